Context: an optimization exercise on an open-source flow, tuned for small area, a short achievable clock period and few clock cycles. The choices shown serve that exercise and are no tape-out recipe. The RTL was checked by simulation tests, not by an equivalence proof against the original design. Runs are listed by start time; runs that overlapped did not see each other's results, and the first one shown may already differ from the original design. The series may have gaps, and a smaller design here may also do less where the tests do not look. Power is estimated from default activity; no workload was simulated.

[flow/config.mk]
export PLATFORM = sky130hd
export DESIGN_NAME = sd_scoreboard
export DESIGN_NICKNAME = sd_scoreboard
export VERILOG_FILES = /design/flow/design.v
export SDC_FILE = /design/flow/constraint.sdc
export NUM_CORES = 4
export LEC_CHECK = 0
export CAP_MARGIN = 20
export CORE_MARGIN = 2
export CORE_UTILIZATION = 40
export SLEW_MARGIN = 20
[flow/constraint.sdc]
create_clock -name core_clock -period 6.5 [get_ports {clk}]
set_input_delay 1.3000 -clock core_clock [delete_from_list [all_inputs] [get_ports {clk}]]
set_output_delay 1.3000 -clock core_clock [all_outputs]
set_load 0.01 [all_outputs]
[flow/design.v]
module sd_input
  #(parameter width = 8)
  (
   input              clk,
   input              reset,
   input              c_srdy,
   output reg         c_drdy,
   input [width-1:0]  c_data,
   output reg         ip_srdy,
   input              ip_drdy,
   output reg [width-1:0] ip_data
   );
  reg 	  load;
  reg 	  drain;
  reg 	  occupied, nxt_occupied;
  reg [width-1:0] hold, nxt_hold;
  reg 		  nxt_c_drdy;
  always @*
    begin
      nxt_hold = hold;
      nxt_occupied = occupied;
      drain = occupied & ip_drdy;
      load = c_srdy & c_drdy & (!ip_drdy | drain);
      if (occupied)
	ip_data = hold;
      else
	ip_data = c_data;
      ip_srdy = (c_srdy & c_drdy) | occupied;
      if (load)
	begin
	  nxt_hold = c_data;
	  nxt_occupied =  1;
	end
      else if (drain)
	nxt_occupied = 0;
      nxt_c_drdy = (!occupied & !load) | (drain & !load);
    end
  always @(posedge clk or posedge reset)
    begin
      if (reset)
	begin
	  hold     <=  0;
	  occupied <=  0;
	  c_drdy   <=  0;
	end
      else
	begin
	  hold     <=  nxt_hold;
	  occupied <=  nxt_occupied;
	  c_drdy   <=  nxt_c_drdy;
	end  
    end  
endmodule
module sd_output
  #(parameter width = 8)
  (
   input              clk,
   input              reset,
   input              ic_srdy,
   output reg         ic_drdy,
   input [width-1:0]  ic_data,
   output reg         p_srdy,
   input              p_drdy,
   output reg [width-1:0] p_data
   );
  reg 	  load;    
  reg 	  nxt_p_srdy;
  always @*
    begin
      ic_drdy = p_drdy | !p_srdy;
      load  = ic_srdy & ic_drdy;
      nxt_p_srdy = load | (p_srdy & !p_drdy);
    end
  always @(posedge clk or posedge reset)
    begin
      if (reset)
	begin
	  p_srdy <=  0;
	end
      else
	begin
	  p_srdy <=  nxt_p_srdy;
	end  
    end  
  always @(posedge clk)
    if (load)
      p_data <=  ic_data;
endmodule  
module behave1p_mem
  #(parameter depth=256,
    parameter width=8,
    parameter addr_sz=$clog2(depth))
  ( 
  d_out,
  wr_en, rd_en, clk, d_in, addr
  );
  input        wr_en, rd_en, clk;
  input [width-1:0] d_in;
  input [addr_sz-1:0]     addr;
  output [width-1:0]     d_out;
  reg [addr_sz-1:0] r_addr;
  reg [width-1:0]            array[0:depth-1];
  always @(posedge clk)
    begin
      if (wr_en)
        begin
          array[addr] <= d_in;
        end
      else if (rd_en)
        begin
          r_addr <= addr;
        end
    end  
  assign d_out = array[r_addr];
endmodule
module sd_scoreboard_fsm
  #(parameter width=8,
    parameter items=64,
    parameter use_txid=0,
    parameter use_mask=0,
    parameter txid_sz=2,
    parameter asz=6)   
  (input      clk,
   input      reset,
   input      ip_srdy,
   output reg     ip_drdy,
   input      ip_req_type,  
   input [txid_sz-1:0] ip_txid,
   input [width-1:0] ip_mask,
   input [width-1:0] ip_data,
   input [asz-1:0]   ip_itemid,
   output reg     ic_srdy,
   input      ic_drdy,
   output reg [txid_sz-1:0] ic_txid,
   output reg [width-1:0]   ic_data,
   input [width-1:0]    d_out,
   output reg               wr_en,
   output reg               rd_en,
   output reg [width-1:0]   d_in,
   output reg [asz-1:0]     addr
   );
  localparam s_idle = 0, s_read = 1, s_rdmod = 2;
  reg [2:0]                 state, nxt_state;
  reg [txid_sz-1:0]         txid, nxt_txid;
  always @*
    begin
      ip_drdy = 0;
      ic_srdy = 0;
      ic_data = 0;
      wr_en = 0;
      rd_en = 0;
      d_in = 0;
      addr = ip_itemid;
      nxt_state = state;
      nxt_txid  = txid;
      if (use_txid)
        ic_txid = txid;
      else
        ic_txid = 0;
      nxt_state[s_read] = 0;
      if (state[s_idle])
        begin
	  if (state[s_read] & !ic_drdy)
	    begin
	    end
          else if (ip_srdy & (ip_req_type==1))
            begin
              if ((use_mask==0) | (ip_mask=={width{1'b1}}))
                begin
                  ip_drdy = 1;
                  wr_en   = 1;
                  d_in    = ip_data;
                end
              else
                begin
                  rd_en = 1;
                  nxt_state[s_rdmod] = 1;
                  nxt_state[s_idle]  = 0;
                end
            end
          else if (ip_srdy & (ip_req_type==0))
            begin
              rd_en = 1;
              nxt_state[s_read] = 1;
              nxt_txid  = ip_txid;
              ip_drdy   = 1;
            end
        end  
      if (state[s_read])
        begin
          ic_srdy = 1;
          ic_data = d_out;
          if (!ic_drdy)
            begin
              nxt_state[s_read] = 1;
            end
        end  
      if (state[s_rdmod])
        begin
          ip_drdy = 1;
          d_in = (d_out & ~ip_mask) | (ip_data & ip_mask);
          wr_en   = 1;
          nxt_state[s_rdmod] = 0;
          nxt_state[s_idle]  = 1;
        end
    end  
  always @(posedge clk or posedge reset)
    begin
      if (reset)
        begin
          state <=  1;
        end
      else
        begin
          state <=  nxt_state;
        end
    end  
  generate
    if (use_txid != 0)
      begin : gen_txid_hold
        always @(posedge clk or posedge reset)
          begin
            if (reset)
              begin
                txid  <=  0;
              end
            else
              begin
                txid  <=  nxt_txid;
              end
          end  
      end  
  endgenerate
endmodule  
module sd_scoreboard
  #(parameter width=32,
    parameter items=128,
    parameter use_txid=1,
    parameter use_mask=1,
    parameter txid_sz=4,
    parameter asz=7)   
  (input      clk,
   input      reset,
   input      c_srdy,
   output     c_drdy,
   input      c_req_type,  
   input [txid_sz-1:0] c_txid,
   input [width-1:0] c_mask,
   input [width-1:0] c_data,
   input [asz-1:0]   c_itemid,
   output     p_srdy,
   input      p_drdy,
   output [txid_sz-1:0] p_txid,
   output [width-1:0]   p_data
   );
  localparam tot_in_sz = ((use_mask)?width*2:width)+
                         ((use_txid)?txid_sz:0)+asz+1;
  wire                  ip_req_type;  
  wire [txid_sz-1:0]    ip_txid;
  wire [width-1:0]      ip_mask;
  wire [width-1:0]      ip_data;
  wire [asz-1:0]        ip_itemid;
  wire [txid_sz-1:0]    ic_txid;
  wire [width-1:0]      ic_data;
  wire [(asz)-1:0]      addr;                    
  wire [(width)-1:0]    d_in;                    
  wire [(width)-1:0]    d_out;                   
  wire                  ic_drdy;                 
  wire                  ic_srdy;                 
  wire                  ip_drdy;                 
  wire                  ip_srdy;                 
  wire                  rd_en;                   
  wire                  wr_en;                   
  wire [tot_in_sz-1:0]  c_hold_data, p_hold_data;
  generate if ((use_txid == 1) && (use_mask == 1))
    begin : txid_and_mask
      assign c_hold_data = {c_txid,c_req_type,c_itemid,c_mask,c_data};
      assign {ip_txid,ip_req_type,ip_itemid,ip_mask,ip_data} = p_hold_data;
    end
  else if ((use_txid == 0) && (use_mask == 1))
    begin : no_txid_and_mask
      assign c_hold_data = {c_req_type,c_itemid,c_mask,c_data};
      assign {ip_req_type,ip_itemid,ip_mask,ip_data} = p_hold_data;
      assign ip_txid = 0;
    end
  else if ((use_txid == 1) && (use_mask == 0))
    begin : txid_and_no_mask
      assign c_hold_data = {c_txid,c_req_type,c_itemid,c_data};
      assign {ip_txid,ip_req_type,ip_itemid,ip_data} = p_hold_data;
      assign ip_mask = 0;
    end
  else if ((use_txid == 0) && (use_mask == 0))
    begin : no_txid_no_mask
      assign c_hold_data = {c_req_type,c_itemid,c_data};
      assign {ip_req_type,ip_itemid,ip_data} = p_hold_data;
      assign ip_mask = 0;
      assign ip_txid = 0;
    end
  endgenerate
  sd_input #(.width(tot_in_sz)) inhold
    (
     .c_data     (c_hold_data),
     .ip_data    (p_hold_data),
     .c_drdy                            (c_drdy),
     .ip_srdy                           (ip_srdy),
     .clk                               (clk),
     .reset                             (reset),
     .c_srdy                            (c_srdy),
     .ip_drdy                           (ip_drdy));
  behave1p_mem #(.depth(items),
                 .addr_sz               (asz),  
                 .width                 (width)) sb_mem
    (
     .addr                              (addr[asz-1:0]),
     .d_out                             (d_out[(width)-1:0]),
     .wr_en                             (wr_en),
     .rd_en                             (rd_en),
     .clk                               (clk),
     .d_in                              (d_in[(width)-1:0]));
  sd_scoreboard_fsm #( 
                      .width            (width),
                      .items            (items),
                      .use_txid         (use_txid),
                      .use_mask         (use_mask),
                      .txid_sz          (txid_sz),
                      .asz              (asz)) fsm
    ( 
     .ip_drdy                           (ip_drdy),
     .ic_srdy                           (ic_srdy),
     .ic_txid                           (ic_txid[(txid_sz)-1:0]),
     .ic_data                           (ic_data[(width)-1:0]),
     .wr_en                             (wr_en),
     .rd_en                             (rd_en),
     .d_in                              (d_in[(width)-1:0]),
     .addr                              (addr[(asz)-1:0]),
     .clk                               (clk),
     .reset                             (reset),
     .ip_srdy                           (ip_srdy),
     .ip_req_type                       (ip_req_type),
     .ip_txid                           (ip_txid[(txid_sz)-1:0]),
     .ip_mask                           (ip_mask[(width)-1:0]),
     .ip_data                           (ip_data[(width)-1:0]),
     .ip_itemid                         (ip_itemid[(asz)-1:0]),
     .ic_drdy                           (ic_drdy),
     .d_out                             (d_out[(width)-1:0]));
  sd_output #(.width(width+txid_sz)) outhold
    (
     .p_data                            ({p_txid,p_data}),
     .ic_data                           ({ic_txid,ic_data}),
     .ic_drdy                           (ic_drdy),
     .p_srdy                            (p_srdy),
     .clk                               (clk),
     .reset                             (reset),
     .ic_srdy                           (ic_srdy),
     .p_drdy                            (p_drdy));
endmodule  
[flow/run.sh]
#!/bin/bash
# synth_recipe.tcl (not shown) runs the flow's synth.tcl, then flattens the netlist and writes it again
# the make line also repeats each setting of config.mk as NAME=value (left out here)
make -C /OpenROAD-flow-scripts/flow DESIGN_CONFIG=/design/flow/config.mk WORK_HOME=/design/flow/orfs CLKGATE_MAP_FILE= SYNTH_SCRIPT=/design/flow/synth_recipe.tcl finish
==> results of run 1 <==
[synth_stat cells (all sizes together)]
| master | count | share of area (%) |
|---|---|---|
| edfxtp | 4139 | 75 |
| mux2i | 782 | 4.8 |
| mux4 | 668 | 9.1 |
| nor2 | 303 | 0.69 |
| buf | 264 | 1.2 |
| clkbuf | 238 | 0.54 |
| o21ai | 228 | 0.70 |
| o221ai | 228 | 1.2 |
| nor3 | 225 | 0.74 |
| nand2 | 201 | 0.46 |
| o22ai | 161 | 0.61 |
| a21oi | 127 | 0.39 |
| nor4 | 100 | 0.42 |
| mux2 | 88 | 0.60 |
| dfrtp | 85 | 1.3 |
| nand4 | 77 | 0.29 |
| and2 | 70 | 0.27 |
| nand3 | 68 | 0.21 |
| a211oi | 34 | 0.15 |
| nand2b | 33 | 0.13 |
| a31o | 32 | 0.17 |
| o211ai | 32 | 0.15 |
| o31ai | 31 | 0.14 |
| inv | 8 | 0.018 |
| or2 | 8 | 0.030 |
| dfxtp | 7 | 0.085 |
| nor2b | 5 | 0.019 |
| nand4b | 4 | 0.021 |
| a31oi | 3 | 0.011 |
| and4bb | 3 | 0.023 |
| nor3b | 3 | 0.014 |
| a22oi | 2 | 0.0091 |
| or3b | 2 | 0.011 |
| a2111oi | 1 | 0.0053 |
| a22o | 1 | 0.0053 |
| and3 | 1 | 0.0038 |
| and4 | 1 | 0.0053 |
| and4b | 1 | 0.0061 |
| clkinv | 1 | 0.0023 |
| dfstp | 1 | 0.016 |
| maj3 | 1 | 0.0061 |
| nand3b | 1 | 0.0046 |
| o21a | 1 | 0.0046 |
| or4 | 1 | 0.0046 |
[cell type report]
| class | count | area [sq um] | area share [%] |
|---|---|---|---|
| sequential | 4232 | 127000 | 66.2 |
| multi-input combinational | 3527 | 36700 | 19.2 |
| clock buffer | 507 | 10900 | 5.69 |
| timing repair buffer | 696 | 7550 | 3.95 |
| tap | 5451 | 6820 | 3.57 |
| clock inverter | 264 | 2650 | 1.39 |
| antenna | 28 | 70.1 | 0.0366 |
| inverter | 9 | 43.8 | 0.0229 |
[power breakdown]
| part | switching (mW) | leakage [nW] | internal [mW] |
|---|---|---|---|
| sequential | 0.465 | 40.6 | 30.8 |
| combinational | 15.9 | 16.3 | 8.14 |
| clock | 10.5 | 6.61 | 13.7 |
| total | 26.8 | 63.5 | 52.6 |
[worst max-delay path, delay by kind of cell (launching register included)]
kind	cells	cell delay, ns
compound gates	2	1.52
buf+inv	4	1.33
flops	1	0.75
simple gates	5	2.17
[kinds of logic (layout without fill, tap and decap cells)]
kind of cell / after synthesis / count (layout) / share of synthesized area [%]
other cells: 0 / 28 / 0
compound gates: 881 / 881 / 3.56
flops: 4232 / 4232 / 76.9
buf+inv: 511 / 1476 / 1.75
fa+ha+maj: 1 / 1 / 0.00608
mux: 1538 / 1538 / 14.5
simple gates: 1107 / 1107 / 3.35
[through the flow]
stage               power, mW  area [sq um]  utilization, %
floorplan                44.8        165000               -
global placement         55.1        178000            43.3
detailed placement       55.2        178000            43.3
CTS                      79.1        191000            46.6
global route             81.1        191000            46.7
finish                   79.5        191000            46.7
[routing by layer]
| layer | up-vias | wire length [microns] |
|---|---|---|
| met5 | - | 132 |
| met1 | 47652 | 205000 |
| met3 | 944 | 66900 |
| li1 | 35571 | - |
| met4 | 20 | 31300 |
| met2 | 6155 | 237000 |
[state kept, by name, indices dropped and copies added, names as in the netlist, named ones only]
name and cells:
fsm.state 3, fsm.txid 4, inhold.c_drdy 1, inhold.hold 76, inhold.occupied 1, outhold.p_data 36
outhold.p_srdy 1, sb_mem.array 4096, sb_mem.r_addr 7
[path summary, 6_finish.rpt]
kind,end,cells past startpoint,start
worst max-delay path,sb_mem.array[103][28]$_DFFE_PP_,11,flop
worst min-delay path,outhold.p_data[35]$_DFFE_PP_,0,fsm.txid[3]$_DFFE_PP0P_
worst max register to register,sb_mem.array[103][28]$_DFFE_PP_,11,flop
worst min register to register,outhold.p_data[35]$_DFFE_PP_,0,fsm.txid[3]$_DFFE_PP0P_
max in group asynchronous,inhold.occupied$_DFFE_PP0P_,3,reset
min in group asynchronous,inhold.hold[70]$_DFFE_PP0P_,2,reset
==> results.ini, run 1 <==
[outcome]
status=no timing/DRC/antenna violations

[power]
p_per_area_mw_per_mm2=415
vdd_drop_max_v=0.000377
p_leak_nw=63.5

[clocking]
holdBufCountCts=0
insertion_delay_ns=1.02
cts-root-buf=clkbuf_16
cts_buffer_depth=4
clock_sinks=4232
cts-buffers-inserted=417
postCtsSetupBuffers=0
cts_resized=0
cts_tree=built
clk_transition_reported_paths_ns=0.06
htreeDepth=5

[route]
wl_per_cell_microns=36.7
dr.pass1.iters=6
vias_per_cell=6.14
detail-route-antenna-nets=0
wl_microns=541000
drc=0
vias=90342
drt_iter0_drc=15351

[layout]
syn2layout_area_growth_pct=16.1
mostFrequentLayoutCells=edfxtp_1, mux2i_1, mux4_2
n_fill_cell=33846
layout_commonest_cell=edfxtp_1
drive_gt1_share_pct=23.6
fin_cells=14714
num-nets-final=8963

[timing]
rsz0062_at_grt=false
fin_ws_ns=0.334
slew_headroom_pct=14.4
period_needed_ns=6.17
tns_ns=0
hold_viol_final=0
worst_pin_slew_ns=1.28
timing.hold.ws_ns=0.454
setup_viol=0
finClkSkew_ns=0.111
fmax_ghz=0.162
min_period_over_period_pct=94.9
slew_viol_final=0

[placed_design]
port-buffer-count=117
dpl_worst_slack_ns=0.721
place_inst=13913
place_hpwl_microns=354000
place.gp.congestion=1.02

[die]
rows=235
fp.dieH_microns=646
core_area_sq_mm=0.410
initial_core_util_pct=40.2
ioPinCount=118
fp.dieW_microns=646
die_area_sq_mm=0.417

[grt]
antenna_found_initial=57
top_usage_layer=met2
grt_pass1_wl_microns=729000
grt_overflow=0
grtUsageTotal_pct=25.4
grt_pass1_vias=85913
grtUsageMet3_pct=7.05
gr-usage-met2_pct=37.2
met1_usage_pct=34.8
grt_max_degree=128

[flow_run]
cap_violations=0

[setup_path]
crit_path_start_kind=flop
cp_slowest_cell=o22ai_1
cp.arrival_ns=6.90
critical_path.max_fanout=42
worstPathCellList=nand2_4 -> buf_4 -> buf_4 -> o22ai_1 -> nor4_1 -> nor4_1 -> buf_4 -> nand4_1 -> nor3_2 -> a31o_4 -> buf_12
reg2reg_setup_slack_ns=0.33
critical_path_class=flop to flop
worstPathRequired_ns=7.23
worst_path_most_repeated_cell=buf_4
endpoint_kind=flop
slowest_delay_ns=0.77

[yosys]
post_synth_num_cell_types=57
ys_warn_count=4
synth_seq_cells=4232
syn_inst=8270
ys_seq_area_share_pct=76.9
syn_area_sq_mm=0.165
avgSynthCellArea_sq_um=19.9
synth_fp_nets=8350

[min_path]
min_path_type=flop to flop

Testbench counts, summed over its fixed seeds: cycles 15,418.
==> run 2, diff against run 1 <==
==> flow/design.v (replaced) <==
module sd_input
  #(parameter width = 8)
  (
   input              clk,
   input              reset,
   input              c_srdy,
   output reg         c_drdy,
   input [width-1:0]  c_data,
   output reg         ip_srdy,
   input              ip_drdy,
   output reg [width-1:0] ip_data
   );
  reg 	  load;
  reg 	  drain;
  reg 	  occupied, nxt_occupied;
  reg [width-1:0] hold, nxt_hold;
  reg 		  nxt_c_drdy;
  always @*
    begin
      nxt_hold = hold;
      nxt_occupied = occupied;
      drain = occupied & ip_drdy;
      load = c_srdy & c_drdy & (!ip_drdy | drain);
      if (occupied)
	ip_data = hold;
      else
	ip_data = c_data;
      ip_srdy = (c_srdy & c_drdy) | occupied;
      if (load)
	begin
	  nxt_hold = c_data;
	  nxt_occupied =  1;
	end
      else if (drain)
	nxt_occupied = 0;
      nxt_c_drdy = (!occupied & !load) | (drain & !load);
    end
  always @(posedge clk or posedge reset)
    begin
      if (reset)
	begin
	  hold     <=  0;
	  occupied <=  0;
	  c_drdy   <=  0;
	end
      else
	begin
	  hold     <=  nxt_hold;
	  occupied <=  nxt_occupied;
	  c_drdy   <=  nxt_c_drdy;
	end  
    end  
endmodule
module sd_output
  #(parameter width = 8)
  (
   input              clk,
   input              reset,
   input              ic_srdy,
   output reg         ic_drdy,
   input [width-1:0]  ic_data,
   output reg         p_srdy,
   input              p_drdy,
   output reg [width-1:0] p_data
   );
  reg 	  load;    
  reg 	  nxt_p_srdy;
  always @*
    begin
      ic_drdy = p_drdy | !p_srdy;
      load  = ic_srdy & ic_drdy;
      nxt_p_srdy = load | (p_srdy & !p_drdy);
    end
  always @(posedge clk or posedge reset)
    begin
      if (reset)
	begin
	  p_srdy <=  0;
	end
      else
	begin
	  p_srdy <=  nxt_p_srdy;
	end  
    end  
  always @(posedge clk)
    if (load)
      p_data <=  ic_data;
endmodule  
module sb_aoi222 (input a0, b0, a1, b1, a2, b2, output y);
  assign y = ~((a0 & b0) | (a1 & b1) | (a2 & b2));
endmodule
module sb_aoi22 (input a0, b0, a1, b1, output y);
  assign y = ~((a0 & b0) | (a1 & b1));
endmodule
module sb_nand4 (input a, b, c, d, output y);
  assign y = ~(a & b & c & d);
endmodule
module sb_nand3 (input a, b, c, output y);
  assign y = ~(a & b & c);
endmodule
module sb_nor4 (input a, b, c, d, output y);
  assign y = ~(a | b | c | d);
endmodule
module sb_nor3 (input a, b, c, output y);
  assign y = ~(a | b | c);
endmodule
module sb_rdbit (input [127:0] sel, input [127:0] d, output y);
  wire [42:0] l1;    
  wire [10:0] l2;    
  wire [2:0]  l3;    
  genvar i;
  generate
    for (i = 0; i < 42; i = i + 1)
      begin : g1
        sb_aoi222 u (.a0(sel[3*i]), .b0(d[3*i]), .a1(sel[3*i+1]), .b1(d[3*i+1]),
                     .a2(sel[3*i+2]), .b2(d[3*i+2]), .y(l1[i]));
      end
    for (i = 0; i < 10; i = i + 1)
      begin : g2
        sb_nand4 u (.a(l1[4*i]), .b(l1[4*i+1]), .c(l1[4*i+2]), .d(l1[4*i+3]), .y(l2[i]));
      end
  endgenerate
  sb_aoi22 u1l (.a0(sel[126]), .b0(d[126]), .a1(sel[127]), .b1(d[127]), .y(l1[42]));
  sb_nand3 u2l (.a(l1[40]), .b(l1[41]), .c(l1[42]), .y(l2[10]));
  sb_nor4  u3a (.a(l2[0]), .b(l2[1]), .c(l2[2]), .d(l2[3]), .y(l3[0]));
  sb_nor4  u3b (.a(l2[4]), .b(l2[5]), .c(l2[6]), .d(l2[7]), .y(l3[1]));
  sb_nor3  u3c (.a(l2[8]), .b(l2[9]), .c(l2[10]), .y(l3[2]));
  sb_nand3 u4  (.a(l3[0]), .b(l3[1]), .c(l3[2]), .y(y));
endmodule
module sd_scoreboard_fsm
  #(parameter width=8,
    parameter items=64,
    parameter use_txid=0,
    parameter use_mask=0,
    parameter txid_sz=2,
    parameter asz=6)   
  (input      clk,
   input      reset,
   input      ip_srdy,
   output reg     ip_drdy,
   input      ip_req_type,  
   input [txid_sz-1:0] ip_txid,
   input [width-1:0] ip_mask,
   input [width-1:0] ip_data,
   input [asz-1:0]   ip_itemid,
   output reg     ic_srdy,
   input      ic_drdy,
   output reg [txid_sz-1:0] ic_txid,
   output reg [width-1:0]   ic_data,
   input [width-1:0]    d_out,
   output reg               wr_en,
   output reg               rd_en,
   output reg [width-1:0]   d_in,
   output reg [asz-1:0]     addr
   );
  localparam s_idle = 0, s_read = 1, s_rdmod = 2;
  reg [2:0]                 state, nxt_state;
  reg [txid_sz-1:0]         txid, nxt_txid;
  always @*
    begin
      ip_drdy = 0;
      ic_srdy = 0;
      ic_data = 0;
      wr_en = 0;
      rd_en = 0;
      d_in = 0;
      addr = ip_itemid;
      nxt_state = state;
      nxt_txid  = txid;
      if (use_txid)
        ic_txid = txid;
      else
        ic_txid = 0;
      nxt_state[s_read] = 0;
      if (state[s_idle])
        begin
	  if (state[s_read] & !ic_drdy)
	    begin
	    end
          else if (ip_srdy & (ip_req_type==1))
            begin
              if ((use_mask==0) | (ip_mask=={width{1'b1}}))
                begin
                  ip_drdy = 1;
                  wr_en   = 1;
                  d_in    = ip_data;
                end
              else
                begin
                  rd_en = 1;
                  nxt_state[s_rdmod] = 1;
                  nxt_state[s_idle]  = 0;
                end
            end
          else if (ip_srdy & (ip_req_type==0))
            begin
              rd_en = 1;
              nxt_state[s_read] = 1;
              nxt_txid  = ip_txid;
              ip_drdy   = 1;
            end
        end  
      if (state[s_read])
        begin
          ic_srdy = 1;
          ic_data = d_out;
          if (!ic_drdy)
            begin
              nxt_state[s_read] = 1;
            end
        end  
      if (state[s_rdmod])
        begin
          ip_drdy = 1;
          d_in = (d_out & ~ip_mask) | (ip_data & ip_mask);
          wr_en   = 1;
          nxt_state[s_rdmod] = 0;
          nxt_state[s_idle]  = 1;
        end
    end  
  always @(posedge clk or posedge reset)
    begin
      if (reset)
        begin
          state <=  1;
        end
      else
        begin
          state <=  nxt_state;
        end
    end  
  generate
    if (use_txid != 0)
      begin : gen_txid_hold
        always @(posedge clk or posedge reset)
          begin
            if (reset)
              begin
                txid  <=  0;
              end
            else
              begin
                txid  <=  nxt_txid;
              end
          end  
      end  
  endgenerate
endmodule  
module sd_scoreboard
  #(parameter width=32,
    parameter items=128,
    parameter use_txid=1,
    parameter use_mask=1,
    parameter txid_sz=4,
    parameter asz=7)   
  (input      clk,
   input      reset,
   input      c_srdy,
   output reg c_drdy,
   input      c_req_type,  
   input [txid_sz-1:0] c_txid,
   input [width-1:0] c_mask,
   input [width-1:0] c_data,
   input [asz-1:0]   c_itemid,
   output reg p_srdy,
   input      p_drdy,
   output reg [txid_sz-1:0] p_txid,
   output reg [width-1:0]   p_data
   );
  localparam qdepth = 3;           
  localparam qsz    = 2;           
  localparam csz    = 3;           
  wire                c_acc = c_srdy & c_drdy;
  localparam nlo = 8;
  localparam nhi = items / nlo;
  reg                 s2_rd;       
  reg [txid_sz-1:0]   s2_txid;
  reg [width-1:0]     s2_val;
  reg [nlo-1:0]       s2_wlo;      
  reg [nhi-1:0]       s2_whi;      
  wire [nlo-1:0]      c_lo = {{nlo-1{1'b0}}, 1'b1} << c_itemid[2:0];
  wire [nhi-1:0]      c_hi = {{nhi-1{1'b0}}, 1'b1} << c_itemid[asz-1:3];
  wire [items*width-1:0] flat;
  wire [items-1:0]    rsel;
  genvar w, b;
  generate
    for (w = 0; w < items; w = w + 1)
      begin : rec
        reg [width-1:0] word;
        always @(posedge clk)
          if (s2_whi[w/nlo] & s2_wlo[w%nlo])
            word <= s2_val;
        assign flat[w*width +: width] = word;
        assign rsel[w] = c_hi[w/nlo] & c_lo[w%nlo];
      end
  endgenerate
  wire [width-1:0]    rd;
  generate
    for (b = 0; b < width; b = b + 1)
      begin : col
        wire [items-1:0] bits;
        for (w = 0; w < items; w = w + 1)
          begin : pick
            assign bits[w] = flat[w*width+b];
          end
        sb_rdbit rdb (.sel(rsel), .d(bits), .y(rd[b]));
      end
  endgenerate
  wire                fwd = (|(s2_whi & c_hi)) & (|(s2_wlo & c_lo));
  wire [width-1:0]    old = fwd ? s2_val : rd;
  wire [width-1:0]    mm  = (~c_req_type) ? {width{1'b0}} :
                            (use_mask)    ? c_mask : {width{1'b1}};
  wire [width-1:0]    nv  = (old & ~mm) | (c_data & mm);
  always @(posedge clk or posedge reset)
    if (reset)
      begin
        s2_rd  <= 0;
        s2_whi <= 0;
      end
    else
      begin
        s2_rd  <= c_acc & ~c_req_type;
        s2_whi <= c_hi & {nhi{c_acc & c_req_type}};
      end
  always @(posedge clk)
    begin
      s2_txid <= (use_txid) ? c_txid : {txid_sz{1'b0}};
      s2_val  <= nv;
      s2_wlo  <= c_lo;
    end
  reg [txid_sz-1:0]   q_txid [0:qdepth-1];
  reg [width-1:0]     q_data [0:qdepth-1];
  reg [qsz-1:0]       q_rp, q_wp;
  reg [qsz:0]         q_cnt;
  reg [csz-1:0]       owed;        
  wire                push  = s2_rd;
  wire                ofree = ~p_srdy | p_drdy;
  wire                qempty = (q_cnt == 0);
  wire                pop   = ofree & ~qempty;
  wire                byp   = ofree & qempty & push;
  wire                enq   = push & ~byp;
  wire                xfer  = p_srdy & p_drdy;
  wire [csz-1:0]      owed_nxt = owed + {{csz-1{1'b0}}, c_acc & ~c_req_type}
                                 - {{csz-1{1'b0}}, xfer};
  always @(posedge clk or posedge reset)
    if (reset)
      begin
        p_srdy <= 0;
        q_rp   <= 0;
        q_wp   <= 0;
        q_cnt  <= 0;
        owed   <= 0;
        c_drdy <= 0;
      end
    else
      begin
        if (ofree)
          p_srdy <= ~qempty | push;
        if (pop)
          q_rp <= (q_rp == qdepth-1) ? {qsz{1'b0}} : q_rp + 1'b1;
        if (enq)
          q_wp <= (q_wp == qdepth-1) ? {qsz{1'b0}} : q_wp + 1'b1;
        q_cnt  <= q_cnt + {{qsz{1'b0}}, enq} - {{qsz{1'b0}}, pop};
        owed   <= owed_nxt;
        c_drdy <= (owed_nxt <= qdepth);
      end
  always @(posedge clk)
    begin
      if (pop)
        begin
          p_txid <= q_txid[q_rp];
          p_data <= q_data[q_rp];
        end
      else if (byp)
        begin
          p_txid <= s2_txid;
          p_data <= s2_val;
        end
      if (enq)
        begin
          q_txid[q_wp] <= s2_txid;
          q_data[q_wp] <= s2_val;
        end
    end
endmodule  
--- a/flow/config.mk
+++ b/flow/config.mk
@@ -7,5 +7,12 @@
 export LEC_CHECK = 0
+export ABC_CLOCK_PERIOD_IN_PS = 3500
 export CAP_MARGIN = 20
 export CORE_MARGIN = 2
-export CORE_UTILIZATION = 40
+export CORE_UTILIZATION = 55
+export CTS_BUF_LIST = sky130_fd_sc_hd__clkbuf_16
+export CTS_CLUSTER_DIAMETER = 80
+export CTS_CLUSTER_SIZE = 24
+export SETUP_SLACK_MARGIN = 3.0
 export SLEW_MARGIN = 20
+export SYNTH_HIERARCHICAL = 1
+export SYNTH_MINIMUM_KEEP_SIZE = 0
==> run 2 against run 1 <==
Compared with the run above:
- clock power shrank about 40%
- register-to-register slack gained 2.7 ns
- via count shrank 4.9%
- synthesized cell count shrank 15%
- utilization grew 16 points
- clock skew shrank 0.051 ns
- wire length shrank 11%
- cell area shrank 10%
- worst setup slack gained 2.0 ns
- largest cell class unchanged
==> results.ini, run 2 <==
[yosys]
synth_xor_area_share_pct=0.0231  ; +0.023 points
synth_top_family_by_area=compound AO/OA/AOI/OAI gates
synth_fp_nets=7090  ; -15%
synth_mux_area_share_pct=0.307  ; -14 points
ys_seq_area_share_pct=85.3  ; +8.4 points
ys_top_cells_by_area=edfxtp_1, a222oi_1, nand4_1, and2_1, nor4_2
syn_inst=7004  ; -15%
synth_top_area_share_pct=84.6  ; +9.2 points
synth_top_cells_by_count=edfxtp_1, a222oi_1, nand4_1
synth_ff_type=edfxtp_1
yosysMostFrequentCell=edfxtp_1
synth_seq_cells=4313  ; +1.9%
ys_warn_count=7  ; +3
ys_async_sr_fraction_pct=0.672  ; -1.4 points
yosysTopAreaCell=edfxtp_1
syn_area_sq_mm=0.152  ; -8.0%
avgSynthCellArea_sq_um=21.6  ; +8.7%
synth_edf_count=4272  ; +3.2%
post_synth_num_cell_types=50  ; -12%
synth_fa_ha_area_share_pct=0.0594  ; +0.053 points
synth-compound-area-share_pct=10.2  ; +6.6 points
synth-simple-area-share_pct=3.85  ; +0.51 points

[die]
fp.dieH_microns=529  ; -18%
core_area_sq_mm=0.274  ; -33%
initial_core_util_pct=55.4  ; +15 points
die_area_sq_mm=0.280  ; -33%
fp.dieW_microns=529  ; -18%
ioPinCount=118  ; unchanged
rows=192  ; -18%

[route]
wl_per_cell_microns=41.5  ; +13%
dr.pass1.iters=10  ; +4
detail-route-antenna-nets=0  ; unchanged
vias=85939  ; -4.9%
drt_iter0_drc=18800  ; +22%
vias_per_cell=7.40  ; +20%
wl_microns=482000  ; -11%
drc=0  ; unchanged

[clocking]
cts_tree=built
insertion_delay_ns=0.96  ; -0.06 ns
clk_transition_reported_paths_ns=0.09  ; +0.03 ns
holdBufCountCts=0  ; unchanged
cts_buffer_depth=4  ; unchanged
cts-root-buf=clkbuf_16
cts-buffers-inserted=206  ; -51%
htreeDepth=4  ; -1
clock_sinks=4313  ; +1.9%

[timing]
period_needed_ns=4.20  ; -1.97 ns
slew_viol_final=0  ; unchanged
timing.hold.ws_ns=0.481  ; +0.0270 ns
tns_ns=0  ; unchanged
rsz0062_at_grt=true
worst_pin_slew_ns=1.23  ; -0.0565 ns
slew_headroom_pct=18.1  ; +3.8 points
min_period_over_period_pct=64.6  ; -30 points
setup_viol=0  ; unchanged
hold_viol_final=0  ; unchanged
finClkSkew_ns=0.0597  ; -0.0514 ns
fmax_ghz=0.238  ; +47%

[layout]
max_flop_register=rec.word
mostFrequentLayoutCells=edfxtp_1, a222oi_1, buf_4
layout_commonest_cell=edfxtp_1
final_core_util_pct=62.7  ; +16 points
fin_cells=11621  ; -21%
syn2layout_area_growth_pct=13.3
largest_reg_flops=4096  ; unchanged
num-nets-final=8033  ; -10%
top_regs=rec.word (4096), q_data (96), p_data (32)
drive_gt1_share_pct=18.3  ; -5.3 points

[placed_design]
place.gp.congestion=0.892  ; -13%
place_hpwl_microns=274000  ; -23%
place_inst=11022  ; -21%
port-buffer-count=117  ; unchanged

[power]
p_per_area_mw_per_mm2=305  ; -27%
vdd_drop_max_v=0.000275  ; -27%
p_leak_nw=53.0  ; -17%

[outcome]
status=no timing/DRC/antenna violations

[setup_path]
cp.arrival_ns=4.83  ; -2.07 ns
worstPathRequired_ns=7.13  ; -0.10 ns
cp-startpoint=c_itemid[3]
rr_startpoint=rec[30].word[17]$_DFFE_PP_
endpoint_kind=flop
critical_path.max_fanout=7  ; -83%
rr_worst_depth=6  ; -5
crit_path_start_kind=primary input
critical_path_class=primary input to flop
reg2reg_setup_slack_ns=3.02  ; +2.69 ns

[grt]
grt_pass1_wl_microns=651000  ; -11%
antenna_found_initial=23  ; -60%
grt_overflow=0  ; unchanged
grtUsageTotal_pct=33.6  ; +8.2 points
grt_pass1_vias=79706  ; -7.2%
grt_max_degree=109  ; -15%

[flow_run]
cap_violations=0  ; unchanged

[min_path]
min_path_type=flop to flop

run 2: cell count changes after synthesis, sizes merged, moves of 190 or more:
cell,change
nand4,+247
mux2i,-746
clkbuf,-194
nor3,-190
buf,-229
a222oi,+1344
o221ai,-228
o21ai,-190
mux4,-667
run 2: logic make-up (layout without fill, tap and decap cells):
| logic type | after synthesis | after routing |
|---|---|---|
| other | 0 | 20 |
| DFF | 4313 | 4313 |
| AOI/OAI and AO/OA | 1555 | 1555 |
| and+or+nand+nor | 983 | 1018 |
| xor gates and xnor gates | 4 | 4 |
| adders and majority gates | 6 | 6 |
| muxes | 44 | 44 |
| buffers and inverters | 99 | 1072 |
run 2: metrics by stage:
| stage | area [sq um] | worst slack [ns] | power [mW] |
|---|---|---|---|
| global route | 172000 | 2.37 | 53.4 |
| floorplan | 152000 | 2.79 | 35.6 |
| detailed placement | 161000 | -0.159 | 38.2 |
| CTS | 170000 | 2.37 | 52.2 |
| global placement | 161000 | -0.171 | 38.0 |
| finish | 172000 | 2.30 | 52.3 |
run 2: worst min-delay path by stage:
stage,from,endpoint,depth (start not counted)
6_report,s2_txid[1]$_DFF_P_,q_txid[1][1]$_DFFE_PP_,0
5_1_grt,s2_txid[3]$_DFF_P_,q_txid[2][3]$_DFFE_PP_,0
4_1_cts,s2_txid[1]$_DFF_P_,q_txid[2][1]$_DFFE_PP_,0
3_5_place_dp,s2_txid[1]$_DFF_P_,q_txid[2][1]$_DFFE_PP_,0
3_3_place_gp,s2_txid[1]$_DFF_P_,q_txid[2][1]$_DFFE_PP_,0
2_1_floorplan,owed[2]$_DFF_PP0_,c_drdy$_DFF_PP0_,1
run 2: routing by layer:
layer | up-vias | GRT usage, % | share of wire, %
li1 | 34153 | - | -
met1 | 44983 | 47.6 | 36
met5 | - | 0 | 0
met4 | 0 | 16.2 | 5.4
met3 | 736 | 5.53 | 12
met2 | 6067 | 51.4 | 46
run 2: final cells by class:
class                      count  area, sq um
antenna                       20         50.0
inverter                      20         75.1
clock buffer                 211         5280
timing repair buffer         779         7770
clock inverter                62          479
sequential                  4313       129000
tap                         3589         4490
multi-input combinational   2627        24300
fill                       18866       102000
run 2: worst max-delay path, cell delays in order:
cell	delay (ns)
buf_12	0.12
buf_8	0.12
nor2b_4	0.12
buf_6	0.12
nand2_8	0.09
nor2_4	0.05
buf_12	0.12
buf_6	0.11
buf_12	0.14
a222oi_1	0.68
nand4_1	0.51
nor4_4	0.81
nand3_2	0.23
a41oi_2	0.19
o31ai_1	0.09
run 2: modules after synthesis (local to each module, per instance), a selection:
module	cells	cell area, sq um	flip-flops and latches
sb_aoi222	1	10.0	0
sb_nand4	1	6.26	0
sb_nor3	1	10.0	0
sb_aoi22	1	12.5	0
sd_scoreboard	5148	134000	4313
sb_nor4	1	12.5	0
sb_nand3	1	5.00	0
run 2: power breakdown:
group / total [mW] / internal [mW] / switching, mW
clock network: 14.4 / 6.02 / 8.40
registers: 33.0 / 32.7 / 0.240
logic: 4.92 / 0.990 / 3.93
run 2: repair_timing:
action	4_1_cts	5_1_grt
endpoints found under the setup margin	50	32
pin swaps	170	194
gates cloned	26	21
buffers inserted	161	88
endpoints found under the hold margin	0	0
gates resized for setup	261	113
Testbench counts for the RTL of run 2, summed over its fixed seeds: cycles 12,044.
==> run 3, diff against run 2 <==
--- a/flow/design.v
+++ b/flow/design.v
@@ -106,9 +106,8 @@
 endmodule
-module sb_rdbit (input [127:0] sel, input [127:0] d, output y);
-  wire [42:0] l1;    
-  wire [10:0] l2;    
-  wire [2:0]  l3;    
+module sb_rd32 (input [31:0] sel, input [31:0] d, output yn);
+  wire [10:0] l1;    
+  wire [2:0]  l2;    
   genvar i;
   generate
-    for (i = 0; i < 42; i = i + 1)
+    for (i = 0; i < 10; i = i + 1)
       begin : g1
@@ -117,13 +116,8 @@
       end
-    for (i = 0; i < 10; i = i + 1)
-      begin : g2
-        sb_nand4 u (.a(l1[4*i]), .b(l1[4*i+1]), .c(l1[4*i+2]), .d(l1[4*i+3]), .y(l2[i]));
-      end
   endgenerate
-  sb_aoi22 u1l (.a0(sel[126]), .b0(d[126]), .a1(sel[127]), .b1(d[127]), .y(l1[42]));
-  sb_nand3 u2l (.a(l1[40]), .b(l1[41]), .c(l1[42]), .y(l2[10]));
-  sb_nor4  u3a (.a(l2[0]), .b(l2[1]), .c(l2[2]), .d(l2[3]), .y(l3[0]));
-  sb_nor4  u3b (.a(l2[4]), .b(l2[5]), .c(l2[6]), .d(l2[7]), .y(l3[1]));
-  sb_nor3  u3c (.a(l2[8]), .b(l2[9]), .c(l2[10]), .y(l3[2]));
-  sb_nand3 u4  (.a(l3[0]), .b(l3[1]), .c(l3[2]), .y(y));
+  sb_aoi22 u1l (.a0(sel[30]), .b0(d[30]), .a1(sel[31]), .b1(d[31]), .y(l1[10]));
+  sb_nand4 u2a (.a(l1[0]), .b(l1[1]), .c(l1[2]), .d(l1[3]), .y(l2[0]));
+  sb_nand4 u2b (.a(l1[4]), .b(l1[5]), .c(l1[6]), .d(l1[7]), .y(l2[1]));
+  sb_nand3 u2c (.a(l1[8]), .b(l1[9]), .c(l1[10]), .y(l2[2]));
+  sb_nor3  u3  (.a(l2[0]), .b(l2[1]), .c(l2[2]), .y(yn));
 endmodule
@@ -269,18 +263,58 @@
    );
-  localparam qdepth = 3;           
+  localparam qdepth = 4;           
   localparam qsz    = 2;           
   localparam csz    = 3;           
-  wire                c_acc = c_srdy & c_drdy;
   localparam nlo = 8;
   localparam nhi = items / nlo;
-  reg                 s2_rd;       
-  reg [txid_sz-1:0]   s2_txid;
-  reg [width-1:0]     s2_val;
-  reg [nlo-1:0]       s2_wlo;      
-  reg [nhi-1:0]       s2_whi;      
+  localparam gsz = 32;             
+  localparam ngr = items / gsz;
+  wire                c_acc = c_srdy & c_drdy;
   wire [nlo-1:0]      c_lo = {{nlo-1{1'b0}}, 1'b1} << c_itemid[2:0];
   wire [nhi-1:0]      c_hi = {{nhi-1{1'b0}}, 1'b1} << c_itemid[asz-1:3];
+  reg                 s0_rd;       
+  reg                 s0_wv;       
+  reg [nhi-1:0]       s0_hi;       
+  reg [nlo-1:0]       s0_lo;       
+  reg [txid_sz-1:0]   s0_txid;
+  reg [width-1:0]     s0_mm;       
+  reg [width-1:0]     s0_nd;       
+  reg                 s1_rd;
+  reg [nhi-1:0]       s1_whi;      
+  reg [nlo-1:0]       s1_lo;
+  reg [txid_sz-1:0]   s1_txid;
+  reg [width-1:0]     s1_km;       
+  reg [width-1:0]     s1_kf;       
+  reg [width-1:0]     s1_nd;       
+  reg                 s1_f2;       
+  reg [width-1:0]     s1_grp [0:ngr-1];   
+  reg                 s2_rd;
+  reg [nhi-1:0]       s2_whi;
+  reg [nlo-1:0]       s2_lo;
+  reg [txid_sz-1:0]   s2_txid;
+  reg [width-1:0]     s2_val;
+  reg [width-1:0]     s3_val;      
+  wire [width-1:0]    c_mm = (~c_req_type) ? {width{1'b0}} :
+                             (use_mask)    ? c_mask : {width{1'b1}};
+  always @(posedge clk or posedge reset)
+    if (reset)
+      begin
+        s0_rd <= 0;
+        s0_wv <= 0;
+      end
+    else
+      begin
+        s0_rd <= c_acc & ~c_req_type;
+        s0_wv <= c_acc & c_req_type;
+      end
+  always @(posedge clk)
+    begin
+      s0_hi   <= c_hi;
+      s0_lo   <= c_lo;
+      s0_txid <= (use_txid) ? c_txid : {txid_sz{1'b0}};
+      s0_mm   <= c_mm;
+      s0_nd   <= c_data & c_mm;
+    end
   wire [items*width-1:0] flat;
   wire [items-1:0]    rsel;
-  genvar w, b;
+  genvar w, b, g;
   generate
@@ -290,25 +324,57 @@
         always @(posedge clk)
-          if (s2_whi[w/nlo] & s2_wlo[w%nlo])
+          if (s2_whi[w/nlo] & s2_lo[w%nlo])
             word <= s2_val;
         assign flat[w*width +: width] = word;
-        assign rsel[w] = c_hi[w/nlo] & c_lo[w%nlo];
+        assign rsel[w] = s0_hi[w/nlo] & s0_lo[w%nlo];
       end
-  endgenerate
-  wire [width-1:0]    rd;
-  generate
-    for (b = 0; b < width; b = b + 1)
-      begin : col
-        wire [items-1:0] bits;
-        for (w = 0; w < items; w = w + 1)
-          begin : pick
-            assign bits[w] = flat[w*width+b];
+    for (g = 0; g < ngr; g = g + 1)
+      begin : grp
+        wire [width-1:0] yn;
+        for (b = 0; b < width; b = b + 1)
+          begin : col
+            wire [gsz-1:0] bits;
+            for (w = 0; w < gsz; w = w + 1)
+              begin : pick
+                assign bits[w] = flat[(g*gsz+w)*width+b];
+              end
+            sb_rd32 rdg (.sel(rsel[g*gsz +: gsz]), .d(bits), .yn(yn[b]));
           end
-        sb_rdbit rdb (.sel(rsel), .d(bits), .y(rd[b]));
+        always @(posedge clk)
+          s1_grp[g] <= yn;
       end
   endgenerate
-  wire                fwd = (|(s2_whi & c_hi)) & (|(s2_wlo & c_lo));
-  wire [width-1:0]    old = fwd ? s2_val : rd;
-  wire [width-1:0]    mm  = (~c_req_type) ? {width{1'b0}} :
-                            (use_mask)    ? c_mask : {width{1'b1}};
-  wire [width-1:0]    nv  = (old & ~mm) | (c_data & mm);
+  wire                hit1 = (|(s1_whi & s0_hi)) & (|(s1_lo & s0_lo));
+  wire                hit2 = (|(s2_whi & s0_hi)) & (|(s2_lo & s0_lo));
+  always @(posedge clk or posedge reset)
+    if (reset)
+      begin
+        s1_rd  <= 0;
+        s1_whi <= 0;
+      end
+    else
+      begin
+        s1_rd  <= s0_rd;
+        s1_whi <= s0_hi & {nhi{s0_wv}};
+      end
+  always @(posedge clk)
+    begin
+      s1_lo   <= s0_lo;
+      s1_txid <= s0_txid;
+      s1_km   <= ~s0_mm & {width{~(hit1 | hit2)}};
+      s1_kf   <= ~s0_mm & {width{hit1 | hit2}};
+      s1_nd   <= s0_nd;
+      s1_f2   <= hit1;
+    end
+  wire [width-1:0]    rd;
+  integer             k;
+  reg [width-1:0]     all_n;
+  always @*
+    begin
+      all_n = {width{1'b1}};
+      for (k = 0; k < ngr; k = k + 1)
+        all_n = all_n & s1_grp[k];
+    end
+  assign rd = ~all_n;
+  wire [width-1:0]    fv = s1_f2 ? s2_val : s3_val;
+  wire [width-1:0]    nv = (rd & s1_km) | (fv & s1_kf) | s1_nd;
   always @(posedge clk or posedge reset)
@@ -321,4 +387,4 @@
       begin
-        s2_rd  <= c_acc & ~c_req_type;
-        s2_whi <= c_hi & {nhi{c_acc & c_req_type}};
+        s2_rd  <= s1_rd;
+        s2_whi <= s1_whi;
       end
@@ -326,5 +392,6 @@
     begin
-      s2_txid <= (use_txid) ? c_txid : {txid_sz{1'b0}};
+      s2_lo   <= s1_lo;
+      s2_txid <= s1_txid;
       s2_val  <= nv;
-      s2_wlo  <= c_lo;
+      s3_val  <= s2_val;
     end
==> flow/flow/run.sh (new file) <==
#!/bin/bash
# Standard layout, with one change: the port buffers that ORFS inserts
# are buf_4 cells instead of its default choice (a delay cell).
# Each tool's full output stays in the ORFS logs under orfs/logs; make's
# output goes to standard.log.
set -euo pipefail
cat >> config.mk <<'EOF'
export BUFFER_PORTS_ARGS = -buffer_cell sky130_fd_sc_hd__buf_4
EOF
bash standard.sh > standard.log 2>&1
==> flow/standard.sh (new file) <==
#!/bin/bash
# synth_recipe.tcl (not shown) runs the flow's synth.tcl, then flattens the netlist and writes it again
# the make line also repeats each setting of config.mk as NAME=value (left out here)
make -C /OpenROAD-flow-scripts/flow DESIGN_CONFIG=/design/flow/config.mk WORK_HOME=/design/flow/orfs CLKGATE_MAP_FILE= SYNTH_SCRIPT=/design/flow/synth_recipe.tcl "${@:-finish}"
--- a/flow/config.mk
+++ b/flow/config.mk
@@ -18 +18,2 @@
 export SYNTH_MINIMUM_KEEP_SIZE = 0
+export BUFFER_PORTS_ARGS = -buffer_cell sky130_fd_sc_hd__buf_4
removed: flow/run.sh
==> run 3 against run 2 <==
Compared with the run above:
- still clean
- global-route usage down 3.3 points
- register-to-register slack better by 0.48 ns
- die area up 6.3%
- worst hold slack got worse by 0.15 ns
- via count is 1.7% lower
- cell area is 2.0% higher
- sequential share of layout area grew 3.5 points
- combinational power decreased by 44%
- power is 4.3% higher
- synthesized cell count rose by 5.5%
- clock skew down 0.015 ns
==> results.ini, run 3 <==
[route]
vias=84442  ; -1.7%
topRoutingLayerUsed=met5
dr.pass1.iters=8  ; -2
drc=0  ; unchanged
wl_met1_microns=176000  ; +0.40%
wl_met3_microns=52800  ; -9.2%
detail-route-antenna-nets=0  ; unchanged
vias_per_cell=7.06  ; -4.5%
drt_iter0_drc=17295  ; -8.0%
wl_per_cell_microns=38.5  ; -7.3%
wl_microns=460000  ; -4.6%
dr_wl_met2_microns=215000  ; -3.7%

[yosys]
ys_top_cells_by_area=edfxtp_1, a222oi_1, dfxtp_1, and2_1, nand4_1
synth_ff_type=edfxtp_1
avgSynthCellArea_sq_um=21.8  ; +0.80%
synth_edf_count=4276  ; +0.094%
yosysTopAreaCell=edfxtp_1
syn_area_sq_mm=0.161  ; +6.4%
synth_fp_nets=7482  ; +5.5%
post_synth_num_cell_types=44  ; -12%
synth_seq_cells=4729  ; +9.6%
syn_inst=7391  ; +5.5%
ys_async_sr_fraction_pct=1.02  ; +0.34 points
ys_warn_count=8  ; +1
synth_top_cells_by_count=edfxtp_1, a222oi_1, dfxtp_1
ys_seq_area_share_pct=85.4  ; +0.14 points
synth_top_area_share_pct=79.6  ; -5.0 points
yosysMostFrequentCell=edfxtp_1

[power]
p_per_area_mw_per_mm2=311  ; +2.3%
vdd_drop_max_v=0.000260  ; -5.5%
p_leak_nw=54.7  ; +3.3%

[die]
ioPinCount=118  ; unchanged
core_area_sq_mm=0.291  ; +6.4%
fp.dieH_microns=545  ; +3.1%
die_area_sq_mm=0.298  ; +6.3%
rows=198  ; +3.1%
initial_core_util_pct=55.4  ; about the same
fp.dieW_microns=545  ; +3.1%

[grt]
grt_pass1_wl_microns=633000  ; -2.8%
grtUsageTotal_pct=30.3  ; -3.3 points
grt_max_degree=92  ; -16%
antenna_found_initial=56  ; +140%
grt_pass1_vias=79552  ; -0.19%
grt_overflow=0  ; unchanged

[setup_path]
rr_startpoint=s2_lo[2]$_DFF_P_
worstPathCellList=buf_4 -> a22oi_1 -> and4_1 -> o22ai_4 -> buf_4 -> nor2_1
worstPathRequired_ns=7.29  ; +0.16 ns
cp.arrival_ns=3.79  ; -1.04 ns
cp-startpoint=s2_lo[2]$_DFF_P_
worst_path_most_repeated_cell=buf_4
slowest_delay_ns=0.99  ; +0.18 ns
cp_top_family=buffers and inverters
cp_slowest_cell=dfxtp_1
critical_path_class=flop to flop
endpoint_kind=flop
crit_path_start_kind=flop
critical_path.max_fanout=32  ; +25
cp_num_buf_inv=2  ; -4

[clocking]
cts-root-buf=clkbuf_16
htreeDepth=4  ; unchanged
cts-buffers-inserted=220  ; +6.8%
clk_transition_reported_paths_ns=0.09  ; about the same
holdBufCountCts=0  ; unchanged
cts_tree=built
clock_sinks=4729  ; +9.6%
postCtsSetupBuffers=0  ; -100%
cts_resized=0  ; -100%
insertion_delay_ns=0.96  ; about the same
cts_buffer_depth=4  ; unchanged

[timing]
slew_viol_final=0  ; unchanged
timing.hold.ws_ns=0.327  ; -0.154 ns
worst_pin_slew_ns=1.24  ; +0.0142 ns
slew_headroom_pct=17.2  ; -0.95 points
tns_ns=0  ; unchanged
rsz0062_at_grt=false
period_needed_ns=3.00  ; -1.20 ns
min_period_over_period_pct=46.2  ; -18 points
hold_viol_final=0  ; unchanged
finClkSkew_ns=0.0451  ; -0.0146 ns
fmax_ghz=0.333  ; +40%
setup_viol=0  ; unchanged

[layout]
largest_reg_flops=4096  ; unchanged
syn2layout_area_growth_pct=8.55
top_regs=rec.word (4096), q_data (128), s1_grp (128)
layout_commonest_cell=edfxtp_1
mostFrequentLayoutCells=edfxtp_1, a222oi_1, dfxtp_1
num-nets-final=7957  ; -0.95%
max_flop_register=rec.word
final_core_util_pct=60.1  ; -2.6 points
drive_gt1_share_pct=13.8  ; -4.5 points

[flow_run]
cap_violations=0  ; unchanged

[placed_design]
port-buffer-count=117  ; unchanged
place_hpwl_microns=251000  ; -8.3%
place.gp.congestion=0.838  ; -6.0%

[outcome]
status=no timing/DRC/antenna violations

[min_path]
min_path_type=flop to flop
hold_start=s0_nd[30]$_DFF_P_

## run 3: metrics by stage
step | instance area, sq um | std cells | power [mW] | worst slack (ns)
6_report | 175000 | 11956 | 54.5 | 3.50
5_1_grt | 175000 | 11938 | 55.9 | 3.46
4_1_cts | 175000 | 11924 | 54.6 | 3.53
3_5_place_dp | 168000 | 11538 | 39.7 | 2.89
3_3_place_gp | 168000 | 11538 | 39.5 | 2.84
2_1_floorplan | 161000 | 7391 | 37.6 | 3.00
## run 3: area by class of cell
type | count | area [sq um]
antenna | 26 | 65.1
clock buffer | 227 | 5680
clock inverter | 159 | 697
fill | 20853 | 116000
inverter | 11 | 41.3
multi-input combinational | 2589 | 23400
sequential | 4729 | 138000
tap | 3900 | 4880
timing repair buffer | 315 | 2460
## run 3: power by group
part           switching, mW  internal [mW]
sequential              1.35           34.9
clock                   9.10           6.42
combinational           1.95          0.818
total                   12.4           42.1
## run 3: per-layer routing
| layer | vias to the layer above | GRT usage [%] |
|---|---|---|
| met4 | 34 | 10.1 |
| li1 | 34307 | - |
| met5 | - | 0 |
| met2 | 5125 | 47.4 |
| met3 | 642 | 6.44 |
| met1 | 44334 | 42.7 |
## run 3: logic make-up (layout without fill, tap and decap cells)
family	count (synthesis)	after routing	share of synthesized area, %
xor gates and xnor gates	4	4	0.0217
other	0	26	0
muxes	106	106	0.996
buffers and inverters	73	712	0.223
adders and majority gates	11	11	0.0947
and+or+nand+nor	998	998	3.95
AOI/OAI and AO/OA	1470	1470	9.31
DFF	4729	4729	85.4
## run 3: final timing paths
kind / end / slack [ns] / cells after the start
max in group asynchronous: s2_whi[14]$_DFF_PP0_ / 5.42 / 3
min: s1_nd[30]$_DFF_P_ / 0.33 / 0
min in group asynchronous: p_srdy$_DFFE_PP0P_ / 0.53 / 3
max reg2reg: s1_km[25]$_DFF_P_ / 3.50 / 6
max: s1_km[25]$_DFF_P_ / 3.50 / 6
min reg2reg: s1_nd[30]$_DFF_P_ / 0.33 / 0
## run 3: Yosys stat by module, one instance, submodules excluded, a selection
module | cell area, sq um | flip-flops and latches | copies in the design | cells inside
sd_scoreboard | 143000 | 4729 | 1 | 5471
sb_aoi222 | 10.0 | 0 | 1280 | 1
sb_aoi22 | 12.5 | 0 | 128 | 1
sb_nand3 | 5.00 | 0 | 128 | 1
sb_nand4 | 6.26 | 0 | 256 | 1
sb_nor3 | 10.0 | 0 | 128 | 1
## run 3: worst reg2reg max path, cell delays in order, from the launching register on
cell     delay [ns]
dfxtp_1        0.99
buf_4          0.50
a22oi_1        0.17
and4_1         0.34
o22ai_4        0.13
buf_4          0.59
nor2_1         0.13
Testbench counts for the RTL of run 3, summed over its fixed seeds: cycles 12,090.
==> run 4, diff against run 3 <==
--- a/flow/design.v
+++ b/flow/design.v
@@ -123,2 +123,8 @@
 endmodule
+module sb_upd (input s, we, wn, dd, output y);
+  assign y = ~((s | we) & (wn | dd));
+endmodule
+module sb_outsel (input q, input qd, input sd, input pop, input byp, output y);
+  assign y = pop ? qd : (byp ? sd : q);
+endmodule
 module sd_scoreboard_fsm
@@ -288,2 +294,3 @@
   reg                 s1_f2;       
+  reg                 s1_ph;       
   reg [width-1:0]     s1_grp [0:ngr-1];   
@@ -318,2 +325,9 @@
   wire [items-1:0]    rsel;
+  reg                 phase;
+  always @(posedge clk or posedge reset)
+    if (reset)
+      phase <= 1'b0;
+    else
+      phase <= ~phase;
+  wire [width-1:0]    wdd = s2_val ^ {width{phase}};
   genvar w, b, g;
@@ -322,6 +336,11 @@
       begin : rec
-        reg [width-1:0] word;
+        reg  [width-1:0] word;
+        wire [width-1:0] nxt;
+        wire             we = s2_whi[w/nlo] & s2_lo[w%nlo];
+        for (b = 0; b < width; b = b + 1)
+          begin : bt
+            sb_upd u (.s(word[b]), .we(we), .wn(~we), .dd(wdd[b]), .y(nxt[b]));
+          end
         always @(posedge clk)
-          if (s2_whi[w/nlo] & s2_lo[w%nlo])
-            word <= s2_val;
+          word <= nxt;
         assign flat[w*width +: width] = word;
@@ -366,2 +385,3 @@
       s1_f2   <= hit1;
+      s1_ph   <= phase;
     end
@@ -376,3 +396,3 @@
     end
-  assign rd = ~all_n;
+  assign rd = ~all_n ^ {width{s1_ph}};
   wire [width-1:0]    fv = s1_f2 ? s2_val : s3_val;
@@ -411,2 +431,19 @@
                                  - {{csz-1{1'b0}}, xfer};
+  wire [txid_sz-1:0]  q_txid_hd = q_txid[q_rp];
+  wire [width-1:0]    q_data_hd = q_data[q_rp];
+  wire [txid_sz-1:0]  p_txid_nxt;
+  wire [width-1:0]    p_data_nxt;
+  genvar o;
+  generate
+    for (o = 0; o < txid_sz; o = o + 1)
+      begin : otx
+        sb_outsel u (.q(p_txid[o]), .qd(q_txid_hd[o]), .sd(s2_txid[o]),
+                     .pop(pop), .byp(byp), .y(p_txid_nxt[o]));
+      end
+    for (o = 0; o < width; o = o + 1)
+      begin : odt
+        sb_outsel u (.q(p_data[o]), .qd(q_data_hd[o]), .sd(s2_val[o]),
+                     .pop(pop), .byp(byp), .y(p_data_nxt[o]));
+      end
+  endgenerate
   always @(posedge clk or posedge reset)
@@ -435,12 +472,4 @@
     begin
-      if (pop)
-        begin
-          p_txid <= q_txid[q_rp];
-          p_data <= q_data[q_rp];
-        end
-      else if (byp)
-        begin
-          p_txid <= s2_txid;
-          p_data <= s2_val;
-        end
+      p_txid <= p_txid_nxt;
+      p_data <= p_data_nxt;
       if (enq)
--- a/flow/config.mk
+++ b/flow/config.mk
@@ -7,3 +7,3 @@
 export LEC_CHECK = 0
-export ABC_CLOCK_PERIOD_IN_PS = 3500
+export ABC_CLOCK_PERIOD_IN_PS = 3000
 export CAP_MARGIN = 20
@@ -14,3 +14,3 @@
 export CTS_CLUSTER_SIZE = 24
-export SETUP_SLACK_MARGIN = 3.0
+export SETUP_SLACK_MARGIN = 3.8
 export SLEW_MARGIN = 20
==> run 4 against run 3 <==
Compared with the run above:
- combinational power grew to 2.7 times the previous value
- register-to-register slack hardly changed
- first-iteration DRC count is 43% higher
- power is 2.5% higher
- worst setup slack worse by 0.011 ns
- cell area is 5.6% lower
- synthesized cell count is 59% higher
- wire length is 30% higher
- global-route usage is 11 points higher
- sequential power is 9.1% lower
- largest power group unchanged
==> results.ini, run 4 <==
[outcome]
status=no timing/DRC/antenna violations

[min_path]
min_path_type=flop to flop

[layout]
mostFrequentLayoutCells=dfxtp_1, o22ai_1, a222oi_1
largest_reg_flops=4096  ; unchanged
layout_commonest_cell=dfxtp_1
final_core_util_pct=62.3  ; +2.2 points
num-nets-final=12690  ; +59%
fin_cells=16200  ; +35%
top_regs=rec.word (4096), q_data (128), s1_grp (128)
drive_gt1_share_pct=11.9  ; -1.8 points
max_flop_register=rec.word
syn2layout_area_growth_pct=12.6

[flow_run]
cap_violations=0  ; unchanged

[route]
wl_microns=598000  ; +30%
detail-route-antenna-nets=0  ; unchanged
dr.pass1.iters=11  ; +3
drc=0  ; unchanged
vias=127349  ; +51%
wl_per_cell_microns=36.9  ; -4.1%
drt_iter0_drc=24658  ; +43%
vias_per_cell=7.86  ; +11%

[clocking]
cts_buffer_depth=4  ; unchanged
cts_tree=built
clk_transition_reported_paths_ns=0.09  ; about the same
cts-root-buf=clkbuf_16
clock_sinks=4731  ; +0.042%
cts-buffers-inserted=220  ; unchanged
htreeDepth=4  ; unchanged
holdBufCountCts=0  ; unchanged
insertion_delay_ns=0.98  ; +0.02 ns

[yosys]
syn_inst=11782  ; +59%
avgSynthCellArea_sq_um=12.5  ; -43%
synth_edf_count=144  ; -97%
synth_top_cells_by_count=dfxtp_1, o22ai_1, a222oi_1
ys_top_cells_by_area=dfxtp_1, o22ai_1, a222oi_1, edfxtp_1, nand4_1
yosysMostFrequentCell=dfxtp_1
synth_seq_cells=4731  ; +0.042%
syn_area_sq_mm=0.147  ; -9.0%
ys_seq_area_share_pct=65.7  ; -20 points
yosysTopAreaCell=dfxtp_1
synth_ff_type=dfxtp_1
synth_top_area_share_pct=61.9  ; -18 points
post_synth_num_cell_types=45  ; +2.3%
synth_fp_nets=11873  ; +59%
ys_warn_count=8  ; unchanged
ys_async_sr_fraction_pct=1.04  ; +0.021 points

[setup_path]
critical_path_class=flop to flop
worst_path_most_repeated_cell=buf_12
worstPathRequired_ns=7.31  ; +0.02 ns
cp.arrival_ns=3.82  ; +0.03 ns
endpoint_kind=flop
slowest_delay_ns=0.72  ; -0.27 ns
cp_top_family=simple AND/OR/NAND/NOR gates
cp_slowest_cell=a222oi_1
critical_path.max_fanout=5  ; -84%
crit_path_start_kind=flop
worstPathCellList=buf_12 -> and2_4 -> buf_12 -> buf_4 -> buf_6 -> a222oi_1 -> nand4_1 -> nor3_4
cp_num_buf_inv=4  ; +2

[power]
p_leak_nw=63.2  ; +16%
vdd_drop_max_v=0.000291  ; +12%
p_per_area_mw_per_mm2=338  ; +8.6%

[die]
fp.dieH_microns=521  ; -4.6%
ioPinCount=118  ; unchanged
initial_core_util_pct=55.3  ; about the same
die_area_sq_mm=0.271  ; -8.9%
fp.dieW_microns=521  ; -4.6%
core_area_sq_mm=0.265  ; -8.9%
rows=189  ; -4.5%

[placed_design]
place.gp.congestion=0.913  ; +8.9%
port-buffer-count=117  ; unchanged
place_hpwl_microns=352000  ; +40%
place_inst=15749  ; +36%

[grt]
grtUsageTotal_pct=41.4  ; +11 points
grt_pass1_vias=116335  ; +46%
grt_overflow=0  ; unchanged
grt_max_degree=129  ; +40%
antenna_found_initial=37  ; -34%
grt_pass1_wl_microns=837000  ; +32%

[timing]
slew_headroom_pct=13.3  ; -3.9 points
period_needed_ns=3.01  ; +0.0105 ns
worst_pin_slew_ns=1.30  ; +0.0579 ns
finClkSkew_ns=0.0416  ; -0.00342 ns
min_period_over_period_pct=46.4  ; +0.16 points
fmax_ghz=0.332  ; -0.35%
rsz0062_at_grt=true
slew_viol_final=0  ; unchanged
hold_viol_final=0  ; unchanged
tns_ns=0  ; unchanged
setup_viol=0  ; unchanged

==> run 4: cell types whose count changed after synthesis, moves of 36 or more <==
cell      change
xor2_1       +64
o21ai_1      +36
mux2i_1      +36
o22ai_1    +4096
edfxtp_1   -4132
nand2_1     +163
inv_1       +130
dfxtp_1    +4133
and2_1      -131
==> run 4: metal layers <==
metal	global-route usage [%]	routed length (microns)	up-vias
li1	-	-	52452
met5	0	219	-
met1	57.8	231000	64179
met4	21.7	36600	24
met3	11.5	82100	1269
met2	58.3	248000	9425
==> run 4: logic make-up after synthesis <==
family                   Yosys count  share of synthesized area, %
AO/OA/AOI/OAI                   5601                          27.8
flip-flops                      4731                          65.7
XOR/XNOR                          68                         0.406
AND/OR/NAND/NOR                 1034                          4.26
adder cells (fa/ha/maj)           11                         0.104
buffers and inverters            231                         0.677
multiplexers                     106                          1.06
==> run 4: final cells by class <==
class	count	area, sq um
repair buffers	679	7060
repair inverters	1	5.00
clock inverters	43	225
multi-input cells	6825	50500
well taps	3533	4420
flip-flops and latches	4731	96600
fillers	21022	100000
clock buffers	230	5760
inverters	141	627
diodes	17	42.5
==> run 4: path summary, 6_finish.rpt <==
kind	start	endpoint	slack [ns]	depth (start not counted)
min in group asynchronous	reset	s2_whi[12]$_DFF_PP0_	0.61	3
max in group asynchronous	reset	phase$_DFF_PP0_	5.27	3
max	s0_lo[6]$_SDFF_PN0_	s1_grp[2][17]$_DFF_P_	3.49	8
min reg2reg	s0_nd[28]$_DFF_P_	s1_nd[28]$_DFF_P_	0.33	0
min	s0_nd[28]$_DFF_P_	s1_nd[28]$_DFF_P_	0.33	0
max reg2reg	s0_lo[6]$_SDFF_PN0_	s1_grp[2][17]$_DFF_P_	3.49	8
==> run 4: stage by stage <==
stage                     hold WS [ns]  power (mW)  worst slack (ns)  instance area, sq um
final                            0.334        55.9              3.49                165000
after global routing             0.337        57.3              3.55                165000
after CTS                        0.333        55.5              3.66                164000
after detailed placement         0.312        40.4              2.93                156000
after global placement           0.312        40.0              2.98                156000
after floorplan                  0.310        37.0              3.11                148000
==> run 4: report_power, final <==
part / switching (mW) / internal, mW
Combinational: 4.84 / 2.57
Sequential: 1.50 / 31.4
Clock: 9.14 / 6.41
Total: 15.5 / 40.4
==> run 4: timing repair <==
item,CTS,global route
pin swaps,94,107
gates resized for setup,275,139
setup buffers,61,56
setup endpoints to repair,3003,483
cloned,11,21
==> run 4: modules after synthesis, one instance, submodules excluded, a selection <==
module | cells | flip-flops and latches | times used
sd_scoreboard | 5658 | 4731 | 1
sb_outsel | 3 | 0 | 36
sb_upd | 1 | 0 | 4096
sb_aoi22 | 1 | 0 | 128
sb_nand4 | 1 | 0 | 256
sb_nand3 | 1 | 0 | 128
sb_aoi222 | 1 | 0 | 1280
sb_nor3 | 1 | 0 | 128
Testbench counts for the RTL of run 4, summed over its fixed seeds: cycles 12,090.
==> run 5, diff against run 4 <==
--- a/flow/design.v
+++ b/flow/design.v
@@ -290,5 +290,5 @@
   reg [txid_sz-1:0]   s1_txid;
-  reg [width-1:0]     s1_km;       
-  reg [width-1:0]     s1_kf;       
+  reg [width-1:0]     s1_keep;     
   reg [width-1:0]     s1_nd;       
+  reg                 s1_fw;       
   reg                 s1_f2;       
@@ -381,4 +381,4 @@
       s1_txid <= s0_txid;
-      s1_km   <= ~s0_mm & {width{~(hit1 | hit2)}};
-      s1_kf   <= ~s0_mm & {width{hit1 | hit2}};
+      s1_keep <= ~s0_mm;
+      s1_fw   <= hit1 | hit2;
       s1_nd   <= s0_nd;
@@ -398,3 +398,4 @@
   wire [width-1:0]    fv = s1_f2 ? s2_val : s3_val;
-  wire [width-1:0]    nv = (rd & s1_km) | (fv & s1_kf) | s1_nd;
+  wire [width-1:0]    old = s1_fw ? fv : rd;
+  wire [width-1:0]    nv = (old & s1_keep) | s1_nd;
   always @(posedge clk or posedge reset)
==> flow/flow/run.sh (replaced) <==
#!/bin/bash
# Standard layout, with two changes:
#  - the port buffers that ORFS inserts are buf_4 cells instead of its
#    default choice (a delay cell);
#  - the floorplan's timing repair runs with no setup margin; the later
#    repairs (after CTS and global routing) aim for 3.8 ns of setup slack.
# Each tool's full output stays in the ORFS logs under orfs/logs; make's
# output goes to standard_*.log.
set -euo pipefail
cat >> config.mk <<'EOF'
export BUFFER_PORTS_ARGS = -buffer_cell sky130_fd_sc_hd__buf_4
EOF
bash standard.sh floorplan > standard_floorplan.log 2>&1
cat >> config.mk <<'EOF'
export SETUP_SLACK_MARGIN = 3.8
EOF
bash standard.sh > standard_finish.log 2>&1
--- a/flow/config.mk
+++ b/flow/config.mk
@@ -10,3 +10,3 @@
 export CORE_MARGIN = 2
-export CORE_UTILIZATION = 55
+export CORE_UTILIZATION = 65
 export CTS_BUF_LIST = sky130_fd_sc_hd__clkbuf_16
@@ -14,3 +14,2 @@
 export CTS_CLUSTER_SIZE = 24
-export SETUP_SLACK_MARGIN = 3.8
 export SLEW_MARGIN = 20
@@ -19 +18,2 @@
 export BUFFER_PORTS_ARGS = -buffer_cell sky130_fd_sc_hd__buf_4
+export SETUP_SLACK_MARGIN = 3.8
==> run 5 against run 4 <==
Compared with the run above:
- register-to-register slack about the same
- power down 1.6%
- synthesized area fell by 0.35%
- largest cell class unchanged
- highest routed layer unchanged
==> results.ini, run 5 <==
[timing]
rsz0062_at_grt=true
tns_ns=0  ; unchanged
setup_viol=0  ; unchanged
hold_viol_final=0  ; unchanged
fmax_ghz=0.333  ; +0.29%
min_period_over_period_pct=46.2  ; -0.13 points
finClkSkew_ns=0.0435  ; +0.00188 ns
worst_pin_slew_ns=1.25  ; -0.0520 ns
slew_viol_final=0  ; unchanged
period_needed_ns=3.00  ; -0.00871 ns
slew_headroom_pct=16.8  ; +3.5 points

[die]
ioPinCount=118  ; unchanged
core_area_sq_mm=0.224  ; -15%
initial_core_util_pct=65.2  ; +9.9 points
rows=174  ; -7.9%
fp.dieW_microns=478  ; -8.1%
die_area_sq_mm=0.229  ; -16%
fp.dieH_microns=478  ; -8.1%

[clocking]
cts-root-buf=clkbuf_16
insertion_delay_ns=0.92  ; -0.06 ns
htreeDepth=4  ; unchanged
cts_buffer_depth=3  ; -1
clk_transition_reported_paths_ns=0.10  ; about the same
cts-buffers-inserted=214  ; -2.7%
clock_sinks=4700  ; -0.66%
cts_tree=built

[yosys]
ys_seq_area_share_pct=65.5  ; -0.19 points
synth_top_area_share_pct=61.7  ; -0.21 points
synth_seq_cells=4700  ; -0.66%
avgSynthCellArea_sq_um=12.4  ; -0.35%
yosysTopAreaCell=dfxtp_1
ys_async_sr_fraction_pct=1.04  ; +0.0068 points
ys_warn_count=8  ; unchanged
synth_fp_nets=11873  ; unchanged
post_synth_num_cell_types=45  ; unchanged
yosysMostFrequentCell=dfxtp_1
syn_area_sq_mm=0.146  ; -0.35%
ys_top_cells_by_area=dfxtp_1, o22ai_1, a222oi_1, edfxtp_1, nand4_1
synth_edf_count=144  ; unchanged
synth_top_cells_by_count=dfxtp_1, o22ai_1, a222oi_1
syn_inst=11782  ; unchanged
synth_ff_type=dfxtp_1

[min_path]
min_path_type=flop to flop
min_path_cells=0  ; unchanged
whs_endpoint=s2_txid[0]$_DFF_P_
hold_start=s1_txid[0]$_DFF_P_

[route]
wl_microns=564000  ; -5.7%
drt_iter0_drc=26289  ; +6.6%
vias_per_cell=8.22  ; +4.5%
drc=0  ; unchanged
dr.pass1.iters=13  ; +2
wl_per_cell_microns=36.2  ; -1.8%
detail-route-antenna-nets=0  ; unchanged
vias=127753  ; +0.32%

[layout]
top_regs=rec.word (4096), q_data (128), s1_grp (128)
drive_gt1_share_pct=10.7  ; -1.3 points
mostFrequentLayoutCells=dfxtp_1, o22ai_1, a222oi_1
num-nets-final=12587  ; -0.81%
layout_commonest_cell=dfxtp_1
max_flop_register=rec.word
n_fill_cell=15605  ; -26%
syn2layout_area_growth_pct=10.9
final_core_util_pct=72.3  ; +10 points
largest_reg_flops=4096  ; unchanged

[power]
p_seq_share_pct=59.7  ; +0.8 points
switchingPower_mw=15.1  ; -2.2%
intPower_mw=39.9  ; -1.4%
pwr-share-comb_pct=13.1  ; about the same
switching_share_pct=27.5  ; -0.17 points
vdd_drop_max_v=0.000288  ; -1.0%
p_per_area_mw_per_mm2=339  ; +0.22%
p_leak_nw=61.1  ; -3.4%
pwr-share-clk_pct=27.1  ; -0.7 points

[grt]
grt_pass1_wl_microns=800000  ; -4.4%
grtUsageTotal_pct=46.4  ; +5.0 points
antenna_found_initial=49  ; +32%
grt_overflow=0  ; unchanged
grt_pass1_vias=116646  ; +0.27%
grt_max_degree=129  ; unchanged

[setup_path]
rr_worst_depth=7  ; -1
rr_endpoint=s1_grp[0][21]$_DFF_P_
critical_path_class=flop to flop
critical_path.max_fanout=8  ; +3
cp.arrival_ns=3.78  ; -0.04 ns
endpoint_kind=flop
reg2reg_setup_slack_ns=3.50  ; about the same
rr_startpoint=s0_lo[6]$_SDFF_PN0_
worstPathRequired_ns=7.28  ; -0.03 ns
crit_path_start_kind=flop

[placed_design]
place.gp.congestion=0.933  ; +2.2%
port-buffer-count=117  ; unchanged
place_hpwl_microns=331000  ; -5.7%

[flow_run]
cap_violations=0  ; unchanged

[outcome]
status=no timing/DRC/antenna violations

[run 5: cell count changes after synthesis, sizes merged, moves of 31 or more]
cell and delta:
nor2 -63, a221o -32, dfxtp -31, nand2b +32, inv +32, mux2i +32, o211ai +32, nand2 +31
[run 5: per-layer routing]
metal	vias up	share of wire, %	global-route usage, %
met3	1767	16	16.0
met4	54	7.4	29.6
met5	-	0.077	0.252
met2	10632	41	64.0
met1	63121	36	62.0
li1	52179	-	-
[run 5: critical path: stages, from the launching register on]
cell and delay (ns):
dfxtp_4 0.37, buf_12 0.16, buf_12 0.15, and2_4 0.17, buf_12 0.13, a222oi_1 0.88, nand4_1 0.61, nor3_2 0.39
[run 5: power by group through the flow]
stage	combinational, mW	sequential [mW]	clock (mW)
3_3_place_gp	6.41	33.2	0
4_1_cts	6.82	32.8	14.8
5_1_grt	7.32	33.0	15.9
6_report	7.22	32.8	14.9
3_5_place_dp	6.67	33.4	0
2_1_floorplan	4.03	32.8	0
[run 5: how the worst max path moves through the flow]
| stage | start | to | cells after the start |
|---|---|---|---|
| finish | s0_lo[6]$_SDFF_PN0_ | s1_grp[0][21]$_DFF_P_ | 7 |
| global route | s0_lo[5]$_SDFF_PN0_ | s1_grp[3][12]$_DFF_P_ | 6 |
| CTS | c_drdy$_DFF_PP0_ | c_drdy | 1 |
| detailed placement | p_drdy | q_cnt[2]$_DFF_PP0_ | 12 |
| global placement | p_drdy | q_cnt[2]$_DFF_PP0_ | 12 |
| floorplan | phase$_DFF_PP0_ | rec[0].word[10]$_DFF_P_ | 4 |
[run 5: modules after synthesis, one instance, submodules excluded, a selection]
module / flip-flops and latches / cells inside / times used
sb_aoi22: 0 / 1 / 128
sb_aoi222: 0 / 1 / 1280
sb_nand3: 0 / 1 / 128
sb_nand4: 0 / 1 / 256
sb_outsel: 0 / 3 / 36
sd_scoreboard: 4700 / 5658 / 1
[run 5: cell families after synthesis]
kind of cell	count (synthesis)	share of synthesized area, %
xor gates and xnor gates	68	0.407
AOI/OAI and AO/OA	5598	27.8
and+or+nand+nor	1033	4.28
muxes	108	1.06
DFF	4700	65.5
adders and majority gates	11	0.104
buffers and inverters	264	0.814
[run 5: timing repair]
action | in CTS | in global routing
pin swaps | 34 | 59
setup buffers | 27 | 44
endpoints found under the setup margin | 2944 | 947
gates resized for setup | 172 | 157
hold buffers | 0 | 0
cloned | 1 | 14
[run 5: through the flow]
step                hold WS (ns)  instances  worst slack (ns)  cell area [sq um]  total power, mW
floorplan                  0.310      11782             0.603             146000             36.8
global placement           0.315      15160              2.64             154000             39.6
detailed placement         0.313      15169              2.74             154000             40.0
CTS                        0.334      15450              3.67             161000             54.4
global route               0.339      15529              3.63             162000             56.2
finish                     0.321      15549              3.50             162000             55.0
[run 5: area by class of cell]
class	count	area (sq um)	area share (%)
clock inverter	32	148	0.0910
inverter	173	807	0.498
timing repair buffer	588	5820	3.59
multi-input combinational	6819	50200	30.9
sequential	4700	95900	59.1
clock buffer	221	5530	3.41
tap	2992	3740	2.31
antenna	24	60.1	0.0370
Testbench counts for the RTL of run 5, summed over its fixed seeds: cycles 12,090.
==> run 6, diff against run 5 <==
--- a/flow/config.mk
+++ b/flow/config.mk
@@ -13,3 +13,3 @@
 export CTS_CLUSTER_DIAMETER = 80
-export CTS_CLUSTER_SIZE = 24
+export CTS_CLUSTER_SIZE = 30
 export SLEW_MARGIN = 20
==> run 6 against run 5 <==
Compared with the run above:
- clock power down 7%
- utilization down 0.40 points
- largest power group unchanged
- still clean on timing, DRC and antenna
- sequential cell count unchanged
- fmax down 0.70%
- cell area down 0.55%
- highest routed layer unchanged
==> results.ini, run 6 <==
[flow_run]
cap_violations=0  ; unchanged

[setup_path]
crit_path_start_kind=flop
cp.arrival_ns=3.80  ; +0.02 ns
cp-startpoint=s0_lo[7]$_SDFF_PN0_
endpoint_kind=flop
slowest_delay_ns=1.02  ; +0.14 ns
critical_path_class=flop to flop
cp_slowest_cell=a222oi_1
worst_path_most_repeated_cell=buf_12
worstPathRequired_ns=7.28  ; about the same
worstPathCellList=buf_12 -> and2_4 -> buf_12 -> a222oi_1 -> nand4_1 -> nor3_2
cp_num_buf_inv=2  ; -1
cp_top_family=simple AND/OR/NAND/NOR gates
critical_path.max_fanout=16  ; +8
rr_startpoint=s0_lo[7]$_SDFF_PN0_

[route]
vias_per_cell=8.20  ; -0.21%
wl_microns=561000  ; -0.41%
dr.pass1.iters=22  ; +9
drt_iter0_drc=25762  ; -2.0%
vias=127132  ; -0.49%
detail-route-antenna-nets=0  ; unchanged
drc=0  ; unchanged
wl_per_cell_microns=36.2  ; -0.13%

[timing]
fmax_ghz=0.331  ; -0.70%
rsz0062_at_grt=true
period_needed_ns=3.03  ; +0.0213 ns
slew_viol_final=0  ; unchanged
worst_pin_slew_ns=1.26  ; +0.0127 ns
min_period_over_period_pct=46.5  ; +0.33 points
hold_viol_final=0  ; unchanged
tns_ns=0  ; unchanged
setup_viol=0  ; unchanged
slew_headroom_pct=15.9  ; -0.85 points
finClkSkew_ns=0.0495  ; +0.00603 ns

[min_path]
hold_start=s1_txid[0]$_DFF_P_
min_path_type=flop to flop

[yosys]
synth_top_area_share_pct=61.7  ; unchanged
synth_edf_count=144  ; unchanged
syn_area_sq_mm=0.146  ; unchanged
yosysMostFrequentCell=dfxtp_1
avgSynthCellArea_sq_um=12.4  ; unchanged
post_synth_num_cell_types=45  ; unchanged
ys_seq_area_share_pct=65.5  ; unchanged
synth_ff_type=dfxtp_1
ys_async_sr_fraction_pct=1.04  ; unchanged
ys_warn_count=8  ; unchanged
synth_fp_nets=11873  ; unchanged
synth_seq_cells=4700  ; unchanged
synth_top_cells_by_count=dfxtp_1, o22ai_1, a222oi_1
yosysTopAreaCell=dfxtp_1
ys_top_cells_by_area=dfxtp_1, o22ai_1, a222oi_1, edfxtp_1, nand4_1
syn_inst=11782  ; unchanged

[die]
ioPinCount=118  ; unchanged
core_area_sq_mm=0.224  ; unchanged
rows=174  ; unchanged
initial_core_util_pct=65.2  ; unchanged
fp.dieW_microns=478  ; unchanged
die_area_sq_mm=0.229  ; unchanged
fp.dieH_microns=478  ; unchanged

[layout]
seq_area_sq_mm=0.0959  ; about the same
fin_cells=15506  ; -0.28%
layout_commonest_cell=dfxtp_1
mostFrequentLayoutCells=dfxtp_1, o22ai_1, a222oi_1
multi_input_area_sq_mm=0.0501  ; about the same
final_cell_area_sq_mm=0.161  ; -0.55%
drive_gt1_share_pct=10.3  ; -0.37 points
n_fill_cell=15691  ; +0.55%
num-nets-final=12535  ; -0.41%
top_regs=rec.word (4096), q_data (128), s1_grp (128)
max_flop_register=rec.word
largest_reg_flops=4096  ; unchanged
syn2layout_area_growth_pct=10.3

[grt]
grt_pass1_wl_microns=798000  ; -0.33%
grtUsageTotal_pct=46.3  ; -0.096 points
antenna_found_initial=51  ; +4.1%
grt_max_degree=129  ; unchanged
grt_overflow=0  ; unchanged
grt_pass1_vias=115779  ; -0.74%

[power]
p_leak_nw=60.6  ; -0.74%
switchingPower_mw=14.9  ; -1.4%
vdd_drop_max_v=0.000350  ; +21%
p_seq_share_pct=60.9  ; +1.2 points
pwr-share-clk_pct=25.7  ; -1.4 points
p_per_area_mw_per_mm2=334  ; -1.5%
switching_share_pct=27.7  ; +0.18 points
intPower_mw=39.0  ; -2.3%
pwr-share-comb_pct=13.3  ; +0.2 points

[clocking]
cts-buffers-inserted=177  ; -17%
cts-root-buf=clkbuf_16
clock_sinks=4700  ; unchanged
cts_buffer_depth=3  ; unchanged
cts_tree=built
htreeDepth=4  ; unchanged
clk_transition_reported_paths_ns=0.11  ; about the same
insertion_delay_ns=0.91  ; about the same

[placed_design]
port-buffer-count=117  ; unchanged
place.gp.congestion=0.933  ; unchanged
place_hpwl_microns=331000  ; unchanged
place_inst=15169  ; unchanged
place_area_sq_mm=0.154  ; unchanged

[outcome]
status=no timing/DRC/antenna violations

==> run 6: cell count changes in the layout (fill, tap and decap cells not counted), moves of 4 or more <==
cell       delta
and2_1        +4
buf_16        +4
buf_4         -9
buf_6        -19
buf_8        +10
clkbuf_16    -41
clkinv_2      +4
dfxtp_1       +4
dfxtp_2       -5
==> run 6: stage by stage <==
stage	setup slack (ns)	utilization (%)	total power, mW	hold slack, ns
detailed placement	2.74	68.7	40.0	0.313
global route	3.63	71.9	55.1	0.339
floorplan	0.603	-	36.8	0.310
global placement	2.64	68.6	39.6	0.315
CTS	3.69	71.2	53.3	0.328
finish	3.47	71.9	53.9	0.321
==> run 6: area by class of cell <==
| cell class | instances | area share (%) |
|---|---|---|
| antenna | 25 | 0.0388 |
| clock buffer | 184 | 2.85 |
| clock inverter | 40 | 0.173 |
| inverter | 173 | 0.493 |
| multi-input combinational | 6819 | 31.1 |
| sequential | 4700 | 59.5 |
| tap | 2992 | 2.32 |
| timing repair buffer | 573 | 3.57 |
==> run 6: kinds of logic after synthesis <==
family                   count (synthesis)  synth area share (%)
AND/OR/NAND/NOR                       1033                  4.28
adder cells (fa/ha/maj)                 11                 0.104
buffers and inverters                  264                 0.814
XOR/XNOR                                68                 0.407
flip-flops                            4700                  65.5
AO/OA/AOI/OAI                         5598                  27.8
multiplexers                           108                  1.06
==> run 6: per-layer routing <==
layer  vias to the layer above  GRT usage [%]  wire length, microns
met5                         -          0.273                   437
met4                        58           29.9                 43800
met3                      1805           15.5                 88300
met2                     10358           63.7                230000
met1                     62816           62.2                199000
li1                      52095              -                     -
==> run 6: power groups by stage <==
stage	clock network (mW)	logic [mW]	registers [mW]
CTS	13.8	6.80	32.8
finish	13.9	7.19	32.8
global placement	0	6.41	33.2
detailed placement	0	6.67	33.4
global route	14.8	7.28	33.0
floorplan	0	4.03	32.8
==> run 6: worst paths after layout <==
path                                              end  slack, ns  depth (start not counted)
worst min register to register     s2_txid[0]$_DFF_P_       0.32                          0
worst max-delay path            s1_grp[0][21]$_DFF_P_       3.47                          6
worst max register to register  s1_grp[0][21]$_DFF_P_       3.47                          6
min in group asynchronous        s2_whi[12]$_DFF_PP0_       0.65                          3
max in group asynchronous             phase$_DFF_PP0_       5.22                          3
worst min-delay path               s2_txid[0]$_DFF_P_       0.32                          0
==> run 6: per-module statistics from Yosys, one instance, submodules excluded, excerpt <==
| module | flip-flops and latches | times used | cells inside |
|---|---|---|---|
| sb_aoi22 | 0 | 128 | 1 |
| sb_nor3 | 0 | 128 | 1 |
| sb_nand4 | 0 | 256 | 1 |
| sb_aoi222 | 0 | 1280 | 1 |
| sb_outsel | 0 | 36 | 3 |
| sd_scoreboard | 4700 | 1 | 5658 |
| sb_upd | 0 | 4096 | 1 |
| sb_nand3 | 0 | 128 | 1 |
==> run 6: what timing repair did <==
| action | CTS | global route |
|---|---|---|
| setup endpoints to repair | 2992 | 612 |
| buffers inserted | 20 | 29 |
| gates cloned | 1 | 9 |
| resized for setup | 170 | 136 |
| pin swaps | 39 | 52 |
| hold buffers | 0 | 0 |
==> run 7, diff against run 6 <==
--- a/flow/design.v
+++ b/flow/design.v
@@ -123,2 +123,24 @@
 endmodule
+module sb_rd16 (input [15:0] sel, input [15:0] d, output yn);
+  wire [5:0] l1;     
+  wire [1:0] l2;     
+  genvar i;
+  generate
+    for (i = 0; i < 5; i = i + 1)
+      begin : g1
+        sb_aoi222 u (.a0(sel[3*i]), .b0(d[3*i]), .a1(sel[3*i+1]), .b1(d[3*i+1]),
+                     .a2(sel[3*i+2]), .b2(d[3*i+2]), .y(l1[i]));
+      end
+  endgenerate
+  sb_nand2 u1l (.a(sel[15]), .b(d[15]), .y(l1[5]));
+  sb_nand3 u2a (.a(l1[0]), .b(l1[1]), .c(l1[2]), .y(l2[0]));
+  sb_nand3 u2b (.a(l1[3]), .b(l1[4]), .c(l1[5]), .y(l2[1]));
+  sb_nor2  u3  (.a(l2[0]), .b(l2[1]), .y(yn));
+endmodule
+module sb_nand2 (input a, b, output y);
+  assign y = ~(a & b);
+endmodule
+module sb_nor2 (input a, b, output y);
+  assign y = ~(a | b);
+endmodule
 module sb_upd (input s, we, wn, dd, output y);
@@ -274,3 +296,3 @@
   localparam nhi = items / nlo;
-  localparam gsz = 32;             
+  localparam gsz = 16;             
   localparam ngr = items / gsz;
@@ -358,3 +380,3 @@
               end
-            sb_rd32 rdg (.sel(rsel[g*gsz +: gsz]), .d(bits), .yn(yn[b]));
+            sb_rd16 rdg (.sel(rsel[g*gsz +: gsz]), .d(bits), .yn(yn[b]));
           end
--- a/flow/config.mk
+++ b/flow/config.mk
@@ -10,6 +10,6 @@
 export CORE_MARGIN = 2
-export CORE_UTILIZATION = 65
+export CORE_UTILIZATION = 55
 export CTS_BUF_LIST = sky130_fd_sc_hd__clkbuf_16
 export CTS_CLUSTER_DIAMETER = 80
-export CTS_CLUSTER_SIZE = 30
+export CTS_CLUSTER_SIZE = 24
 export SLEW_MARGIN = 20
==> run 7 against run 6 <==
Compared with the run above:
- register-to-register slack improved by 0.20 ns
- die area increased by 20%
- utilization shrank 11 points
- clock power up 12%
- worst hold slack got worse by 0.0086 ns
- still clean on timing, DRC and antenna
- combinational power down 3.1%
- sequential cell count grew 128
- final cell count is 7.3% higher
- largest cell class unchanged
==> results.ini, run 7 <==
[yosys]
synth_seq_cells=4828  ; +2.7%
post_synth_num_cell_types=41  ; -8.9%
avgSynthCellArea_sq_um=12.0  ; -3.2%
ys_seq_area_share_pct=66.2  ; +0.75 points
ys_async_sr_fraction_pct=1.01  ; -0.028 points
ys_warn_count=8  ; unchanged
syn_inst=12358  ; +4.9%
synth_fp_nets=12449  ; +4.9%
synth_top_cells_by_count=dfxtp_1, o22ai_1, a222oi_1
yosysMostFrequentCell=dfxtp_1
synth_ff_type=dfxtp_1
synth_top_area_share_pct=62.5  ; +0.81 points
synth_edf_count=144  ; unchanged
ys_top_cells_by_area=dfxtp_1, o22ai_1, a222oi_1, edfxtp_1, nand3_1
syn_area_sq_mm=0.148  ; +1.5%
yosysTopAreaCell=dfxtp_1

[timing]
fmax_ghz=0.354  ; +7.0%
setup_viol=0  ; unchanged
slew_headroom_pct=19.4  ; +3.4 points
hold_viol_final=0  ; unchanged
timing.hold.ws_ns=0.313  ; -0.00858 ns
period_needed_ns=2.83  ; -0.199 ns
tns_ns=0  ; unchanged
rsz0062_at_grt=true
slew_viol_final=0  ; unchanged
finClkSkew_ns=0.0544  ; +0.00488 ns
worst_pin_slew_ns=1.21  ; -0.0530 ns
min_period_over_period_pct=43.5  ; -3.1 points

[clocking]
clk_transition_reported_paths_ns=0.10  ; about the same
cts-root-buf=clkbuf_16
cts-buffers-inserted=224  ; +27%
cts_buffer_depth=4  ; +1
htreeDepth=4  ; unchanged
insertion_delay_ns=0.97  ; +0.06 ns
cts_tree=built
clock_sinks=4828  ; +2.7%

[layout]
max_flop_register=rec.word
num-nets-final=13118  ; +4.7%
syn2layout_area_growth_pct=10.5
final_cell_area_sq_mm=0.164  ; +1.7%
layout_commonest_cell=dfxtp_1
drive_gt1_share_pct=7.72  ; -2.6 points
top_regs=rec.word (4096), s1_grp (256), q_data (128)
final_core_util_pct=61.2  ; -11 points
mostFrequentLayoutCells=dfxtp_1, o22ai_1, a222oi_1
largest_reg_flops=4096  ; unchanged

[route]
drt_iter0_drc=21442  ; -17%
wl_per_cell_microns=33.7  ; -7.0%
vias_per_cell=7.58  ; -7.6%
drc=0  ; unchanged
vias=126060  ; -0.84%
wl_microns=560000  ; -0.26%
dr.pass1.iters=13  ; -41%
detail-route-antenna-nets=0  ; unchanged

[flow_run]
cap_violations=0  ; unchanged

[min_path]
min_path_cells=0  ; unchanged
min_path_type=flop to flop

[setup_path]
critical_path.max_fanout=32  ; +16
critical_path_class=flop to flop
cp.arrival_ns=3.59  ; -0.21 ns
rr_worst_depth=5  ; -1
endpoint_kind=flop
crit_path_start_kind=flop
worstPathRequired_ns=7.26  ; -0.02 ns

[die]
die_area_sq_mm=0.274  ; +20%
fp.dieW_microns=524  ; +9.4%
initial_core_util_pct=55.4  ; -9.9 points
fp.dieH_microns=524  ; +9.4%
ioPinCount=118  ; unchanged
core_area_sq_mm=0.268  ; +20%
rows=190  ; +9.2%

[placed_design]
port-buffer-count=117  ; unchanged
place_area_sq_mm=0.157  ; +2.0%
place_hpwl_microns=320000  ; -3.3%
place.gp.congestion=0.916  ; -1.8%

[grt]
antenna_found_initial=34  ; -33%
grt_pass1_wl_microns=797000  ; about the same
grt_max_degree=129  ; unchanged
grtUsageTotal_pct=38.6  ; -7.7 points
grt_overflow=0  ; unchanged
grt_pass1_vias=117191  ; +1.2%

[outcome]
status=no timing/DRC/antenna violations

[power]
vdd_drop_max_v=0.000282  ; -19%
p_leak_nw=63.0  ; +3.8%
p_per_area_mw_per_mm2=341  ; +2.2%

-- run 7: layout make-up --
class,count,area [sq um]
Antenna cell,20,50.0
Clock buffer,229,5730
Clock inverter,33,206
Fill cell,21743,104000
Inverter,173,758
Multi-Input combinational cell,7269,49700
Sequential cell,4828,98400
Tap cell,3552,4440
Timing Repair Buffer,531,4720
-- run 7: final timing paths --
check	startpoint	endpoint	slack [ns]
worst max register to register	s0_lo[2]$_SDFF_PP0_	s1_grp[0][18]$_DFF_P_	3.67
worst min register to register	s1_lo[7]$_DFF_P_	s2_lo[7]$_DFF_P_	0.31
min in group asynchronous	reset	owed[0]$_DFF_PP0_	0.54
max in group asynchronous	reset	s1_whi[11]$_DFF_PP0_	5.29
worst min-delay path	s1_lo[7]$_DFF_P_	s2_lo[7]$_DFF_P_	0.31
worst max-delay path	s0_lo[2]$_SDFF_PP0_	s1_grp[0][18]$_DFF_P_	3.67
-- run 7: critical path: stages, from the launching register on --
cell and delay (ns):
dfxtp_2 0.50, buf_4 0.34, and2_2 0.52, a222oi_1 0.41, nand3_1 0.22, nor2_1 0.62
-- run 7: metal layers --
layer	global-route usage, %	vias up	share of wire [%]
met2	55.8	8048	43
met1	52.3	63357	39
met4	22.9	26	6.5
met3	9.97	1232	12
met5	0	-	0.029
li1	-	53397	-
-- run 7: timing repair --
| action | 4_1_cts | 5_1_grt |
|---|---|---|
| setup buffers | 15 | 3 |
| resized for setup | 113 | 34 |
| pin swaps | 4 | 6 |
| hold buffers | 0 | 0 |
| cloned | 1 | 2 |
| hold endpoints to repair | 0 | 0 |
| endpoints found under the setup margin | 1106 | 488 |
-- run 7: modules after synthesis (local to each module, per instance), excerpt --
| module | cells | flops+latches | copies in the design | area, sq um |
|---|---|---|---|---|
| sb_nor2 | 1 | 0 | 256 | 3.75 |
| sb_nand3 | 1 | 0 | 512 | 5.00 |
| sb_upd | 1 | 0 | 4096 | 6.26 |
| sd_scoreboard | 5850 | 4828 | 1 | 105000 |
| sb_aoi222 | 1 | 0 | 1280 | 10.0 |
| sb_outsel | 3 | 0 | 36 | 18.8 |
| sb_nand2 | 1 | 0 | 256 | 3.75 |
-- run 7: kinds of logic after synthesis --
| group | share of synthesized area [%] |
|---|---|
| AO/OA/AOI/OAI | 26.4 |
| flip-flops | 66.2 |
| AND/OR/NAND/NOR | 4.99 |
| buffers and inverters | 0.759 |
| multiplexers | 1.07 |
| XOR/XNOR | 0.401 |
| adder cells (fa/ha/maj) | 0.103 |
-- run 7: where the power goes --
group / leakage (nW) / total [mW] / switching [mW] / internal [mW]
combinational: 19.1 / 6.97 / 4.56 / 2.42
sequential: 40.8 / 33.5 / 1.43 / 32.0
clock: 3.00 / 15.6 / 9.20 / 6.39
-- run 7: through the flow --
stage                     power (mW)  std cells  setup slack [ns]
after floorplan                 37.5      12358             0.603
after global placement          40.3      16318              2.74
after detailed placement        40.6      16322              2.91
after CTS                       55.8      16600              3.68
after global routing            57.6      16617              3.67
final                           56.0      16635              3.67
Testbench counts for the RTL of run 7, summed over its fixed seeds: cycles 12,090.

## re-timing with driven ports
The flow's constraints put no driver on any port. The routed layouts listed below were extracted and timed again, unchanged, in two steps.
Step 1 sets driving cells, clkbuf_16 on the clock port and buf_2 on the other inputs (assumed; they add their load-dependent delay and slew).
Step 2 adds t to the input delays and takes it off the output delays; t is the mean of the earliest and latest rising clock arrival at the registers after step 1. Input paths then give back, and output paths get back, about the clock's delay inside the block.
a / b / c = ideal ports / drivers / drivers and shift; a / b = the first two.
run | shift t [ns] | setup slack, ns | clock arrival spread, ns | pins driven straight from the clock port
run 1 | 1.089 | 0.334 / 0.334 / 0.334 | 0.112 / 0.112 | 1
run 2 | 1.028 | 2.300 / 2.200 / 1.173 | 0.061 / 0.061 | 1
run 3 | 1.041 | 3.498 / 3.486 / 2.909 | 0.051 / 0.050 | 1
run 4 | 1.071 | 3.487 / 3.487 / 3.209 | 0.044 / 0.044 | 1
run 5 | 1.004 | 3.496 / 3.496 / 2.989 | 0.044 / 0.043 | 1
run 6 | 0.978 | 3.475 / 3.475 / 2.976 | 0.054 / 0.054 | 1
run 7 | 1.046 | 3.673 / 3.623 / 2.973 | 0.057 / 0.056 | 1
After both steps setup and hold are still met in every run listed. The setup slack of run 2, which loses most, moves by -0.100 ns with the drivers and by -1.127 ns with both steps.
